This design comes from an exercise in tuning for small area on the open sky130 flow, not from production work. Only simulation tests tie the RTL to the original design; equivalence was not proved. Runs are listed by start time; runs that overlapped did not see each other's results, and the first one shown may already differ from the original design. Not every run is shown, and edits may drop behaviour that the tests do not exercise. No activity file was given, so power comes from the tool's default toggle rates.

==> design.v <==
module xspi_sopi_controller (
    input  wire        clk,       
    input  wire        rst_n,     
    output reg         cs_n,      
    output reg         sck,       
    output reg [7:0]   io_out,    
    input  wire [7:0]  io_in,     
    output reg         io_oe,     
    input  wire        start,     
  input  wire [7:0]  command_in,   
  input  wire [47:0] address_in,   
  input  wire [63:0] wr_data_in,   
    output reg [63:0]  rd_data,   
    output reg         done,      
    output reg         crc_ca_match,
    output reg         crc_data_match,
    output reg         crc_ca_error,
    output reg         crc_data_error,
    input wire         crc_ca_error_slave,
    input wire         crc_data_error_slave
);
    reg [2:0] wait_cycles;
    reg [7:0] command;
    reg [47:0] address;
    reg [63:0] wr_data;
    reg [3:0] retransmit_cnt;   
    reg [3:0] state;          
    reg [3:0] next_state;     
    localparam Latency         = 3'd6;
    localparam STATE_IDLE      = 4'd0;  
    localparam STATE_CMD       = 4'd1;  
    localparam STATE_ADDR      = 4'd2;  
    localparam STATE_SEND_CRC_CA = 4'd3;  
    localparam STATE_WR_DATA   = 4'd4;  
    localparam STATE_SEND_CRC_DATA = 4'd5;  
    localparam STATE_RD_DATA   = 4'd6;  
    localparam STATE_RECV_CRC_DATA = 4'd7;  
    localparam STATE_RECV_CRC_CA = 4'd8;  
    localparam STATE_FINISH    = 4'd9;  
    reg [3:0] byte_cnt;       
    reg [63:0] rdata_buf;     
    reg crc_ca_clear, crc_ca_enable;
    wire [7:0] crc_ca_out;
    reg [7:0] crc_ca_recv;
    reg crc_data_clear, crc_data_enable;
    wire [7:0] crc_data_out;
    reg [7:0] crc_data_recv;
    reg [7:0] data_for_crc;
    crc8 crc_ca_inst (
        .clk(clk),
        .rst(!rst_n),
        .enable(crc_ca_enable),
        .clear(crc_ca_clear),
        .data_in(data_for_crc),
        .crc_out(crc_ca_out)
    );
    crc8 crc_data_inst (
        .clk(clk),
        .rst(!rst_n),
        .enable(crc_data_enable),
        .clear(crc_data_clear),
        .data_in(data_for_crc),
        .crc_out(crc_data_out)
    );
    always @(posedge clk or negedge rst_n) begin
        if (!rst_n)
            state <= STATE_IDLE;
        else
            state <= next_state;
    end
    always @(*) begin
        next_state = state;
        case (state)
            STATE_IDLE:
                if (start)
                    next_state = STATE_CMD;
            STATE_CMD:
                next_state = STATE_ADDR;
            STATE_ADDR:
                if (byte_cnt == 6)
                    next_state = STATE_SEND_CRC_CA;
            STATE_SEND_CRC_CA:
                next_state = (command == 8'hFF) ? STATE_RECV_CRC_CA : (command == 8'hA5) ? STATE_WR_DATA : STATE_FINISH;
            STATE_RECV_CRC_CA:
                next_state = (command == 8'hFF) ? STATE_RD_DATA : STATE_FINISH;
            STATE_WR_DATA:
                if (byte_cnt == 14)
                    next_state = STATE_SEND_CRC_DATA;
            STATE_SEND_CRC_DATA:
                next_state = STATE_FINISH;
            STATE_RD_DATA:
                if (byte_cnt == 15)
                    next_state = STATE_RECV_CRC_DATA;
            STATE_RECV_CRC_DATA:
                next_state = STATE_FINISH;
            STATE_FINISH:
                if ((crc_ca_error_slave == 1'b1 || crc_data_error_slave == 1'b1 || crc_data_error == 1'b1) && retransmit_cnt < 4'd3) begin
                    next_state = STATE_CMD;   
                end else begin
                    next_state = STATE_IDLE;
                end
            default:
                next_state = STATE_IDLE;
        endcase
    end
    always @(posedge clk or negedge rst_n) begin
        if (!rst_n) begin
            cs_n     <= 1'b1;
            sck      <= 1'b0;
            io_out   <= 8'h00;
            io_oe    <= 1'b0;
            done     <= 1'b0;
            rd_data  <= 64'h0;
            rdata_buf <= 64'h0;
            byte_cnt <= 4'd0;
            wait_cycles <= 3'd0;
            crc_ca_clear <= 1'b1;
            crc_ca_enable <= 1'b0;
            crc_data_clear <= 1'b1;
            crc_data_enable <= 1'b0;
            crc_ca_match <= 1'b0;
            crc_ca_error <= 1'b0;
            crc_data_match <= 1'b0;
            crc_data_error <= 1'b0;
            retransmit_cnt <= 0;
        end else begin
            crc_ca_enable <= 1'b0;
            crc_data_enable <= 1'b0;
            case (state)
                STATE_IDLE: begin
                    done     <= 1'b0;
                    cs_n     <= 1'b1;
                    sck      <= 1'b0;
                    io_oe    <= 1'b0;
                    byte_cnt <= 4'd0;
                    wait_cycles <= 0;
                    crc_ca_clear <= 1'b1;
                    crc_data_clear <= 1'b1;
                    crc_ca_match <= 1'b0;
                    crc_ca_error <= 1'b0;
                    crc_data_match <= 1'b0;
                    crc_data_error <= 1'b0;
                    command<=command_in;
                    address<=address_in;
                    wr_data<=wr_data_in;
                    retransmit_cnt <= 4'd0;   
                end
                STATE_CMD: begin
                    cs_n     <= 1'b0;
                    io_oe    <= 1'b1;
                    io_out   <= command;
                    byte_cnt <= 1;
                    crc_ca_clear <= 1'b0;
                    crc_ca_enable <= 1'b1;
                    data_for_crc <= command;
                end
                STATE_ADDR: begin
                    io_oe    <= 1'b1;
                    case (byte_cnt)
                        1: begin io_out <= address[47:40]; data_for_crc <= address[47:40]; end
                        2: begin io_out <= address[39:32]; data_for_crc <= address[39:32]; end
                        3: begin io_out <= address[31:24]; data_for_crc <= address[31:24]; end
                        4: begin io_out <= address[23:16]; data_for_crc <= address[23:16]; end
                        5: begin io_out <= address[15:8];  data_for_crc <= address[15:8];  end
                        6: begin io_out <= address[7:0];   data_for_crc <= address[7:0];   end
                    endcase
                  if (byte_cnt<=5)
                    crc_ca_enable <= 1'b1;
                  else crc_ca_enable <= 1'b0;
                    crc_ca_clear <= 1'b0;
                    byte_cnt <= byte_cnt + 1;
                end
                STATE_SEND_CRC_CA: begin
                    io_oe <= 1'b1;
                    io_out <= crc_ca_out;
                    crc_ca_enable <= 1'b0;
                end
                STATE_RECV_CRC_CA: begin
                    io_oe <= 1'b0;
                    crc_ca_recv <= io_in;
                    if (io_in == crc_ca_out) begin
                        crc_ca_match <= 1'b1;
                        crc_ca_error <= 1'b0;
                    end else begin
                        crc_ca_match <= 1'b0;
                        crc_ca_error <= 1'b1;
                    end
                end
                STATE_WR_DATA: begin
                    io_oe    <= 1'b1;
                    case (byte_cnt)
                        7: begin io_out <= wr_data[63:56]; data_for_crc <= wr_data[63:56]; end
                        8: begin io_out <= wr_data[55:48]; data_for_crc <= wr_data[55:48]; end
                        9: begin io_out <= wr_data[47:40]; data_for_crc <= wr_data[47:40]; end
                        10: begin io_out <= wr_data[39:32]; data_for_crc <= wr_data[39:32]; end
                        11: begin io_out <= wr_data[31:24]; data_for_crc <= wr_data[31:24]; end
                        12: begin io_out <= wr_data[23:16]; data_for_crc <= wr_data[23:16]; end
                        13: begin io_out <= wr_data[15:8];  data_for_crc <= wr_data[15:8];  end
                        14: begin io_out <= wr_data[7:0];   data_for_crc <= wr_data[7:0];   end
                    endcase
                  if (byte_cnt<=13)
                    crc_data_enable <= 1'b1;
                  else crc_data_enable <= 1'b0;
                    crc_data_clear <= 0;
                    byte_cnt <= byte_cnt + 1;
                end
                STATE_SEND_CRC_DATA: begin
                    crc_data_clear<=0;
                    io_oe <= 1'b1;
                    io_out <= crc_data_out;
                    crc_data_enable <= 1'b0;
                end
                STATE_RD_DATA: begin
                    crc_ca_match <= 1'b0;
                    io_oe <= 1'b0;
                        case (byte_cnt)
                            8: begin rdata_buf[63:56] <= io_in; data_for_crc <= io_in; end
                            9: begin rdata_buf[55:48] <= io_in; data_for_crc <= io_in; end
                            10: begin rdata_buf[47:40] <= io_in; data_for_crc <= io_in; end
                            11: begin rdata_buf[39:32] <= io_in; data_for_crc <= io_in; end
                            12: begin rdata_buf[31:24] <= io_in; data_for_crc <= io_in; end
                            13: begin rdata_buf[23:16] <= io_in; data_for_crc <= io_in; end
                            14: begin rdata_buf[15:8]  <= io_in; data_for_crc <= io_in; end
                            15: begin rdata_buf[7:0]   <= io_in; data_for_crc <= io_in; end
                        endcase
                  if (byte_cnt>=8 && byte_cnt<=14)
                        crc_data_enable <= 1'b1;
                  else crc_data_enable <= 1'b0;
                      crc_data_clear <= 0;
                  if (Latency-1 > wait_cycles) begin
                        wait_cycles <= wait_cycles +1;
                    end else begin
                        byte_cnt <= byte_cnt + 1;
                    end
                end
                STATE_RECV_CRC_DATA: begin
                    io_oe <= 1'b0;
                    crc_data_recv <= io_in;
                    if (io_in == crc_data_out) begin
                        crc_data_match <= 1'b1;
                        crc_data_error <= 1'b0;
                    end else begin
                        crc_data_match <= 1'b0;
                        crc_data_error <= 1'b1;
                    end
                end
                STATE_FINISH: begin
                    if (crc_ca_error_slave == 1'b1 || crc_data_error_slave == 1'b1 || crc_data_error == 1'b1) begin
                        cs_n    <= 1'b1;   
                        io_oe   <= 1'b0;
                        done    <= 1'b0;
                                    byte_cnt <= 4'd0;
                        wait_cycles <= 3'd0;
                        retransmit_cnt <= retransmit_cnt + 1;   
            crc_ca_clear <= 1'b1;
            crc_data_clear <= 1'b1;
            crc_ca_match <= 1'b0;
            crc_ca_error <= 1'b0;
            crc_data_match <= 1'b0;
            crc_data_error <= 1'b0;
                    end else begin
                        crc_data_match <= 1'b0;
                        cs_n    <= 1'b1;
                        io_oe   <= 1'b0;
                        done    <= 1'b1;
                        rd_data <= rdata_buf;
                    end
                end
            endcase
        end
    end
endmodule
module crc8 (
    input  wire       clk,       
    input  wire       rst,       
    input  wire       enable,    
    input  wire       clear,     
    input  wire [7:0] data_in,   
    output reg  [7:0] crc_out    
);
    parameter POLY = 8'h07;  
    wire [7:0] crc_in = crc_out ^ data_in;
    wire [7:0] stage0 = (crc_in[7]) ? (crc_in << 1) ^ POLY : (crc_in << 1);
    wire [7:0] stage1 = (stage0[7]) ? (stage0 << 1) ^ POLY : (stage0 << 1);
    wire [7:0] stage2 = (stage1[7]) ? (stage1 << 1) ^ POLY : (stage1 << 1);
    wire [7:0] stage3 = (stage2[7]) ? (stage2 << 1) ^ POLY : (stage2 << 1);
    wire [7:0] stage4 = (stage3[7]) ? (stage3 << 1) ^ POLY : (stage3 << 1);
    wire [7:0] stage5 = (stage4[7]) ? (stage4 << 1) ^ POLY : (stage4 << 1);
    wire [7:0] stage6 = (stage5[7]) ? (stage5 << 1) ^ POLY : (stage5 << 1);
    wire [7:0] crc_next = (stage6[7]) ? (stage6 << 1) ^ POLY : (stage6 << 1);
    always @(posedge clk or posedge rst) begin
        if (rst)
            crc_out <= 8'h00;
        else if (clear)
            crc_out <= 8'h00;
        else if (enable)
            crc_out <= crc_next;
    end
endmodule 
==> run.sh <==
#!/bin/bash
# synth_recipe.tcl (not shown) runs the flow's synth.tcl, then flattens the netlist and writes it again
# the make line also repeats each setting of config.mk as NAME=value (left out here)
make -C /OpenROAD-flow-scripts/flow DESIGN_CONFIG=/design/flow/config.mk WORK_HOME=/design/flow/orfs CLKGATE_MAP_FILE= SYNTH_SCRIPT=/design/flow/synth_recipe.tcl finish
==> config.mk <==
export PLATFORM = sky130hd
export DESIGN_NAME = xspi_sopi_controller
export DESIGN_NICKNAME = xspi_sopi_controller
export VERILOG_FILES = /design/flow/design.v
export SDC_FILE = /design/flow/constraint.sdc
export NUM_CORES = 4
export LEC_CHECK = 0
export CAP_MARGIN = 20
export CORE_MARGIN = 2
export CORE_UTILIZATION = 40
export PLACE_DENSITY = 0.6
export SLEW_MARGIN = 20
==> constraint.sdc <==
create_clock -name core_clock -period 5.0 [get_ports {clk}]
set_input_delay 1.0000 -clock core_clock [delete_from_list [all_inputs] [get_ports {clk}]]
set_output_delay 1.0000 -clock core_clock [all_outputs]
set_load 0.01 [all_outputs]
==> results of run 1 <==
-- worst max-delay path, cell delays in order (launching register included) --
cell and delay [ns]:
dfrtp_1 0.45, inv_1 0.14, ha_1 0.83, o21ai_0 0.25, a31oi_2 0.59, nand4_1 0.16
o21ai_0 0.16, o21ai_0 0.12, a221o_1 0.27
-- stage by stage --
stage               worst slack, ns  utilization  instances  hold WS, ns
finish                         1.76        0.513       1614        0.381
global route                   1.43        0.513       1614        0.413
CTS                            1.75        0.513       1614        0.392
detailed placement             1.74        0.482       1557        0.459
global placement               1.89        0.482       1557        0.454
floorplan                     0.399            -        956        0.464
-- power by group through the flow --
stage | Clock, mW | Sequential, mW | Combinational, mW
floorplan | 0 | 3.60 | 1.50
global placement | 0 | 3.65 | 2.45
detailed placement | 0 | 3.66 | 2.49
CTS | 2.35 | 3.61 | 2.49
global route | 2.44 | 3.67 | 2.71
finish | 2.30 | 3.60 | 2.48
-- synthesized netlist by cell type (16+ instances only) --
| library cell | n |
|---|---|
| o21ai_0 | 34 |
| a21oi_1 | 34 |
| edfxtp_1 | 128 |
| xnor2_1 | 29 |
| nand2_1 | 64 |
| a22oi_1 | 16 |
| dfrtp_1 | 175 |
| mux2_2 | 129 |
| clkbuf_1 | 34 |
| xor2_1 | 29 |
| buf_2 | 16 |
| nor2_1 | 58 |
-- cell families (layout without fill, tap and decap cells) --
| logic type | count (synthesis) | after routing | share of synthesized area |
|---|---|---|---|
| flops | 306 | 306 | 0.635 |
| simple gates | 192 | 192 | 0.0694 |
| compound gates | 175 | 175 | 0.0972 |
| mux | 136 | 136 | 0.116 |
| buf+inv | 74 | 290 | 0.0246 |
| xor+xnor | 65 | 65 | 0.0505 |
| fa+ha+maj | 7 | 7 | 0.00670 |
| other cells | 1 | 1 | 0.000287 |
-- cell type report --
cell class / instances / area (sq um) / area share
timing repair buffer: 223 / 2230 / 0.134
clock inverter: 5 / 55.1 / 0.00331
clock buffer: 52 / 975 / 0.0586
inverter: 10 / 37.5 / 0.00226
tap: 442 / 553 / 0.0333
sequential: 306 / 8300 / 0.499
multi-input combinational: 576 / 4470 / 0.269
-- metal layers --
metal  global-route usage  wire (microns)  vias up
li1                     -               -     3909
met4               0.0422             563        2
met5                    0              13        -
met1                0.279           15100     4231
met2                0.300           14800      312
met3               0.0364            2200       44
-- flip-flops by register name, summed over array words and instances (netlist names), 3 cells and up --
signal / cells
rd_data: 64
rdata_buf: 64
wr_data: 64
address: 48
command: 8
crc_ca_inst.crc_out: 8
crc_data_inst.crc_out: 8
data_for_crc: 8
io_out: 8
byte_cnt: 4
retransmit_cnt: 4
state: 4
wait_cycles: 3
-- worst paths after layout --
| check | cells past startpoint | from | slack, ns | endpoint |
|---|---|---|---|---|
| max | 8 | byte_cnt[1]$_DFFE_PN0P_ | 1.76 | data_for_crc[1]$_DFFE_PP_ |
| max in group asynchronous | 3 | rst_n | 2.60 | rd_data[32]$_DFFE_PN0P_ |
| max reg2reg | 8 | byte_cnt[1]$_DFFE_PN0P_ | 1.76 | data_for_crc[1]$_DFFE_PP_ |
| min in group core_clock | 2 | cs_n$_DFFE_PN1P_ | 0.47 | cs_n$_DFFE_PN1P_ |
| min reg2reg | 2 | cs_n$_DFFE_PN1P_ | 0.47 | cs_n$_DFFE_PN1P_ |
| min | 1 | rst_n | 0.38 | rdata_buf[30]$_DFFE_PN0P_ |
-- cell usage in the layout (no fill, tap or decap), types with 12 or more instances in the layout --
cell and instances:
clkdlybuf4s50_1 210, clkbuf_8 12, o21ai_0 34, nor2_1 57, a22oi_1 16, xnor2_1 29
mux2_2 129, a21oi_1 34, xor2_1 29, clkbuf_16 31, nand2_1 64, dfrtp_1 175
edfxtp_1 128
==> run notes, run 1 <==
- Worst-Margin Slew: 1.00 ns
- Hold Crit Class: in -> async
- CTS sink count: 306
- Final min period: 3.24 ns
- Dpl hpwl: 23,100 microns
- Maxcap violations: 0
- Largest cells by area after synthesis: dfrtp_1 (33%), edfxtp_1 (29%), mux2_2 (11%)
- Crit Path Category: reg -> reg
- Final Hold Fails: 0
- H-tree depth: 1
- Max frequency: 0.309 GHz
- DIE AREA: 34,200 sq um
- Slew HR: 0.332
- Synth Instances: 956
- Num CTS Buffers: 31
- CTS clock-pin slew for the worst setup and hold paths: 0.06 ns
- Syn-to-layout area delta: 27.1%
- DRT iter0 DRCs: 610
- Die width: 185 microns
- Die Span Y: 185 microns
- PostCTS Resize Cnt: 0
- Crit path DAT: 3.55 ns
- Worst-Skew Late Latency: 0.56 ns
- # Post-CTS Setup Buffers: 0
- CP max FO: 23
- Int Pwr: 5.81 mW
- YS warnings: 2
- Fin Clk Skew: 0.00988 ns
- Seq/Total Area, Yosys: 0.635
- Routability cong.: 0.852
- Final net count: 1,288
- EDFF count, synth: 128
- Initial Util: 0.404
- Fin. max-slew vios: 0
- Setup crit start kind: register
- Post-Syn Area: 13,100 sq um
- IO Count: 213
- WL final: 32,700 microns
- Mapped Nets: 1,096
- LEAKAGE: 6.60 nW
- Cell taking the most area after synthesis: dfrtp_1
- Root Buffer: clkbuf_16
- CTS tree: done
- Routed via count: 8,498
- Switch share: 0.307
- Hold Buf Count CTS: 0
- RSZ-0062 raised after global routing: false
- Drt via density: 5.27
- Register share of total power: 0.430
- Core Footprint: 32,400 sq um
- Pwr dens: 504 nW/um^2
- Seq cells post-synth: 306
- Vias in the first global route: 8,435
- Drc violations: 0
- Initial antenna violation count: 1
- Clock power frac: 0.275
- P_sw: 2.57 mW
- # diodes: 0
- Crit end category: register
- Final Cycle Share: 0.647
- Async SR Flop Fraction: 0.582
- VDD IR max: 302 uV
- Worst-case clock buffer depth: 3
- Status: no timing/DRC/antenna violations
- Synth top area share: 0.335
- Critical path required time: 5.31 ns
- Antenna-violating nets left: 0
- Row cnt: 66
- Placed cell areas: 15,600 sq um
- Yosys cell types: 69
- Mean post-synth cell area: 13.7 sq um
- Fillers: 2,851
- Post-route cell area: 16,600 sq um
- First-pass GRT wire length: 49,900 microns
- Finish-stage setup viols: 0
- Layout cell share with drive strength beyond 1: 0.178
- Comb pwr share: 0.295
- All-Layer GR Usage: 0.192
- DR WL/cell: 20.3 microns
- First-pass iteration count of the detailed router: 5
- Ys flop type: dfrtp_1
- Total power: 8.38 mW
- Setup TNS: 0 ns
- Largest net degree at the start of global routing: 69
- Port bufs: 211
- Grt ovf: 0
==> run 2, diff against run 1 <==
==> design.v (replaced) <==
module xspi_sopi_controller (
    input  wire        clk,
    input  wire        rst_n,
    output wire        cs_n,
    output wire        sck,
    output wire [7:0]  io_out,
    input  wire [7:0]  io_in,
    output wire        io_oe,
    input  wire        start,
    input  wire [7:0]  command_in,
    input  wire [47:0] address_in,
    input  wire [63:0] wr_data_in,
    output wire [63:0] rd_data,
    output reg         done,
    output wire        crc_ca_match,
    output wire        crc_data_match,
    output wire        crc_ca_error,
    output wire        crc_data_error,
    input  wire        crc_ca_error_slave,
    input  wire        crc_data_error_slave
);
    reg [4:0]  cnt;       
    reg [1:0]  rc;        
    reg [55:0] ca;        
    reg [63:0] dat;       
    reg [7:0]  crc;
    reg        ca_err;
    wire idle = (cnt == 5'd0);
    wire [7:0] cmd = ca[55:48];
    wire rd = (cmd == 8'hFF);
    wire wr = (cmd == 8'hA5);
    wire c9  = (cnt == 5'd9);
    wire c10 = (cnt == 5'd10);
    wire c25 = (cnt == 5'd25);
    wire sh_ca = (cnt >= 5'd2) && (cnt <= 5'd8);
    wire d_tx  = !rd && (cnt >= 5'd10) && (cnt <= 5'd17);
    wire d_rx  = rd && (cnt >= 5'd16) && (cnt <= 5'd23);
    wire rx    = rd && (c9 || cnt >= 5'd16);
    wire crc_zero = (crc == 8'h00);
    assign io_out = sh_ca ? ca[55:48] : d_tx ? dat[63:56] : crc;
    wire [7:0] x = rx ? io_in : io_out;
    wire crc_hold = (cnt == 5'd8) || (cnt == 5'd17 && !rd) || (cnt == 5'd23);
    wire [7:0] s0 = crc ^ x;
    wire [7:0] s1 = s0[7] ? ((s0 << 1) ^ 8'h07) : (s0 << 1);
    wire [7:0] s2 = s1[7] ? ((s1 << 1) ^ 8'h07) : (s1 << 1);
    wire [7:0] s3 = s2[7] ? ((s2 << 1) ^ 8'h07) : (s2 << 1);
    wire [7:0] s4 = s3[7] ? ((s3 << 1) ^ 8'h07) : (s3 << 1);
    wire [7:0] s5 = s4[7] ? ((s4 << 1) ^ 8'h07) : (s4 << 1);
    wire [7:0] s6 = s5[7] ? ((s5 << 1) ^ 8'h07) : (s5 << 1);
    wire [7:0] s7 = s6[7] ? ((s6 << 1) ^ 8'h07) : (s6 << 1);
    wire [7:0] s8 = s7[7] ? ((s7 << 1) ^ 8'h07) : (s7 << 1);
    wire fin = c25 || (cnt == 5'd18 && !rd) || (c9 && !rd && !wr);
    assign crc_data_match = c25 && crc_zero;
    assign crc_data_error = c25 && !crc_zero;
    assign crc_ca_match   = rd && c10 && crc_zero;
    assign crc_ca_error   = rd && (c10 ? !crc_zero : (ca_err && (cnt > 5'd10 || done)));
    wire err = crc_ca_error_slave || crc_data_error_slave || crc_data_error;
    wire again = err && (rc != 2'd3);
    assign cs_n  = (cnt <= 5'd1);
    assign io_oe = (cnt >= 5'd2) && (cnt <= 5'd9 || !rd);
    assign sck   = 1'b0;
    assign rd_data = dat;
    always @(posedge clk or negedge rst_n) begin
        if (!rst_n) begin
            cnt  <= 5'd0;
            done <= 1'b0;
            crc  <= 8'h00;
        end else begin
            if (!crc_hold)
                crc <= s8;
            done <= fin && !err;
            if (idle)
                cnt <= start ? 5'd1 : 5'd0;
            else if (fin)
                cnt <= again ? 5'd1 : 5'd0;
            else
                cnt <= cnt + 5'd1;
        end
    end
    always @(posedge clk) begin
        if (idle)
            rc <= 2'd0;
        else if (fin && err)
            rc <= rc + 2'd1;
        if (idle)
            ca <= {command_in, address_in};
        else if (sh_ca)
            ca <= {ca[47:0], ca[55:48]};
        if (idle)
            dat <= wr_data_in;
        else if (d_tx || d_rx)
            dat <= {dat[55:0], x};
        if (c10)
            ca_err <= !crc_zero;
    end
endmodule
==> run 2 against run 1 <==
Cell count fell by 28%. Synthesized area fell by 47%. Sequential power fell by 22%. Sequential cell count fell by 169. Non-clock buffer count fell by 8. Die area fell by 46%. Largest power group is now combinational cells. Fmax fell by 21%. Count of clock-buffer cells in the layout fell by 32. Synthesized cell count fell by 24%. Sequential share of layout area fell by 8.8 points. Combinational power rose by 57%. First-iteration DRC count fell by 34%.
==> run notes, run 2 <==
- CP delay by family, top: compound AO/OA/AOI/OAI gates
- YS warnings: 1 (-1)
- WP buf/inv: 2 (+1)
- IO Count: 213 (unchanged)
- Simple-gate portion of the synthesized area: 0.254 (+0.185)
- RR Startpoint: cnt[0]$_DFF_PN0_
- Drt via density: 5.06 (-4.0%)
- Synth top area share: 0.524 (+0.189)
- VDD IR max: 472 uV (+56%)
- Final Hold Fails: 0 (unchanged)
- Hold Crit Class: reg -> reg
- Initial Util: 0.405 (+0.00139)
- Biggest registers after layout: dat: 64 flops, ca: 56 flops, crc: 8 flops
- Mapped Nets: 863 (-21%)
- Final Worst Setup Slack: 0.916 ns (-0.848 ns)
- Crit path DAT: 3.08 ns (-0.47 ns)
- Critical-path top delay cell: a21oi_2
- EDFF count, synth: 121 (-5.5%)
- Layout cell share with drive strength beyond 1: 0.0612 (-0.117)
- Seq. cell area: 4020 sq um (-52%)
- PostCTS Resize Cnt: 0 (unchanged)
- Maxcap violations: 0 (unchanged)
- CP max FO: 18 (-22%)
- Crit Path Category: reg -> out
- First-pass GRT wire length: 32,500 microns (-35%)
- Worst hold stages: 2
- Setup TNS: 0 ns (unchanged)
- Worst-Skew Late Latency: 0.42 ns (-0.14 ns)
- Setup crit start kind: register
- Top-count cell post-synth: nand2_1
- Seq/Total Area, Yosys: 0.580 (-0.0549)
- Multi-input gate area: 2760 sq um (-38%)
- FF-to-FF path depth: 11 (+3)
- Vias in the first global route: 5,863 (-30%)
- Synth top cells by count: nand2_1 (355), edfxtp_1 (121), nor2_1 (39)
- Dpl hpwl: 14,900 microns (-36%)
- Worst-Margin Slew: 0.995 ns (-0.00640 ns)
- Die width: 136 microns (-27%)
- Worst-case clock buffer depth: 2 (-1)
- Largest cells by area after synthesis: edfxtp_1 (52%), nand2_1 (19%), dfrtp_1 (5.0%)
- Seq cells post-synth: 137 (-55%)
- Max reg flops: 64
- Port bufs: 211 (unchanged)
- FF-to-FF End: crc[4]$_DFFE_PN0N_
- Synth Area in XOR/XNOR: 0.0476 (-0.00291)
- Synth Instances: 725 (-24%)
- Mux contribution to synthesized area: 0.00920 (-0.107)
- DIE AREA: 18,400 sq um (-46%)
- Slew HR: 0.337 (+0.00426)
- CP max stage delay: 0.60 ns (-0.23 ns)
- Fillers: 1,552 (-46%)
- First-pass iteration count of the detailed router: 5 (unchanged)
- CTS sink count: 137 (-55%)
- Row cnt: 48 (-27%)
- Worst slack at placement: 1.38 ns (-0.359 ns)
- Hold Buf Count CTS: 0 (unchanged)
- Largest family of logic cells by synthesized area: simple AND/OR/NAND/NOR gates
- DR WL/cell: 18.1 microns (-11%)
- Crit end category: output pin
- Initial antenna violation count: 0 (-1)
- Fin. max-slew vios: 0 (unchanged)
- Root Buffer: clkbuf_16
- LEAKAGE: 4.02 nW (-39%)
- Fin Clk Skew: 0.0105 ns (+0.000597 ns)
- Antenna-violating nets left: 0 (unchanged)
- All-Layer GR Usage: 0.234 (+0.0423)
- WL final: 20,900 microns (-36%)
- Cell taking the most area after synthesis: edfxtp_1
- Status: no timing/DRC/antenna violations
- Most common cell after layout, fill and taps aside: nand2_1
- Syn-to-layout area delta: 41.0%
- Largest net degree at the start of global routing: 92 (+33%)
- Finish-stage setup viols: 0 (unchanged)
- DRT iter0 DRCs: 404 (-34%)
- Register with the most flip-flops: dat
- Yosys cell types: 68 (-1.4%)
- CTS tree: done
- Worst R2R Setup Slack: 1.70 ns (-0.06 ns)
- Routed via count: 5,844 (-31%)
- Critical path required time: 4.00 ns (-1.31 ns)
- Hold Crit Start: rc[1]$_SDFFE_PP0P_
- # Post-CTS Setup Buffers: 0 (unchanged)
- Cells along the critical path: inv_1, ha_1, and4bb_2, a21oi_2, nor2_1, a31oi_1, clkdlybuf4s50_1
- Core Footprint: 17,100 sq um (-47%)
- # diodes: 0 (unchanged)
- Routability cong.: 0.830 (-2.7%)
- Pwr dens: 810 nW/um^2 (+61%)
- Max frequency: 0.245 GHz (-21%)
- Num CTS Buffers: 17 (-45%)
- Mean post-synth cell area: 9.57 sq um (-30%)
- Most frequent cells in the layout: nand2_1 (353), clkdlybuf4s50_1 (211), edfxtp_1 (121)
- Final min period: 4.08 ns (+0.848 ns)
- Post-Syn Area: 6940 sq um (-47%)
- Synth Area in Compound Gates: 0.0736 (-0.0236)
- Final net count: 1,056 (-18%)
- H-tree depth: 4 (+3)
- Synth Area in Adders: 0.00902 (+0.00232)
- RSZ-0062 raised after global routing: false
- CTS clock-pin slew for the worst setup and hold paths: 0.05 ns (about the same)
- Ys flop type: edfxtp_1
- Drc violations: 0 (unchanged)
- Grt ovf: 0 (unchanged)
- Worst Hold End: rc[1]$_SDFFE_PP0P_
- Die Span Y: 136 microns (-27%)
- Final Cycle Share: 0.817 (+0.170)
- Async SR Flop Fraction: 0.102 (-0.480)
- Crit path depth: 7 (-1)
run 2: worst max path at each step:
stage / startpoint / end / slack (ns)
final: cnt[0]$_DFF_PN0_ / io_out[0] / 0.92
after detailed placement: cnt[0]$_DFF_PN0_ / io_out[5] / 1.38
after global placement: cnt[0]$_DFF_PN0_ / io_out[0] / 1.42
after global routing: cnt[1]$_DFF_PN0_ / io_out[3] / 0.72
after CTS: cnt[0]$_DFF_PN0_ / io_out[5] / 0.93
after floorplan: cnt[4]$_DFF_PN0_ / dat[0]$_DFFE_PP_ / 1.41
run 2: worst reg2reg max path, delay by kind of cell (launching register included):
kind	cells	cell delay, ns
AOI/OAI and AO/OA	2	1.04
adders and majority gates	1	0.26
buffers and inverters	1	0.11
DFF	1	0.49
xor gates and xnor gates	4	0.74
and+or+nand+nor	3	0.53
run 2: cell type report:
class                   count  share of cell area
inverters                   4             0.00153
multi-input cells         543               0.282
clock buffers              20              0.0446
well taps                 225              0.0288
clock inverters            12              0.0128
flip-flops and latches    137               0.411
repair buffers            215               0.219
run 2: logic make-up (layout without fill, tap and decap cells):
logic type	count (synthesis)	after routing
other	1	1
multiplexers	6	6
AND/OR/NAND/NOR	436	436
buffers and inverters	45	251
AO/OA/AOI/OAI	63	63
adder cells (fa/ha/maj)	5	5
flip-flops	137	137
XOR/XNOR	32	32
run 2: through the flow:
stage	hold slack, ns	std cells	instance area, sq um	util	power [mW]
final	0.514	1156	9780	0.572	7.92
after detailed placement	0.498	1124	9220	0.539	6.75
after global placement	0.483	1124	9220	0.539	6.70
after global routing	0.537	1156	9780	0.572	8.52
after CTS	0.515	1156	9780	0.572	8.01
after floorplan	0.468	725	6940	-	5.18
run 2: where the power goes:
part | leakage [nW] | switching [mW] | internal, mW
logic | 2.39 | 2.14 | 1.76
registers | 1.35 | 0.478 | 2.32
clock network | 0.273 | 0.492 | 0.731
run 2: per-layer routing:
metal | global-route usage | wire (microns)
met1 | 0.313 | 9110
met2 | 0.368 | 9800
met3 | 0.0759 | 1680
met4 | 0.0642 | 342
met5 | 0 | 0
==> run 3, diff against run 2 <==
--- a/design.v
+++ b/design.v
@@ -36,6 +36,9 @@
     wire d_tx  = !rd && (cnt >= 5'd10) && (cnt <= 5'd17);
     wire d_rx  = rd && (cnt >= 5'd16) && (cnt <= 5'd23);
     wire rx    = rd && (c9 || cnt >= 5'd16);
+    wire d_sh  = d_tx || d_rx;
+    wire ca_hd = !idle && !sh_ca;
+    wire d_hd  = !idle && !d_sh;
     wire crc_zero = (crc == 8'h00);
     assign io_out = sh_ca ? ca[55:48] : d_tx ? dat[63:56] : crc;
     wire [7:0] x = rx ? io_in : io_out;
@@ -82,14 +85,12 @@
             rc <= 2'd0;
         else if (fin && err)
             rc <= rc + 2'd1;
-        if (idle)
-            ca <= {command_in, address_in};
-        else if (sh_ca)
-            ca <= {ca[47:0], ca[55:48]};
-        if (idle)
-            dat <= wr_data_in;
-        else if (d_tx || d_rx)
-            dat <= {dat[55:0], x};
+        ca  <= ({56{idle}} & {command_in, address_in}) |
+               ({56{sh_ca}} & {ca[47:0], ca[55:48]}) |
+               ({56{ca_hd}} & ca);
+        dat <= ({64{idle}} & wr_data_in) |
+               ({64{d_sh}} & {dat[55:0], x}) |
+               ({64{d_hd}} & dat);
         if (c10)
             ca_err <= !crc_zero;
     end
--- a/config.mk
+++ b/config.mk
@@ -8,5 +8,6 @@
 export CAP_MARGIN = 20
 export CORE_MARGIN = 2
 export CORE_UTILIZATION = 40
+export CTS_BUF_LIST = sky130_fd_sc_hd__clkbuf_4 sky130_fd_sc_hd__clkbuf_8
 export PLACE_DENSITY = 0.6
 export SLEW_MARGIN = 20
==> run 3 against run 2 <==
Cell area fell by 8.9%. Cell count fell by 1.1%. Non-clock buffer count rose by 1. Via count rose by 3.2%.
==> run notes, run 3 <==
- Status: no timing/DRC/antenna violations
- Fin Clk Skew: 0.0208 ns (+0.0103 ns)
- Final Worst Setup Slack: 0.651 ns (-0.265 ns)
- Layout cell share with drive strength beyond 1: 0.0751 (+0.0139)
- Largest net degree at the start of global routing: 83 (-9.8%)
- Slew HR: 0.427 (+0.0904)
- Initial antenna violation count: 0 (unchanged)
- WL final: 19,900 microns (-5.1%)
- Dpl hpwl: 14,500 microns (-2.9%)
- CTS clock-pin slew for the worst setup and hold paths: 0.09 ns (+0.04 ns)
- Routed via count: 6,030 (+3.2%)
- # diodes: 0 (unchanged)
- H-tree depth: 4 (unchanged)
- Most common cell after layout, fill and taps aside: nand2_1
- Drc violations: 0 (unchanged)
- CP max stage delay: 0.69 ns (+0.09 ns)
- Num CTS Buffers: 17 (unchanged)
- Grt ovf: 0 (unchanged)
- Crit path DAT: 3.35 ns (+0.27 ns)
- RSZ-0062 raised after global routing: false
- VDD IR max: 417 uV (-12%)
- Fin. max-slew vios: 0 (unchanged)
- Initial Util: 0.410 (+0.00418)
- LEAKAGE: 3.75 nW (-6.6%)
- Final Cycle Share: 0.870 (+0.0531)
- Most frequent cells in the layout: nand2_1 (247), clkdlybuf4s50_1 (211), dfxtp_1 (122)
- Die width: 129 microns (-4.9%)
- Final Hold Fails: 0 (unchanged)
- Ys flop type: dfxtp_1
- Worst-Margin Slew: 0.859 ns (-0.136 ns)
- Worst-Skew Late Latency: 0.45 ns (+0.03 ns)
- Core Footprint: 15,300 sq um (-11%)
- DRT iter0 DRCs: 532 (+32%)
- Pwr dens: 877 nW/um^2 (+8.3%)
- CP max FO: 14 (-4)
- Port bufs: 211 (unchanged)
- Die Span Y: 129 microns (-4.9%)
- Critical path required time: 4.00 ns (about the same)
- Register with the most flip-flops: dat
- Mapped Nets: 870 (+0.81%)
- CTS tree: done
- Maxcap violations: 0 (unchanged)
- Crit end category: output pin
- IO Count: 213 (unchanged)
- Synth Instances: 732 (+0.97%)
- Seq/Total Area, Yosys: 0.452 (-0.128)
- Seq cells post-synth: 137 (unchanged)
- DIE AREA: 16,600 sq um (-9.7%)
- Final net count: 1,057 (+0.095%)
- Worst-case clock buffer depth: 2 (unchanged)
- Root Buffer: clkbuf_8
- CTS sink count: 137 (unchanged)
- Row cnt: 45 (-6.3%)
- Hold Crit Class: reg -> reg
- Global-route met2 utilization: 0.378 (+0.00968)
- Top-count cell post-synth: nand2_1
- Biggest registers after layout: dat: 64 flops, ca: 56 flops, crc: 8 flops
- Drt via density: 5.28 (+4.4%)
- Synth top area share: 0.391 (-0.133)
- All-Layer GR Usage: 0.240 (+0.00567)
- Finish-stage setup viols: 0 (unchanged)
- Crit Path Category: reg -> out
- Setup crit start kind: register
- Mean post-synth cell area: 8.54 sq um (-11%)
- Cells along the critical path: or3b_4, o22a_2, nor2_2, mux2_2, mux2i_1, inv_1, clkdlybuf4s50_1
- Post-Syn Area: 6250 sq um (-9.9%)
- DR WL/cell: 17.4 microns (-4.0%)
- Routability cong.: 0.842 (+1.5%)
- First-pass GRT wire length: 31,200 microns (-4.0%)
- Synth top cells by count: nand2_1 (247), dfxtp_1 (122), a22oi_1 (117)
- Critical-path top delay cell: dfrtp_1
- # Post-CTS Setup Buffers: 0 (unchanged)
- EDFF count, synth: 1 (-99%)
- Cell taking the most area after synthesis: dfxtp_1
- Antenna-violating nets left: 0 (unchanged)
- Setup TNS: 0 ns (unchanged)
- Fillers: 1,408 (-9.3%)
- PostCTS Resize Cnt: 0 (unchanged)
- Max reg flops: 64 (unchanged)
- Largest cells by area after synthesis: dfxtp_1 (39%), nand2_1 (15%), a22oi_1 (14%)
- Vias in the first global route: 5,923 (+1.0%)
- Syn-to-layout area delta: 42.6%
- Hold Buf Count CTS: 0 (unchanged)
- Yosys cell types: 69 (+1.5%)
- YS warnings: 1 (unchanged)
- Final min period: 4.35 ns (+0.265 ns)
- First-pass iteration count of the detailed router: 5 (unchanged)
- Max frequency: 0.230 GHz (-6.1%)
- Routing usage on met1: 0.325 (+0.0124)
- M3 GR Usage: 0.0557 (-0.0202)
- Async SR Flop Fraction: 0.102 (unchanged)
- Worst slack at placement: 1.19 ns (-0.197 ns)
- Busiest layer in global routing: met2
-- run 3: changes by cell type in the layout (fill, tap and decap cells not counted), sizes merged, moves of 4 or more --
cell,delta
o21ai,+6
edfxtp,-120
inv,+10
dfxtp,+120
nor3,+5
clkinv,-4
a21oi,-6
a31oi,-5
nand2,-108
a22oi,+115
nor2,-12
nor4,+8
-- run 3: cells by family (layout without fill, tap and decap cells) --
logic type,Yosys count,after routing,share of synthesized area
xor+xnor,28,28,0.0463
flops,137,137,0.452
mux,3,3,0.00501
buf+inv,56,256,0.0372
other cells,1,1,0.000600
compound gates,173,173,0.220
fa+ha+maj,5,5,0.0100
simple gates,329,329,0.229
-- run 3: metrics by stage --
step	hold WS [ns]	total power [mW]	cell area (sq um)	util	cells
4_1_cts	0.447	7.86	8910	0.584	1143
3_5_place_dp	0.435	6.90	8510	0.558	1111
6_report	0.446	7.81	8910	0.584	1143
5_1_grt	0.453	8.48	8910	0.584	1143
3_3_place_gp	0.431	6.76	8480	0.556	1110
2_1_floorplan	0.422	5.31	6250	-	732
-- run 3: where the power goes --
group	switching [mW]	total [mW]	leakage, nW	internal, mW
combinational	2.51	4.64	2.35	2.13
clock	0.490	0.918	0.200	0.428
sequential	0.545	2.26	1.20	1.71
total	3.55	7.81	3.75	4.27
-- run 3: worst paths after layout --
check / startpoint / end / slack, ns / cells past startpoint
max in group asynchronous: rst_n / cnt[2]$_DFF_PN0_ / 3.55 / 1
worst max-delay path: cnt[4]$_DFF_PN0_ / io_out[6] / 0.65 / 7
worst min register to register: ca[24]$_DFF_P_ / ca[24]$_DFF_P_ / 0.45 / 2
worst min-delay path: ca[24]$_DFF_P_ / ca[24]$_DFF_P_ / 0.45 / 2
min in group asynchronous: rst_n / crc[2]$_DFFE_PN0N_ / 0.98 / 1
worst max register to register: cnt[1]$_DFF_PN0_ / crc[4]$_DFFE_PN0N_ / 1.63 / 11
-- run 3: per-layer routing --
| layer | share of wire | routed length [microns] |
|---|---|---|
| met4 | 0.023 | 460 |
| met3 | 0.067 | 1340 |
| met1 | 0.45 | 8910 |
| met2 | 0.46 | 9170 |
| met5 | 0 | 0 |
-- run 3: final cells by class --
type	count	area [sq um]	area share
Multi-Input combinational cell	539	3220	0.362
Sequential cell	137	2820	0.317
Tap cell	211	264	0.0296
Inverter	8	30.0	0.00337
Clock inverter	14	154	0.0173
Clock buffer	18	248	0.0278
Timing Repair Buffer	216	2170	0.244
-- run 3: critical path, delay by kind of cell, from the launching register on --
family,cells,cell delay (ns)
AO/OA/AOI/OAI,1,0.36
multiplexers,2,0.62
AND/OR/NAND/NOR,2,0.67
buffers and inverters,2,0.56
flip-flops,1,0.69
==> run 4, diff against run 3 <==
==> flow/run.sh (new file) <==
#!/bin/bash
# Standard layout, with every port buffered by the smallest buffer cell
# instead of the cell buffer_ports picks by default.
set -euo pipefail
export BUFFER_PORTS_ARGS="-buffer_cell sky130_fd_sc_hd__buf_1"
bash standard.sh finish > standard_flow.log 2>&1
==> standard.sh (new file) <==
#!/bin/bash
# synth_recipe.tcl (not shown) runs the flow's synth.tcl, then flattens the netlist and writes it again
# the make line also repeats each setting of config.mk as NAME=value (left out here)
make -C /OpenROAD-flow-scripts/flow DESIGN_CONFIG=/design/flow/config.mk WORK_HOME=/design/flow/orfs CLKGATE_MAP_FILE= SYNTH_SCRIPT=/design/flow/synth_recipe.tcl "${@:-finish}"
--- a/config.mk
+++ b/config.mk
@@ -8,6 +8,5 @@
 export CAP_MARGIN = 20
 export CORE_MARGIN = 2
 export CORE_UTILIZATION = 40
-export CTS_BUF_LIST = sky130_fd_sc_hd__clkbuf_4 sky130_fd_sc_hd__clkbuf_8
 export PLACE_DENSITY = 0.6
 export SLEW_MARGIN = 20
removed: run.sh
==> run 4 against run 3 <==
Synthesized cell count is the same. Clock skew shrank 0.011 ns. Setup slack gained 0.40 ns. Sequential share of layout area grew 4.7 points. Routed wire length shrank 5.4%. Total power shrank 3.0%. Worst hold slack lost 0.0073 ns. Critical path type unchanged.
==> run notes, run 4 <==
- Crit Path Category: reg -> out
- Final Cycle Share: 0.789 (-0.0808)
- P_sw: 3.50 mW (-1.4%)
- Dpl hpwl: 13,300 microns (-8.4%)
- Vias in the first global route: 5,476 (-7.5%)
- Maxcap violations: 0 (unchanged)
- Final min period: 3.94 ns (-0.404 ns)
- DR WL/cell: 16.5 microns (-5.3%)
- Routability cong.: 0.874 (+3.8%)
- Largest cells by area after synthesis: dfxtp_1 (39%), nand2_1 (15%), a22oi_1 (14%)
- Core Footprint: 15,300 sq um (unchanged)
- Post-Syn Area: 6250 sq um (unchanged)
- Die width: 129 microns (unchanged)
- Inst Count DP: 1,111 (unchanged)
- Largest net degree at the start of global routing: 72 (-13%)
- All-Layer GR Usage: 0.228 (-0.0117)
- Synth Instances: 732 (unchanged)
- Fillers: 1,552 (+10%)
- Ys flop type: dfxtp_1
- FF-to-FF path depth: 12 (+1)
- DIE AREA: 16,600 sq um (unchanged)
- Mean post-synth cell area: 8.54 sq um (unchanged)
- Switch share: 0.461 (+0.00738)
- Routed via count: 6,004 (-0.43%)
- Max frequency: 0.253 GHz (+10%)
- Final net count: 1,057 (unchanged)
- Total power: 7.58 mW (-3.0%)
- # Post-CTS Setup Buffers: 0 (unchanged)
- Register with the most flip-flops: dat
- VDD IR max: 470 uV (+13%)
- Finish-stage setup viols: 0 (unchanged)
- PostCTS Resize Cnt: 0 (unchanged)
- Grt ovf: 0 (unchanged)
- Hold_ws: 0.438 ns (-0.00735 ns)
- Hold Crit Class: reg -> reg
- CTS clock-pin slew for the worst setup and hold paths: 0.06 ns (-0.03 ns)
- Comb pwr share: 0.537 (-0.056)
- LEAKAGE: 3.26 nW (-13%)
- Async SR Flop Fraction: 0.102 (unchanged)
- RSZ-0062 raised after global routing: false
- Synth top area share: 0.391 (unchanged)
- Worst R2R Setup Slack: 1.62 ns (about the same)
- EDFF count, synth: 1 (unchanged)
- Worst hold stages: 2 (unchanged)
- Setup crit start kind: register
- Syn-to-layout area delta: 24.0%
- Fin. max-slew vios: 0 (unchanged)
- Num CTS Buffers: 17 (unchanged)
- Seq cells post-synth: 137 (unchanged)
- Cell taking the most area after synthesis: dfxtp_1
- First-pass iteration count of the detailed router: 5 (unchanged)
- Synth top cells by count: nand2_1 (247), dfxtp_1 (122), a22oi_1 (117)
- Row cnt: 45 (unchanged)
- Most common cell after layout, fill and taps aside: nand2_1
- Hold Buf Count CTS: 0 (unchanged)
- WL final: 18,800 microns (-5.4%)
- Root Buffer: clkbuf_16
- Crit path DAT: 2.94 ns (-0.41 ns)
- Mapped Nets: 870 (unchanged)
- FF-to-FF End: crc[2]$_DFFE_PN0N_
- Clock power frac: 0.163 (+0.045)
- Initial antenna violation count: 0 (unchanged)
- Worst-Skew Late Latency: 0.42 ns (-0.03 ns)
- Drc violations: 0 (unchanged)
- DRT iter0 DRCs: 450 (-15%)
- Setup TNS: 0 ns (unchanged)
- Status: no timing/DRC/antenna violations
- Antenna-violating nets left: 0 (unchanged)
- Port bufs: 211 (unchanged)
- Cell Count, Final, Fillers Out: 1,142 (-0.087%)
- Cells along the critical path: or3b_4, o22a_2, nor2_2, mux2_2, mux2i_1, inv_1, buf_1
- Slew HR: 0.431 (+0.00340)
- Int Pwr: 4.08 mW (-4.3%)
- Critical path required time: 4.00 ns (about the same)
- Worst-case clock buffer depth: 2 (unchanged)
- CTS sink count: 137 (unchanged)
- YS warnings: 1 (unchanged)
- Initial Util: 0.410 (unchanged)
- Biggest registers after layout: dat: 64 flops, ca: 56 flops, crc: 8 flops
- RR Startpoint: cnt[1]$_DFF_PN0_
- Register share of total power: 0.300 (+0.011)
- CP max stage delay: 0.68 ns (about the same)
- Yosys cell types: 69 (unchanged)
- First-pass GRT wire length: 29,500 microns (-5.4%)
- Top-count cell post-synth: nand2_1
- H-tree depth: 4 (unchanged)
- Critical-path top delay cell: dfrtp_1
- Pwr dens: 978 nW/um^2 (+12%)
- Max reg flops: 64 (unchanged)
- Fin Clk Skew: 0.00966 ns (-0.0112 ns)
- Final Hold Fails: 0 (unchanged)
- Most frequent cells in the layout: nand2_1 (247), buf_1 (211), dfxtp_1 (122)
- Crit end category: output pin
- CP Capture Point: io_out[6]
- IO Count: 213 (unchanged)
- Die Span Y: 129 microns (unchanged)
- Worst-Margin Slew: 0.854 ns (-0.00510 ns)
- Drt via density: 5.26 (-0.34%)
- CP max FO: 14 (unchanged)
- Layout cell share with drive strength beyond 1: 0.0720 (-0.00306)
- CTS tree: done
- Worst setup startpoint: cnt[4]$_DFF_PN0_
- Seq/Total Area, Yosys: 0.452 (unchanged)
==> run 4: worst max-delay path, delay by kind of cell (launching register included) <==
family	cells	cell delay (ns)
flip-flops	1	0.68
buffers and inverters	2	0.20
AO/OA/AOI/OAI	1	0.35
multiplexers	2	0.64
AND/OR/NAND/NOR	2	0.66
==> run 4: how the worst min path moves through the flow <==
stage,from,endpoint,slack (ns)
global route,ca[17]$_DFF_P_,ca[17]$_DFF_P_,0.45
CTS,ca[17]$_DFF_P_,ca[17]$_DFF_P_,0.44
global placement,ca[17]$_DFF_P_,ca[17]$_DFF_P_,0.43
detailed placement,ca[17]$_DFF_P_,ca[17]$_DFF_P_,0.43
floorplan,ca[0]$_DFF_P_,ca[0]$_DFF_P_,0.42
finish,ca[43]$_DFF_P_,ca[43]$_DFF_P_,0.44
==> run 4: cell families after synthesis <==
kind of cell	synth area share
AOI/OAI and AO/OA	0.220
and+or+nand+nor	0.229
muxes	0.00501
adders and majority gates	0.0100
buffers and inverters	0.0372
DFF	0.452
xor gates and xnor gates	0.0463
other	0.000600
==> run 4: area by class of cell <==
cell class,count,area (sq um),area share
clock buffer,20,457,0.0589
timing repair buffer,216,830,0.107
clock inverter,10,121,0.0157
sequential,137,2820,0.364
tap,211,264,0.0341
inverter,8,30.0,0.00388
multi-input combinational,539,3220,0.416
antenna,1,2.50,0.000323
==> run 4: metrics by stage <==
step	util	setup WS (ns)	instance area, sq um
after floorplan	-	1.98	6250
after global placement	0.470	1.59	7170
after detailed placement	0.470	1.54	7170
after CTS	0.508	1.09	7750
after global routing	0.508	0.974	7750
final	0.508	1.06	7750
==> run 4: power groups by stage <==
| stage | sequential, mW | clock, mW | combinational [mW] |
|---|---|---|---|
| final | 2.27 | 1.24 | 4.07 |
| after global routing | 2.34 | 1.32 | 4.60 |
| after CTS | 2.27 | 1.27 | 4.08 |
| after detailed placement | 2.28 | 0 | 4.05 |
| after global placement | 2.27 | 0 | 4.01 |
| after floorplan | 2.19 | 0 | 3.12 |
==> run 4: layer usage <==
layer  vias up  part of all wire  global-route usage
li1       2959                 -                   -
met1      2823              0.47               0.329
met2       204              0.46               0.339
met3        18             0.059              0.0582
met4         0             0.011              0.0639
met5         -                 0                   0
==> run 5, diff against run 4 <==
--- a/config.mk
+++ b/config.mk
@@ -7,6 +7,7 @@
 export LEC_CHECK = 0
 export CAP_MARGIN = 20
 export CORE_MARGIN = 2
-export CORE_UTILIZATION = 40
-export PLACE_DENSITY = 0.6
+export CORE_UTILIZATION = 65
+export CTS_BUF_LIST = sky130_fd_sc_hd__clkbuf_4 sky130_fd_sc_hd__clkbuf_8
+export PLACE_DENSITY = 0.8
 export SLEW_MARGIN = 20
==> run 5 against run 4 <==
Largest cell class unchanged. Count of clock-buffer cells in the layout down 2. Worst hold slack improved by 0.0059 ns. Cell count fell by 7.2%. Register-to-register slack worse by 0.05 ns. Critical endpoint is now io_out[0]. Sequential power barely moved. Synthesized cell count did not move.
==> run notes, run 5 <==
- CTS sink count: 137 (unchanged)
- YS warnings: 1 (unchanged)
- Port bufs: 211 (unchanged)
- Mux contribution to synthesized area: 0.00501 (unchanged)
- Final min period: 4.08 ns (+0.132 ns)
- Simple-gate portion of the synthesized area: 0.229 (unchanged)
- Die Span Y: 102 microns (-21%)
- Synth Area in Adders: 0.0100 (unchanged)
- Dpl hpwl: 12,700 microns (-4.4%)
- First-pass GRT wire length: 27,500 microns (-6.9%)
- Mean post-synth cell area: 8.54 sq um (unchanged)
- Hold Crit Class: reg -> reg
- Drt via density: 5.91 (+12%)
- Post-Syn Area: 6250 sq um (unchanged)
- Setup TNS: 0 ns (unchanged)
- All-Layer GR Usage: 0.338 (+0.109)
- Root Buffer: clkbuf_8
- Fin. max-slew vios: 0 (unchanged)
- EDFF count, synth: 1 (unchanged)
- Row cnt: 35 (-22%)
- Setup crit start kind: register
- Worst-Margin Slew: 0.808 ns (-0.0463 ns)
- Cell taking the most area after synthesis: dfxtp_1
- RSZ-0062 raised after global routing: false
- Fin Clk Skew: 0.0144 ns (+0.00472 ns)
- Register with the most flip-flops: dat
- Worst-Skew Late Latency: 0.43 ns (about the same)
- Initial antenna violation count: 0 (unchanged)
- Crit Path Category: reg -> out
- Crit end category: output pin
- DIE AREA: 10,400 sq um (-37%)
- Synth Area in Compound Gates: 0.220 (unchanged)
- Max reg flops: 64 (unchanged)
- Largest cells by area after synthesis: dfxtp_1 (39%), nand2_1 (15%), a22oi_1 (14%)
- Most common cell after layout, fill and taps aside: nand2_1
- Drc violations: 0 (unchanged)
- WL final: 17,800 microns (-5.2%)
- Core Footprint: 9280 sq um (-39%)
- LEAKAGE: 3.19 nW (-2.3%)
- Seq/Total Area, Yosys: 0.452 (unchanged)
- DRT iter0 DRCs: 477 (+6.0%)
- CTS tree: done
- Finish-stage setup viols: 0 (unchanged)
- Routability cong.: 0.926 (+6.0%)
- Slew HR: 0.461 (+0.0309)
- Biggest registers after layout: dat: 64 flops, ca: 56 flops, crc: 8 flops
- Vias in the first global route: 5,725 (+4.5%)
- Mapped Nets: 870 (unchanged)
- FF-to-FF path depth: 11 (-1)
- Max frequency: 0.245 GHz (-3.2%)
- Num CTS Buffers: 17 (unchanged)
- Maxcap violations: 0 (unchanged)
- # Post-CTS Setup Buffers: 0 (unchanged)
- H-tree depth: 4 (unchanged)
- Fillers: 647 (-58%)
- Ys flop type: dfxtp_1
- Syn-to-layout area delta: 20.0%
- Largest family of logic cells by synthesized area: simple AND/OR/NAND/NOR gates
- Synth top area share: 0.391 (unchanged)
- Synth Area in XOR/XNOR: 0.0463 (unchanged)
- Antenna-violating nets left: 0 (unchanged)
- Routed via count: 6,269 (+4.4%)
- DR WL/cell: 16.8 microns (+2.1%)
- Critical path required time: 4.00 ns (about the same)
- PostCTS Resize Cnt: 0 (unchanged)
- IO Count: 213 (unchanged)
- First-pass iteration count of the detailed router: 6 (+1)
- Most frequent cells in the layout: nand2_1 (247), buf_1 (211), dfxtp_1 (122)
- Crit path DAT: 3.08 ns (+0.14 ns)
- Final Cycle Share: 0.815 (+0.0264)
- Grt ovf: 0 (unchanged)
- Total power: 7.39 mW (-2.4%)
- Largest net degree at the start of global routing: 72 (unchanged)
- Layout cell share with drive strength beyond 1: 0.0741 (+0.00207)
- Synth top cells by count: nand2_1 (247), dfxtp_1 (122), a22oi_1 (117)
- Final net count: 1,057 (unchanged)
- Status: no timing/DRC/antenna violations
- Worst hold stages: 2 (unchanged)
- Initial Util: 0.673 (+0.264)
- Pwr dens: 986 nW/um^2 (+0.83%)
- Final Hold Fails: 0 (unchanged)
- Synth Instances: 732 (unchanged)
- CTS clock-pin slew for the worst setup and hold paths: 0.09 ns (+0.03 ns)
- Yosys cell types: 69 (unchanged)
- # diodes: 0 (-1)
- Async SR Flop Fraction: 0.102 (unchanged)
- Worst-case clock buffer depth: 2 (unchanged)
- Hold Buf Count CTS: 0 (unchanged)
- VDD IR max: 449 uV (-4.6%)
- Top-count cell post-synth: nand2_1
- CP max FO: 58 (+44)
- Seq cells post-synth: 137 (unchanged)
- Die width: 102 microns (-21%)
run 5: changes by cell type in the layout (fill, tap and decap cells not counted):
cell and change:
inv_6 +2, clkinvlp_4 +2, clkinv_4 -1, clkbuf_1 -1, bufinv_16 +1, buf_16 +1, clkbuf_8 +15, diode_2 -1
clkbuf_4 +1, buf_4 -1, clkinv_2 -1, clkbuf_16 -17
run 5: critical path: stages (launching register included):
cell      delay [ns]
dfrtp_1         0.51
inv_1           0.17
ha_1            0.23
nand3b_1        0.16
a21oi_4         0.51
buf_4           0.60
nor2_1          0.18
nor2_1          0.14
buf_1           0.16
run 5: worst paths after layout:
| check | startpoint | to | slack, ns |
|---|---|---|---|
| worst max-delay path | cnt[1]$_DFF_PN0_ | io_out[0] | 0.92 |
| worst min-delay path | ca[17]$_DFF_P_ | ca[17]$_DFF_P_ | 0.44 |
| worst max register to register | cnt[1]$_DFF_PN0_ | crc[6]$_DFFE_PN0N_ | 1.57 |
| worst min register to register | ca[17]$_DFF_P_ | ca[17]$_DFF_P_ | 0.44 |
| max in group asynchronous | rst_n | crc[0]$_DFFE_PN0N_ | 3.86 |
| min in group asynchronous | rst_n | done$_DFF_PN0_ | 0.63 |
run 5: metal layers:
layer	routed length [microns]	track usage
met4	359	0.103
met1	7320	0.447
met2	8620	0.549
met3	1530	0.0848
met5	0	0
run 5: report_power, final:
part	internal, mW	total (mW)	switching, mW	leakage, nW
Clock	0.502	0.938	0.436	0.200
Sequential	1.71	2.26	0.547	1.20
Combinational	1.65	4.19	2.55	1.79
Total	3.86	7.39	3.53	3.19
run 5: cell type report:
class	count	area, sq um	area share
clock inverters	13	170	0.0227
flip-flops and latches	137	2820	0.377
well taps	129	161	0.0215
inverters	8	30.0	0.00401
clock buffers	18	241	0.0322
repair buffers	216	850	0.113
multi-input cells	539	3220	0.430
run 5: through the flow:
| step | cell area, sq um | cells | util | setup WS, ns | hold WS [ns] |
|---|---|---|---|---|---|
| after CTS | 7470 | 1059 | 0.805 | 0.956 | 0.443 |
| after global placement | 7060 | 1028 | 0.760 | 1.57 | 0.429 |
| after detailed placement | 7060 | 1028 | 0.760 | 1.43 | 0.433 |
| after global routing | 7500 | 1060 | 0.808 | 0.797 | 0.455 |
| after floorplan | 6250 | 732 | - | 1.98 | 0.422 |
| final | 7500 | 1060 | 0.808 | 0.923 | 0.444 |
run 5: logic make-up (layout without fill, tap and decap cells):
group,count (synthesis),after routing
simple gates,329,329
mux,3,3
other cells,1,1
buf+inv,56,255
fa+ha+maj,5,5
xor+xnor,28,28
flops,137,137
compound gates,173,173
==> run 6, diff against run 5 <==
--- a/config.mk
+++ b/config.mk
@@ -7,7 +7,8 @@
 export LEC_CHECK = 0
 export CAP_MARGIN = 20
 export CORE_MARGIN = 2
-export CORE_UTILIZATION = 65
-export CTS_BUF_LIST = sky130_fd_sc_hd__clkbuf_4 sky130_fd_sc_hd__clkbuf_8
-export PLACE_DENSITY = 0.8
+export CORE_UTILIZATION = 40
+export CTS_BUF_LIST = sky130_fd_sc_hd__clkbuf_8
+export CTS_CLUSTER_SIZE = 40
+export PLACE_DENSITY = 0.6
 export SLEW_MARGIN = 20
==> run 6 against run 5 <==
Still clean. Critical endpoint is now io_out[6]. Setup slack gained 0.12 ns. Largest power group unchanged. Sequential power about the same. Critical path depth down 1. Fmax grew 3.1%.
==> run notes, run 6 <==
- Drc violations: 0 (unchanged)
- Finish-stage setup viols: 0 (unchanged)
- Seq/Total Area, Yosys: 0.452 (unchanged)
- Final min period: 3.95 ns (-0.124 ns)
- Largest cells by area after synthesis: dfxtp_1 (39%), nand2_1 (15%), a22oi_1 (14%)
- Most frequent cells in the layout: nand2_1 (247), buf_1 (211), dfxtp_1 (122)
- Comb pwr share: 0.561 (-0.006)
- LEAKAGE: 3.18 nW (-0.26%)
- Synth top area share: 0.391 (unchanged)
- Final Worst Setup Slack: 1.05 ns (+0.124 ns)
- Num CTS Buffers: 17 (unchanged)
- Largest family of logic cells by synthesized area: simple AND/OR/NAND/NOR gates
- CTS sink count: 137 (unchanged)
- CTS tree: done
- RSZ-0062 raised after global routing: false
- Synth Area in Adders: 0.0100 (unchanged)
- Cell Count, Final, Fillers Out: 1,142 (+7.7%)
- Initial Util: 0.410 (-0.264)
- Max frequency: 0.253 GHz (+3.1%)
- # Post-CTS Setup Buffers: 0 (unchanged)
- P_sw: 3.44 mW (-2.5%)
- Status: no timing/DRC/antenna violations
- PostCTS Resize Cnt: 0 (unchanged)
- Final Hold Fails: 0 (unchanged)
- First-pass iteration count of the detailed router: 5 (-1)
- Layout cell share with drive strength beyond 1: 0.0720 (-0.00207)
- Async SR Flop Fraction: 0.102 (unchanged)
- YS warnings: 1 (unchanged)
- Antenna-violating nets left: 0 (unchanged)
- DIE AREA: 16,600 sq um (+60%)
- Initial antenna violation count: 0 (unchanged)
- Setup TNS: 0 ns (unchanged)
- Crit path DAT: 2.95 ns (-0.13 ns)
- Largest net degree at the start of global routing: 72 (unchanged)
- Post-Syn Area: 6250 sq um (unchanged)
- Metal2 WL: 8590 microns (-0.31%)
- VDD IR max: 467 uV (+4.1%)
- EDFF count, synth: 1 (unchanged)
- Switch share: 0.476 (-0.00149)
- Setup crit start kind: register
- Worst slack at placement: 1.54 ns (+0.108 ns)
- Fin. max-slew vios: 0 (unchanged)
- Pwr dens: 957 nW/um^2 (-3.0%)
- Register share of total power: 0.313 (+0.007)
- Max Used Layer: met4
- Root Buffer: clkbuf_8
- Ys flop type: dfxtp_1
- Fin Clk Skew: 0.0133 ns (-0.00112 ns)
- Register with the most flip-flops: dat
- Clock power frac: 0.125 (-0.002)
- Metal-1 WL: 8770 microns (+20%)
- Dpl hpwl: 13,300 microns (+4.6%)
- Synth Instances: 732 (unchanged)
- Yosys cell types: 69 (unchanged)
- Core Footprint: 15,300 sq um (+64%)
- Mean post-synth cell area: 8.54 sq um (unchanged)
- Biggest registers after layout: dat: 64 flops, ca: 56 flops, crc: 8 flops
- Seq cells post-synth: 137 (unchanged)
- Port bufs: 211 (unchanged)
- Vias in the first global route: 5,431 (-5.1%)
- Max reg flops: 64 (unchanged)
- Final net count: 1,057 (unchanged)
- Simple-gate portion of the synthesized area: 0.229 (unchanged)
- Mux contribution to synthesized area: 0.00501 (unchanged)
- DR WL/cell: 16.4 microns (-2.6%)
- Critical path required time: 4.00 ns (about the same)
- Die Span Y: 129 microns (+26%)
- Routability cong.: 0.874 (-5.7%)
- DR WL met3: 1120 microns (-26%)
- IO Count: 213 (unchanged)
- Int Pwr: 3.79 mW (-1.9%)
- CTS clock-pin slew for the worst setup and hold paths: 0.08 ns (about the same)
- Crit end category: output pin
- WL final: 18,700 microns (+4.9%)
- Inst Count DP: 1,111 (+8.1%)
- Maxcap violations: 0 (unchanged)
- CP max FO: 14 (-76%)
- Drt via density: 5.25 (-11%)
- Slew HR: 0.428 (-0.0339)
- Worst-Skew Late Latency: 0.45 ns (+0.02 ns)
- First-pass GRT wire length: 29,300 microns (+6.6%)
- Synth Area in XOR/XNOR: 0.0463 (unchanged)
- Synth Area in Compound Gates: 0.220 (unchanged)
- H-tree depth: 4 (unchanged)
- DRT iter0 DRCs: 472 (-1.0%)
- Syn-to-layout area delta: 20.9%
- All-Layer GR Usage: 0.225 (-0.112)
- Routed via count: 5,993 (-4.4%)
- Cell taking the most area after synthesis: dfxtp_1
- Final Cycle Share: 0.791 (-0.0247)
- Worst-Margin Slew: 0.859 ns (+0.0508 ns)
- Crit Path Category: reg -> out
- Synth top cells by count: nand2_1 (247), dfxtp_1 (122), a22oi_1 (117)
- Top-count cell post-synth: nand2_1
- Row cnt: 45 (+29%)
- Mapped Nets: 870 (unchanged)
- Die width: 129 microns (+26%)
- Grt ovf: 0 (unchanged)
- Worst-case clock buffer depth: 2 (unchanged)
- Hold Crit Class: reg -> reg
- Hold Buf Count CTS: 0 (unchanged)
- Most common cell after layout, fill and taps aside: nand2_1
==> run 6: cell families (layout without fill, tap and decap cells) <==
family | Yosys count | after routing
AO/OA/AOI/OAI | 173 | 173
XOR/XNOR | 28 | 28
adder cells (fa/ha/maj) | 5 | 5
buffers and inverters | 56 | 254
flip-flops | 137 | 137
multiplexers | 3 | 3
other | 1 | 2
AND/OR/NAND/NOR | 329 | 329
==> run 6: routing by layer <==
metal | GRT usage | vias to the layer above
met4 | 0.0652 | 0
met1 | 0.328 | 2821
met5 | 0 | -
met3 | 0.0511 | 17
met2 | 0.334 | 199
li1 | - | 2956
==> run 6: power groups by stage <==
stage | logic [mW] | clock network, mW | registers [mW]
after CTS | 4.07 | 0.929 | 2.26
final | 4.06 | 0.905 | 2.27
after detailed placement | 4.05 | 0 | 2.28
after floorplan | 3.12 | 0 | 2.19
after global routing | 4.60 | 0.978 | 2.34
after global placement | 4.01 | 0 | 2.27
==> run 6: worst paths after layout <==
| kind | start | end | slack [ns] | cells past startpoint |
|---|---|---|---|---|
| max in group asynchronous | rst_n | crc[7]$_DFFE_PN0N_ | 3.83 | 1 |
| max reg2reg | cnt[1]$_DFF_PN0_ | crc[2]$_DFFE_PN0N_ | 1.65 | 12 |
| min | ca[43]$_DFF_P_ | ca[43]$_DFF_P_ | 0.44 | 2 |
| min reg2reg | ca[43]$_DFF_P_ | ca[43]$_DFF_P_ | 0.44 | 2 |
| max | cnt[4]$_DFF_PN0_ | io_out[6] | 1.05 | 7 |
| min in group asynchronous | rst_n | done$_DFF_PN0_ | 0.63 | 1 |
==> run 6: per-stage QoR <==
stage | util | area (sq um) | power [mW] | hold WS, ns
CTS | 0.495 | 7550 | 7.26 | 0.445
detailed placement | 0.470 | 7170 | 6.33 | 0.433
floorplan | - | 6250 | 5.31 | 0.422
global placement | 0.470 | 7170 | 6.28 | 0.431
finish | 0.495 | 7560 | 7.23 | 0.443
global route | 0.495 | 7550 | 7.91 | 0.456
==> run 6: critical path, stage by stage, from the launching register on <==
cell and delay [ns]:
dfrtp_1 0.68, or3b_4 0.48, o22a_2 0.35, nor2_2 0.17, mux2_2 0.39, mux2i_1 0.23, inv_1 0.07, buf_1 0.13
==> run 6: cell type report <==
cell class,count,area (sq um)
Sequential cell,137,2820
Clock buffer,19,262
Inverter,8,30.0
Antenna cell,1,2.50
Multi-Input combinational cell,539,3220
Fill cell,1573,7700
Tap cell,211,264
Timing Repair Buffer,216,830
Clock inverter,11,125
==> run 7, diff against run 6 <==
--- a/design.v
+++ b/design.v
@@ -25,10 +25,11 @@
     reg [63:0] dat;       
     reg [7:0]  crc;
     reg        ca_err;
+    reg        ph;        
     wire idle = (cnt == 5'd0);
-    wire [7:0] cmd = ca[55:48];
-    wire rd = (cmd == 8'hFF);
-    wire wr = (cmd == 8'hA5);
+    wire [7:0] ctop = ca[55:48];
+    wire rd = ph ? (ctop == 8'h00) : (ctop == 8'hFF);
+    wire wr = ph ? (ctop == 8'h5A) : (ctop == 8'hA5);
     wire c9  = (cnt == 5'd9);
     wire c10 = (cnt == 5'd10);
     wire c25 = (cnt == 5'd25);
@@ -40,8 +41,10 @@
     wire ca_hd = !idle && !sh_ca;
     wire d_hd  = !idle && !d_sh;
     wire crc_zero = (crc == 8'h00);
-    assign io_out = sh_ca ? ca[55:48] : d_tx ? dat[63:56] : crc;
+    wire [7:0] top = sh_ca ? ctop : dat[63:56];
+    assign io_out = (sh_ca || d_tx) ? (top ^ {8{ph}}) : crc;
     wire [7:0] x = rx ? io_in : io_out;
+    wire [7:0] d_in = x ^ {8{cnt[0]}};
     wire crc_hold = (cnt == 5'd8) || (cnt == 5'd17 && !rd) || (cnt == 5'd23);
     wire [7:0] s0 = crc ^ x;
     wire [7:0] s1 = s0[7] ? ((s0 << 1) ^ 8'h07) : (s0 << 1);
@@ -85,12 +88,13 @@
             rc <= 2'd0;
         else if (fin && err)
             rc <= rc + 2'd1;
-        ca  <= ({56{idle}} & {command_in, address_in}) |
-               ({56{sh_ca}} & {ca[47:0], ca[55:48]}) |
-               ({56{ca_hd}} & ca);
-        dat <= ({64{idle}} & wr_data_in) |
-               ({64{d_sh}} & {dat[55:0], x}) |
-               ({64{d_hd}} & dat);
+        ph  <= idle || !ph;
+        ca  <= ~(({56{idle}} & {command_in, address_in}) |
+                 ({56{sh_ca}} & {ca[47:0], ca[55:48]}) |
+                 ({56{ca_hd}} & ca));
+        dat <= ~(({64{idle}} & wr_data_in) |
+                 ({64{d_sh}} & {dat[55:0], d_in}) |
+                 ({64{d_hd}} & dat));
         if (c10)
             ca_err <= !crc_zero;
     end
==> flow/run.sh (replaced) <==
#!/bin/bash
# Layout flow: the standard synthesis, then its combinational logic mapped
# again for area (registers untouched, see remap.tcl), then the standard
# layout with every port buffered by the smallest buffer cell.
set -euo pipefail
here=$(pwd)
res=$here/orfs/results/$FLOW_PLATFORM/xspi_sopi_controller/base
export BUFFER_PORTS_ARGS="-buffer_cell sky130_fd_sc_hd__buf_1"
yosys_bin=$(command -v yosys || echo "$FLOW_HOME/../tools/install/yosys/bin/yosys")

bash standard.sh synth > log_standard_synth.txt 2>&1

cp "$res/1_2_yosys.v" "$res/1_2_yosys_standard.v"
dont_use=$(sed -n '/^export DONT_USE_CELLS/,/^$/p' "$FLOW_HOME/platforms/$FLOW_PLATFORM/config.mk" | tr -d '\\' | grep -o 'sky130_fd_sc_hd__[a-z0-9_]*' | tr '\n' ' ')
REMAP_IN="$res/1_2_yosys_standard.v" REMAP_OUT="$res/1_2_yosys.v" \
REMAP_LIB="$FLOW_HOME/platforms/$FLOW_PLATFORM/lib/sky130_fd_sc_hd__tt_025C_1v80.lib" \
REMAP_ABC="$here/flow/area.abc" REMAP_TOP="$FLOW_TOP" REMAP_DONT_USE="$dont_use" \
  "$yosys_bin" -c "$here/flow/remap.tcl" > log_remap.txt 2>&1
rm -f "$res/1_synth.odb"

bash standard.sh finish > log_layout.txt 2>&1
==> flow/area.abc (new file) <==
strash
dch
amap
==> flow/remap.tcl (new file) <==
# Re-map the combinational logic of the standard synthesis for area.
# Registers (and tie cells) are kept as they are: same instances, names and
# cell types. Only the gates between them are mapped again, with ABC's
# area-oriented mapper. Environment: REMAP_IN, REMAP_OUT, REMAP_LIB,
# REMAP_ABC (ABC script), REMAP_DONT_USE (cell names).
yosys -import
set lib $::env(REMAP_LIB)
read_liberty -ignore_miss_func -overwrite $lib
read_verilog -overwrite $::env(REMAP_IN)
hierarchy -check -top $::env(REMAP_TOP)
blackbox sky130_fd_sc_hd__df* sky130_fd_sc_hd__edf* sky130_fd_sc_hd__sdf* sky130_fd_sc_hd__sedf* sky130_fd_sc_hd__dl* sky130_fd_sc_hd__conb_1
flatten
opt_clean -purge
tee -o remap_before.txt stat -liberty $lib
set du {}
foreach c $::env(REMAP_DONT_USE) { lappend du -dont_use $c }
abc -liberty $lib {*}$du -script $::env(REMAP_ABC)
opt_clean -purge
# cell interfaces for the checks below
read_liberty -lib -overwrite -ignore_miss_func $lib
hilomap -singleton -hicell sky130_fd_sc_hd__conb_1 HI -locell sky130_fd_sc_hd__conb_1 LO
insbuf -buf sky130_fd_sc_hd__buf_4 A X
opt_clean -purge
# give every internal net a plain generated name (write_verilog names the
# hidden ones _N_); ports keep theirs
yosys rename -hide w:* i:* %d o:* %d
check -assert -mapped
tee -o remap_after.txt stat -liberty $lib
write_verilog -noattr -nohex -nodec $::env(REMAP_OUT)
--- a/config.mk
+++ b/config.mk
@@ -9,6 +9,5 @@
 export CORE_MARGIN = 2
 export CORE_UTILIZATION = 40
 export CTS_BUF_LIST = sky130_fd_sc_hd__clkbuf_8
-export CTS_CLUSTER_SIZE = 40
 export PLACE_DENSITY = 0.6
 export SLEW_MARGIN = 20
==> run 7 against run 6 <==
Highest routed layer unchanged. Die area down 8.4%. Sequential share of layout area up 4.7 points. Critical path type unchanged. Register-to-register slack worse by 0.88 ns. Cell area down 10%. Count of clock-buffer cells in the layout unchanged. Synthesized cell count down 24%. Routed wire length down 7.4%. Critical path depth up 4.
==> run notes, run 7 <==
- Status: no timing/DRC/antenna violations
- Layout cell share with drive strength beyond 1: 0.0594 (-0.0127)
- Row cnt: 43 (-4.4%)
- Mean post-synth cell area: 10.3 sq um (+20%)
- Antenna-violating nets left: 0 (unchanged)
- Crit-path most repeated cell: nor2_1
- Seq. cell area: 2840 sq um (+0.71%)
- Vias in the first global route: 5,055 (-6.9%)
- Crit Path Category: reg -> out
- CTS tree: done
- Drt via density: 6.09 (+16%)
- WP buf/inv: 3 (+1)
- Die Span Y: 123 microns (-4.3%)
- Dpl hpwl: 12,500 microns (-5.7%)
- Most common cell after layout, fill and taps aside: buf_1
- Int Pwr: 3.73 mW (-1.4%)
- Crit end category: output pin
- Crit path DAT: 3.51 ns (+0.56 ns)
- Register with the most flip-flops: dat
- Grt ovf: 0 (unchanged)
- Cells along the critical path: nor2_1, nand4_1, o21ai_4, buf_6, clkinvlp_4, o21ai_0, nor2_1, a21oi_1, nor2b_1, o21bai_1, buf_1
- Synth Instances: 556 (-24%)
- Fillers: 1,405 (-11%)
- P_sw: 3.01 mW (-13%)
- CTS sink count: 138 (+0.73%)
- Critical path required time: 4.00 ns (about the same)
- All-Layer GR Usage: 0.220 (-0.00536)
- Multi-input gate area: 2250 sq um (-30%)
- Total power: 6.74 mW (-6.7%)
- Worst-Skew Late Latency: 0.45 ns (about the same)
- RSZ-0062 raised after global routing: false
- Switch share: 0.446 (-0.0298)
- Most frequent cells in the layout: buf_1 (211), dfxtp_1 (123), a222oi_1 (117)
- Initial antenna violation count: 0 (unchanged)
- Setup TNS: 0 ns (unchanged)
- Syn-to-layout area delta: 18.6%
- CP max stage delay: 0.41 ns (-0.27 ns)
- DRT iter0 DRCs: 808 (+71%)
- Final Cycle Share: 0.901 (+0.111)
- Initial Util: 0.411 (+0.00152)
- Comb pwr share: 0.519 (-0.042)
- Max reg flops: 64 (unchanged)
- DIE AREA: 15,200 sq um (-8.4%)
- Port bufs: 211 (unchanged)
- Maxcap violations: 0 (unchanged)
- Post-route cell area: 6770 sq um (-10%)
- First-pass iteration count of the detailed router: 10 (+5)
- LEAKAGE: 2.34 nW (-27%)
- VDD IR max: 390 uV (-16%)
- H-tree depth: 4 (unchanged)
- Largest net degree at the start of global routing: 72 (unchanged)
- Worst-Margin Slew: 1.10 ns (+0.245 ns)
- Final min period: 4.51 ns (+0.553 ns)
- Worst-case clock buffer depth: 2 (unchanged)
- Mapped Nets: 689 (-21%)
- Fin Clk Skew: 0.0155 ns (+0.00220 ns)
- Clock power frac: 0.146 (+0.021)
- WL final: 17,300 microns (-7.4%)
- DR WL/cell: 18.8 microns (+15%)
- # diodes: 0 (-1)
- CP delay by family, top: simple AND/OR/NAND/NOR gates
- IO Count: 213 (unchanged)
- Routability cong.: 0.863 (-1.3%)
- Max frequency: 0.222 GHz (-12%)
- Placed cell areas: 6320 sq um (-12%)
- Worst slack at placement: 0.589 ns (-0.954 ns)
- Critical-path top delay cell: dfrtp_1
- Num CTS Buffers: 17 (unchanged)
- Fin. max-slew vios: 0 (unchanged)
- Hold_ws: 0.448 ns (+0.00567 ns)
- Slew HR: 0.256 (-0.171)
- Routed via count: 5,606 (-6.5%)
- Register share of total power: 0.336 (+0.023)
- Drc violations: 0 (unchanged)
- Hold Buf Count CTS: 0 (unchanged)
- Core Footprint: 13,900 sq um (-9.0%)
- Final Hold Fails: 0 (unchanged)
- Setup crit start kind: register
- CTS clock-pin slew for the worst setup and hold paths: 0.07 ns (about the same)
- Finish-stage setup viols: 0 (unchanged)
- CP max FO: 59 (+45)
- YS warnings: 1 (unchanged)
- Root Buffer: clkbuf_8
- Biggest registers after layout: dat: 64 flops, ca: 56 flops, crc: 8 flops
- Final Worst Setup Slack: 0.494 ns (-0.553 ns)
- Hold Crit Class: reg -> reg
- Pwr dens: 997 nW/um^2 (+4.2%)
- Post-Syn Area: 5710 sq um (-8.7%)
- Die width: 123 microns (-4.3%)
- First-pass GRT wire length: 25,500 microns (-13%)
- Final net count: 862 (-18%)
[run 7: metrics by stage]
| step | util | cells |
|---|---|---|
| CTS | 0.487 | 921 |
| global route | 0.487 | 921 |
| detailed placement | 0.455 | 890 |
| global placement | 0.455 | 890 |
| finish | 0.487 | 921 |
| floorplan | - | 556 |
[run 7: cell type report]
type / count / area share
flip-flops and latches: 138 / 0.420
multi-input cells: 311 / 0.332
repair buffers: 218 / 0.125
clock buffers: 19 / 0.0386
well taps: 180 / 0.0333
clock inverters: 12 / 0.0255
inverters: 43 / 0.0246
[run 7: worst register-to-register path: stages (launching register included)]
cell        delay (ns)
dfrtp_1           0.41
nor2_1            0.40
nand4_1           0.27
o21ai_4           0.14
buf_6             0.40
clkinvlp_4        0.35
a22o_1            0.28
a21oi_1           0.29
nor2_1            0.07
o32ai_1           0.42
clkinv_1          0.17
o22ai_1           0.34
clkinv_1          0.17
o22ai_1           0.25
o22ai_1           0.11
[run 7: power groups by stage]
| stage | logic (mW) | registers (mW) | clock network, mW |
|---|---|---|---|
| final | 3.50 | 2.26 | 0.984 |
| after global routing | 3.92 | 2.33 | 1.06 |
| after CTS | 3.49 | 2.25 | 1.01 |
| after detailed placement | 3.48 | 2.28 | 0 |
| after global placement | 3.41 | 2.25 | 0 |
| after floorplan | 2.87 | 2.10 | 0 |
[run 7: path summary, 6_finish.rpt]
check | start | end | slack (ns) | cells after the start
hold reg to reg | ca[4]$_DFF_P_ | ca[4]$_DFF_P_ | 0.45 | 1
min in group asynchronous | rst_n | crc[6]$_DFFE_PN0N_ | 0.66 | 1
hold / removal | ca[4]$_DFF_P_ | ca[4]$_DFF_P_ | 0.45 | 1
max in group asynchronous | rst_n | cnt[3]$_DFF_PN0_ | 3.79 | 1
setup / recovery | cnt[1]$_DFF_PN0_ | io_out[2] | 0.49 | 11
setup reg to reg | cnt[1]$_DFF_PN0_ | crc[7]$_DFFE_PN0N_ | 0.77 | 14
[run 7: what timing repair did]
action	4_1_cts	5_1_grt
hold endpoints to repair	0	0
resized for setup	0	3
endpoints found under the setup margin	0	7
buffers inserted	0	0
[run 7: per-layer routing]
metal	global-route usage	wire, microns
met5	0	0
met4	0.0703	240
met3	0.0780	1580
met2	0.360	8250
met1	0.270	7240
==> run 8, diff against run 7 <==
--- a/flow/run.sh
+++ b/flow/run.sh
@@ -6,6 +6,9 @@
 here=$(pwd)
 res=$here/orfs/results/$FLOW_PLATFORM/xspi_sopi_controller/base
 export BUFFER_PORTS_ARGS="-buffer_cell sky130_fd_sc_hd__buf_1"
+export PRE_FLOORPLAN_TCL="$here/flow/fanout.tcl"
+export POST_GLOBAL_PLACE_TCL="$here/flow/fanout_placed.tcl"
+export CTS_ARGS="-sink_clustering_enable -repair_clock_nets -dont_use_dummy_load -buf_list sky130_fd_sc_hd__clkbuf_4"
 yosys_bin=$(command -v yosys || echo "$FLOW_HOME/../tools/install/yosys/bin/yosys")
 
 bash standard.sh synth > log_standard_synth.txt 2>&1
==> flow/fanout.tcl (new file) <==
# Split high-fanout signal nets: loads are grouped by position and each group
# of at most fanout_group loads is driven through its own buf_1. Runs before
# global placement (cells already have the rough positions of the first
# placement); global placement then places the new buffers.
set fanout_group 16
# before placement (floorplan) the groups follow netlist order
set placed [expr {[info exists ::env(FANOUT_PLACED)] && $::env(FANOUT_PLACED)}]
set block [ord::get_db_block]
set buf_master [[ord::get_db] findMaster sky130_fd_sc_hd__buf_1]
set nbuf 0
foreach net [$block getNets] {
  if {[$net getSigType] ne "SIGNAL"} { continue }
  if {[llength [$net getBTerms]] > 0} { continue }
  set loads {}
  set is_clock 0
  foreach it [$net getITerms] {
    if {[$it isInputSignal]} {
      if {[[$it getMTerm] getSigType] eq "CLOCK" || [[$it getMTerm] getName] eq "CLK"} { set is_clock 1 }
      lappend loads $it
    }
  }
  if {$is_clock || [llength $loads] <= $fanout_group} { continue }
  # order loads along a serpentine over rows of the die, then cut into groups
  set keyed {}
  foreach it $loads {
    set loc [[$it getInst] getLocation]
    lappend keyed [list [lindex $loc 0] [lindex $loc 1] $it]
  }
  set keyed [lsort -integer -index 0 $keyed]
  set ngroups [expr {int(ceil(double([llength $keyed]) / $fanout_group))}]
  set per [expr {int(ceil(double([llength $keyed]) / $ngroups))}]
  for {set g 0} {$g < $ngroups} {incr g} {
    set grp [lrange $keyed [expr {$g * $per}] [expr {($g + 1) * $per - 1}]]
    if {[llength $grp] == 0} { continue }
    set sx 0; set sy 0
    foreach k $grp { incr sx [lindex $k 0]; incr sy [lindex $k 1] }
    set name "fob_${nbuf}"
    set newnet [odb::dbNet_create $block "${name}_net"]
    set inst [odb::dbInst_create $block $buf_master $name]
    [$inst findITerm A] connect $net
    [$inst findITerm X] connect $newnet
    foreach k $grp {
      set it [lindex $k 2]
      $it disconnect
      $it connect $newnet
    }
    if {$placed} {
      $inst setLocation [expr {$sx / [llength $grp]}] [expr {$sy / [llength $grp]}]
      $inst setPlacementStatus PLACED
    }
    incr nbuf
  }
}
puts "fanout: inserted $nbuf buffers"
==> flow/fanout_placed.tcl (new file) <==
set ::env(FANOUT_PLACED) 1
source [file join [file dirname [info script]] fanout.tcl]
==> run 8 against run 7 <==
First-iteration DRC count up 20%. Cell count up 1.7%. Cell area down 3.2%. Synthesized area up 1.7%. Fmax down 1.6%. Largest cell class unchanged. Clock skew up 0.023 ns. Sequential share of layout area up 1.4 points. Critical endpoint is now io_out[0]. Synthesized cell count up 4.7%. Critical path depth down 1.
==> run notes, run 8 <==
- LEAKAGE: 2.21 nW (-5.3%)
- Total power: 6.35 mW (-5.9%)
- Cells along the critical path: clkinv_1, nand4_1, o21ai_4, buf_4, buf_1, a22o_1, a21oi_1, clkinv_1, o22ai_1, buf_1
- Worst-Skew Late Latency: 0.54 ns (+0.09 ns)
- Largest net degree at the start of global routing: 17 (-76%)
- Drc violations: 0 (unchanged)
- Drt via density: 6.05 (-0.59%)
- Fin Clk Skew: 0.0383 ns (+0.0228 ns)
- Mapped Nets: 715 (+3.8%)
- Routed via count: 5,670 (+1.1%)
- Final net count: 888 (+3.0%)
- CTS sink count: 138 (unchanged)
- Critical path required time: 4.00 ns (about the same)
- All-Layer GR Usage: 0.237 (+0.0167)
- Post-Syn Area: 5800 sq um (+1.7%)
- Crit Path Category: reg -> out
- Num CTS Buffers: 17 (unchanged)
- # diodes: 0 (unchanged)
- RSZ-0062 raised after global routing: false
- Synth Instances: 582 (+4.7%)
- Crit path DAT: 3.58 ns (+0.07 ns)
- Maxcap violations: 0 (unchanged)
- Final Cycle Share: 0.916 (+0.0145)
- Hold Buf Count CTS: 0 (unchanged)
- Mean post-synth cell area: 9.97 sq um (-2.8%)
- Core Footprint: 14,400 sq um (+3.5%)
- Setup TNS: 0 ns (unchanged)
- IO Count: 213 (unchanged)
- Final min period: 4.58 ns (+0.0724 ns)
- DIE AREA: 15,500 sq um (+1.7%)
- WP buf/inv: 5 (+2)
- DRT iter0 DRCs: 973 (+20%)
- Finish-stage setup viols: 0 (unchanged)
- Worst-case clock buffer depth: 2 (unchanged)
- Cell Count, Final, Fillers Out: 937 (+1.7%)
- Die Span Y: 124 microns (+0.82%)
- Slew HR: 0.359 (+0.102)
- CP max FO: 16 (-73%)
- CP delay by family, top: buffers and inverters
- Inst Count DP: 920 (+3.4%)
- Vias in the first global route: 5,469 (+8.2%)
- Setup crit start kind: register
- Final Hold Fails: 0 (unchanged)
- Max reg flops: 64 (unchanged)
- YS warnings: 1 (unchanged)
- Pwr dens: 969 nW/um^2 (-2.7%)
- Die width: 124 microns (+0.82%)
- CTS clock-pin slew for the worst setup and hold paths: 0.11 ns (+0.04 ns)
- H-tree depth: 4 (unchanged)
- Initial Util: 0.404 (-0.00717)
- Syn-to-layout area delta: 12.9%
- Fin. max-slew vios: 0 (unchanged)
- Initial antenna violation count: 0 (unchanged)
- Most frequent cells in the layout: buf_1 (239), dfxtp_1 (123), a222oi_1 (117)
- Fillers: 1,428 (+1.6%)
- Grt ovf: 0 (unchanged)
- Hold Crit Class: reg -> reg
- Row cnt: 44 (+2.3%)
- Crit end category: output pin
- Worst-Margin Slew: 0.952 ns (-0.152 ns)
- First-pass GRT wire length: 29,100 microns (+14%)
- Most common cell after layout, fill and taps aside: buf_1
- Layout cell share with drive strength beyond 1: 0.0359 (-0.0235)
- Final Worst Setup Slack: 0.421 ns (-0.0724 ns)
- Status: no timing/DRC/antenna violations
- Critical-path top delay cell: dfrtp_1
- # Post-CTS Setup Buffers: 0 (unchanged)
- WL final: 18,600 microns (+7.5%)
- DR WL/cell: 19.9 microns (+5.7%)
- Worst slack at placement: 0.818 ns (+0.229 ns)
- Max frequency: 0.218 GHz (-1.6%)
- Root Buffer: clkbuf_4
- VDD IR max: 365 uV (-6.5%)
- Port bufs: 211 (unchanged)
- Biggest registers after layout: dat: 64 flops, ca: 56 flops, crc: 8 flops
- Dpl hpwl: 14,600 microns (+17%)
- CP max stage delay: 0.54 ns (+0.13 ns)
- Register with the most flip-flops: dat
- First-pass iteration count of the detailed router: 6 (-4)
- Antenna-violating nets left: 0 (unchanged)
- CTS tree: done
==> run 8: layer usage <==
| metal | global-route usage | share of wire | vias to the layer above |
|---|---|---|---|
| met4 | 0.109 | 0.032 | 0 |
| met5 | 0 | 0 | - |
| met1 | 0.289 | 0.41 | 2685 |
| li1 | - | - | 2669 |
| met3 | 0.0554 | 0.074 | 31 |
| met2 | 0.396 | 0.48 | 285 |
==> run 8: repair_timing <==
action / 4_1_cts / 5_1_grt
endpoints found under the hold margin: 0 / 0
setup endpoints to repair: 0 / 5
gates resized for setup: 0 / 1
==> run 8: worst register-to-register path, stage by stage, from the launching register on <==
cell      delay, ns
dfrtp_1        0.54
clkinv_1       0.45
nand4_1        0.33
o21ai_4        0.10
buf_4          0.17
buf_1          0.30
a22o_1         0.34
a21oi_1        0.23
nor2_1         0.07
o32ai_1        0.50
clkinv_1       0.18
o22ai_1        0.19
nor2_1         0.06
a21oi_1        0.19
clkinv_1       0.11
o22ai_1        0.12
o22ai_1        0.09
==> run 8: per-stage QoR <==
step | area (sq um) | hold WS [ns] | util
after global placement | 6310 | 0.438 | 0.439
after floorplan | 5800 | 0.423 | -
after detailed placement | 6420 | 0.449 | 0.447
after global routing | 6550 | 0.449 | 0.456
after CTS | 6550 | 0.448 | 0.456
final | 6550 | 0.447 | 0.456
==> run 8: power breakdown <==
part | leakage (nW) | internal, mW | switching [mW]
clock | 0.0782 | 0.155 | 0.337
combinational | 0.924 | 1.42 | 2.14
sequential | 1.21 | 1.77 | 0.527
total | 2.21 | 3.35 | 3.00
==> run 8: worst paths after layout <==
path	from	endpoint	slack (ns)	cells past startpoint
max in group asynchronous	rst_n	crc[5]$_DFFE_PN0N_	3.92	1
worst max register to register	cnt[0]$_DFF_PN0_	crc[2]$_DFFE_PN0N_	0.87	16
min in group asynchronous	rst_n	crc[1]$_DFFE_PN0N_	0.53	1
worst min register to register	ca[42]$_DFF_P_	ca[50]$_DFF_P_	0.45	1
worst max-delay path	cnt[0]$_DFF_PN0_	io_out[0]	0.42	10
worst min-delay path	ca[42]$_DFF_P_	ca[50]$_DFF_P_	0.45	1
==> run 8: final cells by class <==
cell class / count / area, sq um / area share
Inverter: 43 / 164 / 0.0250
Clock buffer: 17 / 128 / 0.0195
Timing Repair Buffer: 216 / 830 / 0.127
Tap cell: 184 / 230 / 0.0352
Multi-Input combinational cell: 311 / 2250 / 0.344
Buffer: 28 / 105 / 0.0160
Sequential cell: 138 / 2840 / 0.434

[static timing again, ports no longer ideal]
The flow's constraints put no driver on any port. The routed layouts listed below were extracted and timed again, unchanged, in two steps. Step 1: set_driving_cell puts a clkbuf_16 on clk and a buf_2 on each other input, an assumption about the parent block. Step 2 moves the port delays by t, midway between the first and last clock arrival at a register: inputs arrive t later, outputs are due t later. That takes back most of the time a late clock gives input paths. Slacks: ideal ports / drivers / drivers and shift; pairs: ideal ports / drivers.
run | t, ns | setup WS [ns] | latest minus earliest clock arrival (ns) | pins driven straight from the clock port
run 1 | 0.607 | 1.764 / 1.764 / 1.764 | 0.012 / 0.012 | 1
run 2 | 0.458 | 0.916 / 0.876 / 1.334 | 0.011 / 0.010 | 1
run 3 | 0.480 | 0.651 / 0.614 / 1.095 | 0.020 / 0.021 | 1
run 4 | 0.449 | 1.055 / 1.017 / 1.466 | 0.010 / 0.010 | 1
run 5 | 0.456 | 0.923 / 0.888 / 1.344 | 0.017 / 0.018 | 1
run 6 | 0.477 | 1.047 / 1.011 / 1.488 | 0.013 / 0.014 | 1
run 7 | 0.476 | 0.494 / 0.456 / 0.770 | 0.016 / 0.016 | 1
run 8 | 0.560 | 0.421 / 0.387 / 0.874 | 0.044 / 0.044 | 1
After both steps setup and hold are still met in every run listed.
